What follows belongs to an exercise in optimizing a design on an open flow for a short achievable clock period and few clock cycles; a production flow would make more cautious choices. Function was checked by simulation only, so behaviour that the tests miss may differ from the original. The runs stand in the order in which they began. Some may have run side by side, so a run need not build on the results above it, and the first need not be the original design. Some runs may be left out. An edit can pass the tests and still lose a function that they never use. Power is estimated from default activity; no workload was simulated.

### design/flow/run.sh
#!/bin/bash
# synth_recipe.tcl (not shown) runs the flow's synth.tcl, then flattens the netlist and writes it again
# the make line also repeats each setting of config.mk as NAME=value (left out here)
make -C /OpenROAD-flow-scripts/flow DESIGN_CONFIG=/design/flow/config.mk WORK_HOME=/design/flow/orfs CLKGATE_MAP_FILE= SYNTH_SCRIPT=/design/flow/synth_recipe.tcl finish
### design/flow/config.mk
export PLATFORM = sky130hd
export DESIGN_NAME = mp2
export DESIGN_NICKNAME = mp2
export VERILOG_FILES = /design/flow/design.v
export SDC_FILE = /design/flow/constraint.sdc
export NUM_CORES = 4
export LEC_CHECK = 0
export CAP_MARGIN = 20
export CORE_MARGIN = 2
export CORE_UTILIZATION = 40
export PLACE_DENSITY = 0.6
export SLEW_MARGIN = 20
### design/flow/constraint.sdc
create_clock -name core_clock -period 11.0 [get_ports {clk}]
set_input_delay 2.2000 -clock core_clock [delete_from_list [all_inputs] [get_ports {clk}]]
set_output_delay 2.2000 -clock core_clock [all_outputs]
set_load 0.01 [all_outputs]
### design/flow/design.v
package pcmux;
typedef enum bit [1:0] {
    pc_plus4  = 2'b00
    ,alu_out  = 2'b01
    ,alu_mod2 = 2'b10
} pcmux_sel_t;
endpackage
package marmux;
typedef enum bit {
    pc_out = 1'b0
    ,alu_out = 1'b1
} marmux_sel_t;
endpackage
package cmpmux;
typedef enum bit {
    rs2_out = 1'b0
    ,i_imm = 1'b1
} cmpmux_sel_t;
endpackage
package alumux;
typedef enum bit {
    rs1_out = 1'b0
    ,pc_out = 1'b1
} alumux1_sel_t;
typedef enum bit [2:0] {
    i_imm    = 3'b000
    ,u_imm   = 3'b001
    ,b_imm   = 3'b010
    ,s_imm   = 3'b011
    ,j_imm   = 3'b100
    ,rs2_out = 3'b101
} alumux2_sel_t;
endpackage
package regfilemux;
typedef enum bit [3:0] {
    alu_out   = 4'b0000
    ,br_en    = 4'b0001
    ,u_imm    = 4'b0010
    ,lw       = 4'b0011
    ,pc_plus4 = 4'b0100
    ,lb        = 4'b0101
    ,lbu       = 4'b0110   
    ,lh        = 4'b0111
    ,lhu       = 4'b1000   
} regfilemux_sel_t;
endpackage
package rv32i_types;
typedef logic [31:0] rv32i_word;
typedef logic [4:0] rv32i_reg;
typedef logic [3:0] rv32i_mem_wmask;
typedef enum bit [6:0] {
    op_lui   = 7'b0110111,  
    op_auipc = 7'b0010111,  
    op_jal   = 7'b1101111,  
    op_jalr  = 7'b1100111,  
    op_br    = 7'b1100011,  
    op_load  = 7'b0000011,  
    op_store = 7'b0100011,  
    op_imm   = 7'b0010011,  
    op_reg   = 7'b0110011,  
    op_csr   = 7'b1110011   
} rv32i_opcode;
typedef enum bit [2:0] {
    beq  = 3'b000,
    bne  = 3'b001,
    blt  = 3'b100,
    bge  = 3'b101,
    bltu = 3'b110,
    bgeu = 3'b111
} branch_funct3_t;
typedef enum bit [2:0] {
    lb  = 3'b000,
    lh  = 3'b001,
    lw  = 3'b010,
    lbu = 3'b100,
    lhu = 3'b101
} load_funct3_t;
typedef enum bit [2:0] {
    sb = 3'b000,
    sh = 3'b001,
    sw = 3'b010
} store_funct3_t;
typedef enum bit [2:0] {
    add  = 3'b000,  
    sll  = 3'b001,
    slt  = 3'b010,
    sltu = 3'b011,
    axor = 3'b100,
    sr   = 3'b101,  
    aor  = 3'b110,
    aand = 3'b111
} arith_funct3_t;
typedef enum bit [2:0] {
    alu_add = 3'b000,
    alu_sll = 3'b001,
    alu_sra = 3'b010,
    alu_sub = 3'b011,
    alu_xor = 3'b100,
    alu_srl = 3'b101,
    alu_or  = 3'b110,
    alu_and = 3'b111
} alu_ops;
endpackage : rv32i_types
module alu
(
    input rv32i_types::alu_ops aluop,
    input [31:0] a, b,
    output logic [31:0] f
);
always_comb
begin
    unique case (aluop)
        rv32i_types::alu_add:  f = a + b;
        rv32i_types::alu_sll:  f = a << b[4:0];
        rv32i_types::alu_sra:  f = $signed(a) >>> b[4:0];
        rv32i_types::alu_sub:  f = a - b;
        rv32i_types::alu_xor:  f = a ^ b;
        rv32i_types::alu_srl:  f = a >> b[4:0];
        rv32i_types::alu_or:   f = a | b;
        rv32i_types::alu_and:  f = a & b;
    endcase
end
endmodule
module cmp
(
    input rv32i_types::branch_funct3_t cmpop,  
    input [31:0] rs1_out,
    input [31:0] cmpmux_out,
    output logic br_en
);
always_comb
begin
    unique case (cmpop)
        rv32i_types::beq:  br_en = (rs1_out == cmpmux_out);  
        rv32i_types::bne:  br_en = (rs1_out != cmpmux_out);  
        rv32i_types::blt:  br_en = ($signed(rs1_out) < $signed(cmpmux_out));  
        rv32i_types::bge:  br_en = ($signed(rs1_out) >= $signed(cmpmux_out));  
        rv32i_types::bltu: br_en = (rs1_out < cmpmux_out);  
        rv32i_types::bgeu: br_en = (rs1_out >= cmpmux_out);  
    endcase
end
endmodule
module regfile
(
    input clk,
    input rst,
    input load,
    input [31:0] in,
    input [4:0] src_a, src_b, dest,
    output logic [31:0] reg_a, reg_b
);
logic [31:0] data [32];
always_ff @(posedge clk)
begin
    if (rst)
    begin
        for (int i=0; i<32; i=i+1) begin
            data[i] <= '0;
        end
    end
    else if (load && dest)
    begin
        data[dest] <= in;
    end
end
always_comb
begin
    reg_a = src_a ? data[src_a] : 0;
    reg_b = src_b ? data[src_b] : 0;
end
endmodule
module ir
(
    input clk,
    input rst,
    input load,
    input [31:0] in,
    output [2:0] funct3,
    output [6:0] funct7,
    output rv32i_types::rv32i_opcode opcode,
    output [31:0] i_imm,
    output [31:0] s_imm,
    output [31:0] b_imm,
    output [31:0] u_imm,
    output [31:0] j_imm,
    output [4:0] rs1,
    output [4:0] rs2,
    output [4:0] rd
);
logic [31:0] data;
assign funct3 = data[14:12];
assign funct7 = data[31:25];
assign opcode = rv32i_types::rv32i_opcode'(data[6:0]);
assign i_imm = {{21{data[31]}}, data[30:20]};
assign s_imm = {{21{data[31]}}, data[30:25], data[11:7]};
assign b_imm = {{20{data[31]}}, data[7], data[30:25], data[11:8], 1'b0};
assign u_imm = {data[31:12], 12'h000};
assign j_imm = {{12{data[31]}}, data[19:12], data[20], data[30:21], 1'b0};
assign rs1 = data[19:15];
assign rs2 = data[24:20];
assign rd = data[11:7];
always_ff @(posedge clk)
begin
    if (rst)
    begin
        data <= '0;
    end
    else if (load == 1)
    begin
        data <= in;
    end
    else
    begin
        data <= data;
    end
end
endmodule
module control
(
    input clk,
    input rst,
    input mem_resp,
    input rv32i_types::rv32i_opcode opcode,
    input logic [2:0] funct3,
    input logic [6:0] funct7,
    input logic br_en,
    input logic [4:0] rs1,
    input logic [4:0] rs2,
    input rv32i_types::rv32i_word mem_address,
    output pcmux::pcmux_sel_t pcmux_sel,
    output alumux::alumux1_sel_t alumux1_sel,
    output alumux::alumux2_sel_t alumux2_sel,
    output regfilemux::regfilemux_sel_t regfilemux_sel,
    output marmux::marmux_sel_t marmux_sel,
    output cmpmux::cmpmux_sel_t cmpmux_sel,
    output rv32i_types::alu_ops aluop,
    output rv32i_types::branch_funct3_t cmpop,                    
    output logic load_pc,
    output logic load_ir,
    output logic load_regfile,
    output logic load_mar,
    output logic load_mdr,
    output logic load_data_out,
    output logic mem_read,
    output logic mem_write,
    output logic [3:0] mem_byte_enable
);
logic trap;
logic [4:0] rs1_addr, rs2_addr;
logic [3:0] rmask, wmask;
rv32i_types::branch_funct3_t branch_funct3;
rv32i_types::store_funct3_t store_funct3;
rv32i_types::load_funct3_t load_funct3;
rv32i_types::arith_funct3_t arith_funct3;
assign arith_funct3 = rv32i_types::arith_funct3_t'(funct3);
assign branch_funct3 = rv32i_types::branch_funct3_t'(funct3);
assign load_funct3 = rv32i_types::load_funct3_t'(funct3);
assign store_funct3 = rv32i_types::store_funct3_t'(funct3);
assign rs1_addr = rs1;
assign rs2_addr = rs2;
always_comb
begin : trap_check
    trap = '0;
    rmask = '0;
    wmask = '0;
    case (opcode)
        rv32i_types::op_lui, rv32i_types::op_auipc, rv32i_types::op_imm, rv32i_types::op_reg, rv32i_types::op_jal, rv32i_types::op_jalr:;
        rv32i_types::op_br: begin
            case (branch_funct3)
                rv32i_types::beq, rv32i_types::bne, rv32i_types::blt, rv32i_types::bge, rv32i_types::bltu, rv32i_types::bgeu:;
                default: trap = '1;
            endcase
        end
        rv32i_types::op_load: begin
            case (load_funct3)
                rv32i_types::lw: rmask = 4'b1111;
                rv32i_types::lh, rv32i_types::lhu: rmask = 4'b0011 << mem_address[1:0];
                rv32i_types::lb, rv32i_types::lbu: rmask = 4'b0001 << mem_address[1:0];
                default: trap = '1;
            endcase
        end
        rv32i_types::op_store: begin
            case (store_funct3)
                rv32i_types::sw: wmask = 4'b1111;
                rv32i_types::sh: wmask = 4'b0011 << mem_address[1:0];
                rv32i_types::sb: wmask = 4'b0001 << mem_address[1:0];
                default: trap = '1;
            endcase
        end
        default: trap = '1;
    endcase
end
enum int unsigned {
    FETCH1,
    FETCH2,
    FETCH3,
    DECODE,
    IMM,
    LUI,
    BR,
    AUIPC,
    CALC_ADDR,
    LD1,
    LD2,
    ST1,
    ST2,
    JAL,
    JALR,
    REGREG
} state, next_states;
function void set_defaults();
    load_pc = 1'b0;
    load_ir = 1'b0;
    load_regfile = 1'b0;
    load_mar = 1'b0;
    load_mdr = 1'b0;
    load_data_out = 1'b0;
    aluop = rv32i_types::alu_add;
    cmpop = rv32i_types::beq;
    pcmux_sel = pcmux::pc_plus4;
    alumux1_sel = alumux::rs1_out;
    alumux2_sel = alumux::i_imm;
    regfilemux_sel = regfilemux::alu_out;
    marmux_sel = marmux::pc_out;
    cmpmux_sel = cmpmux::rs2_out;
    mem_read = 1'b0;
    mem_write = 1'b0;
    mem_byte_enable = 4'b0000;
endfunction
function void loadPC(pcmux::pcmux_sel_t sel);
    load_pc = 1'b1;
    pcmux_sel = sel;
endfunction
function void loadRegfile(regfilemux::regfilemux_sel_t sel);
    load_regfile = 1'b1;
    regfilemux_sel = sel;
endfunction
function void loadMAR(marmux::marmux_sel_t sel);
    load_mar = 1'b1;
    marmux_sel = sel;
endfunction
function void loadMDR();
    load_mdr = 1'b1;
endfunction
function void setALU(alumux::alumux1_sel_t sel1, alumux::alumux2_sel_t sel2, logic setop, rv32i_types::alu_ops op);
    if (setop) begin
        aluop = op;  
        alumux1_sel = sel1;
        alumux2_sel = sel2;
    end
endfunction
function automatic void setCMP(cmpmux::cmpmux_sel_t sel, logic setop, rv32i_types::branch_funct3_t op);
    if (setop) begin
        cmpmux_sel = sel;
        cmpop = op;
    end
endfunction
always_comb
begin : state_actions
    set_defaults();
    case(state)
        FETCH1 : begin
            loadMAR(marmux::pc_out);
        end
        FETCH2 : begin
            load_mdr = 1'b1;
            mem_read = 1'b1;
        end
        FETCH3  : begin
            load_ir = 1'b1;
        end
        DECODE : begin
        end
        IMM : begin
            loadPC(pcmux::pc_plus4);
            case(arith_funct3)
            rv32i_types::add : begin
                loadRegfile(regfilemux::alu_out);
                setALU(alumux::rs1_out, alumux::i_imm, 1'b1, rv32i_types::alu_ops'(funct3));
            end
            rv32i_types::slt : begin
                loadRegfile(regfilemux::br_en);
                setCMP(cmpmux::i_imm,1'b1,rv32i_types::blt);
            end
            rv32i_types::sltu : begin
                loadRegfile(regfilemux::br_en);
                setCMP(cmpmux::i_imm,1'b1,rv32i_types::bltu);
            end
            rv32i_types::axor : begin
                loadRegfile(regfilemux::alu_out);
                setALU(alumux::rs1_out, alumux::i_imm, 1'b1, rv32i_types::alu_ops'(funct3));
            end
            rv32i_types::aor : begin
                loadRegfile(regfilemux::alu_out);
                setALU(alumux::rs1_out, alumux::i_imm, 1'b1, rv32i_types::alu_ops'(funct3));
            end
            rv32i_types::aand : begin
                loadRegfile(regfilemux::alu_out);
                setALU(alumux::rs1_out, alumux::i_imm, 1'b1, rv32i_types::alu_ops'(funct3));
            end
            rv32i_types::sll : begin
                loadRegfile(regfilemux::alu_out);
                setALU(alumux::rs1_out, alumux::i_imm, 1'b1, rv32i_types::alu_ops'(funct3));
            end
            rv32i_types::sr : begin
                loadRegfile(regfilemux::alu_out);
                if(funct7[5] == 0) begin
                    setALU(alumux::rs1_out, alumux::i_imm, 1'b1, rv32i_types::alu_srl);
                end
                else begin
                    setALU(alumux::rs1_out, alumux::i_imm, 1'b1, rv32i_types::alu_sra);
                end
            end
            endcase
        end
        LUI : begin
            loadPC(pcmux::pc_plus4);
            loadRegfile(regfilemux::u_imm);
        end
        BR : begin
            setCMP(cmpmux::rs2_out, 1'b1, branch_funct3);
            case(br_en)
                1'b0 : begin
                    loadPC(pcmux::pc_plus4);
                end
                1'b1 : begin
                    setALU(alumux::pc_out, alumux::b_imm, 1'b1, rv32i_types::alu_add);
                    loadPC(pcmux::alu_out);
                end
            endcase
        end
        AUIPC : begin
            loadRegfile(regfilemux::alu_out);
            setALU(alumux::pc_out, alumux::u_imm, 1'b1, rv32i_types::alu_add);
            loadPC(pcmux::pc_plus4);
        end
        CALC_ADDR : begin
            loadMAR(marmux::alu_out);
            case(opcode)
                rv32i_types::op_load : begin
					setALU(alumux::rs1_out, alumux::i_imm, 1'b1, rv32i_types::alu_add);
                end
                rv32i_types::op_store : begin
                    setALU(alumux::rs1_out, alumux::s_imm, 1'b1, rv32i_types::alu_add);
                    load_data_out = 1'b1;
                end
            endcase
        end
        LD1 : begin
            loadMDR();
            mem_read = 1'b1;
        end
        LD2 : begin
            case(load_funct3)
                rv32i_types::lb : begin
                    loadRegfile(regfilemux::lb);
                end
                rv32i_types::lh : begin
                    loadRegfile(regfilemux::lh);
                end
                rv32i_types::lw : begin
                    loadRegfile(regfilemux::lw);
                end
                rv32i_types::lbu : begin
                    loadRegfile(regfilemux::lbu);
                end
                rv32i_types::lhu : begin
                    loadRegfile(regfilemux::lhu);
                end
            endcase  
            loadPC(pcmux::pc_plus4);
        end
        ST1 : begin
            mem_write = 1'b1;
            mem_byte_enable = wmask;
            setALU(alumux::rs1_out, alumux::s_imm, 1'b1, rv32i_types::alu_ops'(rv32i_types::alu_add));
        end
        ST2 : begin
            setALU(alumux::rs1_out, alumux::s_imm, 1'b1, rv32i_types::alu_ops'(rv32i_types::alu_add));
            loadPC(pcmux::pc_plus4);
        end
        JAL : begin
            loadRegfile(regfilemux::pc_plus4);
            setALU(alumux::pc_out, alumux::j_imm, 1'b1, rv32i_types::alu_ops'(rv32i_types::alu_add));
            loadPC(pcmux::alu_out);
        end
        JALR : begin
            loadRegfile(regfilemux::pc_plus4);
            setALU(alumux::rs1_out, alumux::i_imm, 1'b1, rv32i_types::alu_ops'(rv32i_types::alu_add));
            loadPC(pcmux::alu_mod2);
        end
        REGREG : begin
            loadPC(pcmux::pc_plus4);
            case(arith_funct3)
            rv32i_types::add : begin
                loadRegfile(regfilemux::alu_out);
                if(funct7[5] == 0) begin
                    setALU(alumux::rs1_out, alumux::rs2_out, 1'b1, rv32i_types::alu_ops'(funct3));
                end
                else begin
                    setALU(alumux::rs1_out, alumux::rs2_out, 1'b1, rv32i_types::alu_ops'(rv32i_types::alu_sub));
                end
            end
            rv32i_types::sll : begin
                loadRegfile(regfilemux::alu_out);
                setALU(alumux::rs1_out, alumux::rs2_out, 1'b1, rv32i_types::alu_ops'(funct3));
            end
            rv32i_types::slt : begin
                loadRegfile(regfilemux::br_en);
                setCMP(cmpmux::rs2_out,1'b1,rv32i_types::blt);            
            end
            rv32i_types::sltu : begin
                loadRegfile(regfilemux::br_en);
                setCMP(cmpmux::rs2_out,1'b1,rv32i_types::bltu);            
            end
            rv32i_types::axor : begin
                loadRegfile(regfilemux::alu_out);
                setALU(alumux::rs1_out, alumux::rs2_out, 1'b1, rv32i_types::alu_ops'(funct3));
            end
            rv32i_types::sr : begin
                loadRegfile(regfilemux::alu_out);
                if(funct7[5] == 0) begin
                    setALU(alumux::rs1_out, alumux::rs2_out, 1'b1, rv32i_types::alu_srl);
                end
                else begin
                    setALU(alumux::rs1_out, alumux::rs2_out, 1'b1, rv32i_types::alu_sra);
                end
            end
            rv32i_types::aor : begin
                loadRegfile(regfilemux::alu_out);
                setALU(alumux::rs1_out, alumux::rs2_out, 1'b1, rv32i_types::alu_ops'(funct3));
            end
            rv32i_types::aand : begin
                loadRegfile(regfilemux::alu_out);
                setALU(alumux::rs1_out, alumux::rs2_out, 1'b1, rv32i_types::alu_ops'(funct3));
            end
            endcase
        end
    endcase
end
always_comb
begin : next_state_logic
    next_states = FETCH1;
    unique case(state)
        FETCH1 : begin
            next_states = FETCH2;
        end
        FETCH2 : begin
            if(mem_resp == 0) begin
                next_states = FETCH2;
            end
            else begin
                next_states = FETCH3;
            end
        end
        FETCH3  : begin
            next_states = DECODE;
        end
        DECODE : begin
            case(opcode)
                rv32i_types::op_lui : begin
                    next_states = LUI;
                end
                rv32i_types::op_auipc : begin
                    next_states = AUIPC;
                end
                rv32i_types::op_jal : begin
                    next_states = JAL;
                end
                rv32i_types::op_jalr : begin
                    next_states = JALR;
                end
                rv32i_types::op_br : begin
                    next_states = BR;
                end
                rv32i_types::op_load : begin
                    next_states = CALC_ADDR;
                end
                rv32i_types::op_store : begin
                    next_states = CALC_ADDR;
                end
                rv32i_types::op_imm : begin
                    next_states = IMM;
                end
                rv32i_types::op_reg : begin
                    next_states = REGREG;
                end
                rv32i_types::op_csr : begin
                end
            endcase
        end
        IMM : begin
            next_states = FETCH1;
        end
        LUI : begin
            next_states = FETCH1;
        end
        BR : begin
            next_states = FETCH1;
        end
        AUIPC : begin
            next_states = FETCH1;
        end
        CALC_ADDR : begin
            case(opcode)
                rv32i_types::op_load : begin
                    next_states = LD1;
                end
                rv32i_types::op_store : begin
                    next_states = ST1;
                end
            endcase
        end
        LD1 : begin
            if(mem_resp == 0) begin
                next_states = LD1;
            end
            else begin
                next_states = LD2;
            end
        end
        LD2 : begin
            next_states = FETCH1;
        end
        ST1 : begin
            if(mem_resp == 0) begin
                next_states = ST1;
            end
            else begin
                next_states = ST2;
            end
        end
        ST2 : begin
            next_states = FETCH1;
        end
        JAL : begin
            next_states = FETCH1;
        end
        JALR : begin
            next_states = FETCH1;
        end
        REGREG : begin
            next_states = FETCH1;
        end
    endcase
end
always_ff @(posedge clk)
begin: next_state_assignment;
    if(rst) begin
        state <= FETCH1;
    end
    else begin
        state <= next_states;
    end
end
endmodule
module datapath
(
    input clk,                  
    input rst,
    output logic br_en,                                      
    output rv32i_types::rv32i_opcode opcode,                              
    output logic [2:0] funct3,                               
    output logic [6:0] funct7,                               
    output logic [4:0] rs2,             
    output logic [4:0] rs1,
    input pcmux::pcmux_sel_t pcmux_sel,                      
    input alumux::alumux1_sel_t alumux1_sel,                 
    input alumux::alumux2_sel_t alumux2_sel,                 
    input regfilemux::regfilemux_sel_t regfilemux_sel,       
    input marmux::marmux_sel_t marmux_sel,                   
    input cmpmux::cmpmux_sel_t cmpmux_sel,                   
    input rv32i_types::alu_ops aluop,                                     
    input rv32i_types::branch_funct3_t cmpop,                             
    input load_ir,                                           
    input load_mdr,
    input load_mar,                                          
    input load_pc,                                           
    input load_data_out,                                     
    input load_regfile,                                      
    input rv32i_types::rv32i_word mem_rdata,
    output rv32i_types::rv32i_word mem_wdata,  
    output rv32i_types::rv32i_word mem_address                           
);
rv32i_types::rv32i_word pcmux_out;
rv32i_types::rv32i_word mdrreg_out;
rv32i_types::rv32i_word alumux1_out;
rv32i_types::rv32i_word alumux2_out;
rv32i_types::rv32i_word marmux_out;
rv32i_types::rv32i_word cmpmux_out;
rv32i_types::rv32i_word i_imm;
rv32i_types::rv32i_word s_imm;
rv32i_types::rv32i_word b_imm;
rv32i_types::rv32i_word u_imm;
rv32i_types::rv32i_word j_imm;
rv32i_types::rv32i_word pc_out;
rv32i_types::rv32i_word alu_out;
rv32i_types::rv32i_word rs1_out;
rv32i_types::rv32i_word rs2_out;
rv32i_types::rv32i_word regfilemux_out;
logic [4:0] rd;
ir IR(
    .clk(clk),
    .rst(rst),
    .load(load_ir),
    .in(mdrreg_out),
    .funct3(funct3),
    .funct7(funct7),
    .opcode(opcode),
    .i_imm(i_imm),
    .s_imm(s_imm),
    .b_imm(b_imm),
    .u_imm(u_imm),
    .j_imm(j_imm),
    .rs1(rs1),
    .rs2(rs2),
    .rd(rd)
);
regfile RF(
    .clk(clk),
    .rst(rst),
    .load(load_regfile), 
    .in(regfilemux_out),
    .src_a(rs1),
    .src_b(rs2),
    .dest(rd),
    .reg_a(rs1_out),
    .reg_b(rs2_out)
);
always_ff @(posedge clk)
begin
    if(rst)
    begin
        mdrreg_out <= 32'b0;
    end
    else if(load_mdr)
    begin
        mdrreg_out <= mem_rdata;
    end
end
always_ff @(posedge clk)
begin
    if(rst)
    begin
        mem_address <= 32'b0;
    end
    else if(load_mar)
    begin
        mem_address <= marmux_out;
    end
end
always_ff @(posedge clk)
begin
    if(rst)
    begin
        pc_out <= 32'h40000000;
    end
    else if(load_pc)
    begin
        pc_out <= pcmux_out;
    end
end
rv32i_types::rv32i_word mem_temp;
always_ff @(posedge clk)
begin
    if(rst)
    begin
        mem_temp <= 32'b0;
    end
    else if(load_data_out)
    begin
        mem_temp <= rs2_out;
    end
end
assign mem_wdata = mem_temp << (8*mem_address[1:0]);
alu ALU(
    .aluop(aluop),
    .a(alumux1_out), 
    .b(alumux2_out),
    .f(alu_out)
);
cmp CMP(
    .cmpop(cmpop),
    .rs1_out(rs1_out),
    .cmpmux_out(cmpmux_out),
    .br_en(br_en)
);
always_comb begin : MUXES
    unique case (marmux_sel)
        marmux::pc_out : marmux_out = pc_out;
        marmux::alu_out : marmux_out = alu_out;
    endcase
    unique case (pcmux_sel)
        pcmux::pc_plus4: pcmux_out = pc_out + 4;
        pcmux::alu_out: pcmux_out  = alu_out;
        pcmux::alu_mod2: pcmux_out = {alu_out[31:1], 1'b0};
    endcase
    unique case (alumux1_sel)
        alumux::rs1_out : alumux1_out = rs1_out;
        alumux::pc_out : alumux1_out = pc_out;
    endcase
    unique case (cmpmux_sel)
        cmpmux::rs2_out : cmpmux_out = rs2_out;
        cmpmux::i_imm : cmpmux_out = i_imm;
    endcase
    unique case (alumux2_sel)
        alumux::i_imm : alumux2_out = i_imm;
        alumux::u_imm : alumux2_out = u_imm;
        alumux::b_imm : alumux2_out = b_imm;
        alumux::s_imm : alumux2_out = s_imm;
        alumux::j_imm : alumux2_out = j_imm;
        alumux::rs2_out : alumux2_out = rs2_out;
    endcase    
    unique case (regfilemux_sel)
        regfilemux::alu_out : regfilemux_out = alu_out;
        regfilemux::br_en : regfilemux_out = {31'b0, br_en};
        regfilemux::u_imm : regfilemux_out = u_imm;
        regfilemux::lw : regfilemux_out = mdrreg_out;
        regfilemux::pc_plus4 : regfilemux_out = pc_out + 4;
        regfilemux::lb : begin
            case(mem_address[1:0])
                2'b00: begin
                    regfilemux_out = {{24{mdrreg_out[7]}}, mdrreg_out[7:0]};
                end
                2'b01: begin
                    regfilemux_out = {{24{mdrreg_out[15]}}, mdrreg_out[15:8]};
                end
                2'b10: begin
                    regfilemux_out = {{24{mdrreg_out[23]}}, mdrreg_out[23:16]};
                end
                2'b11: begin
                    regfilemux_out = {{24{mdrreg_out[31]}}, mdrreg_out[31:24]};
                end
            endcase
        end
        regfilemux::lbu : begin
            case(mem_address[1:0])
                2'b00: begin
                    regfilemux_out = {24'b0, mdrreg_out[7:0]};
                end
                2'b01: begin
                    regfilemux_out = {24'b0, mdrreg_out[15:8]};
                end
                2'b10: begin
                    regfilemux_out = {24'b0, mdrreg_out[23:16]};
                end
                2'b11: begin
                    regfilemux_out = {24'b0, mdrreg_out[31:24]};
                end
            endcase
        end
        regfilemux::lh : begin
            case(mem_address[1:0])
                2'b10: begin
                    regfilemux_out = {{16{mdrreg_out[31]}}, mdrreg_out[31:16]};
                end
                default: begin
                    regfilemux_out = {{16{mdrreg_out[15]}}, mdrreg_out[15:0]};
                end
            endcase
        end
        regfilemux::lhu : begin
            case(mem_address[1:0])
                2'b10: begin
                    regfilemux_out = {16'b0, mdrreg_out[31:16]};
                end
                default: begin
                    regfilemux_out = {16'b0, mdrreg_out[15:0]};
                end
            endcase
        end
    endcase
end
endmodule
module mp2
(
    input clk,
    input rst,
    input mem_resp,
    input rv32i_types::rv32i_word mem_rdata,
    output logic mem_read,
    output logic mem_write,
    output logic [3:0] mem_byte_enable,
    output rv32i_types::rv32i_word mem_address,
    output rv32i_types::rv32i_word mem_wdata
);
logic load_pc;
logic load_regfile;
logic load_mdr;
logic load_mar;
pcmux::pcmux_sel_t pcmux_sel;
alumux::alumux1_sel_t alumux1_sel;
alumux::alumux2_sel_t alumux2_sel;
regfilemux::regfilemux_sel_t regfilemux_sel;
marmux::marmux_sel_t marmux_sel;
cmpmux::cmpmux_sel_t cmpmux_sel;
logic br_en;
rv32i_types::rv32i_opcode opcode;
logic [2:0] funct3;
logic [6:0] funct7;
logic [4:0] rs2;
logic [4:0] rs1;
rv32i_types::alu_ops aluop;
rv32i_types::branch_funct3_t cmpop;
logic load_ir;
logic load_data_out;
control control( 
    .clk(clk), 
    .rst(rst), 
    .mem_resp(mem_resp), 
    .opcode(opcode),  
    .funct3(funct3),  
    .funct7(funct7),  
    .br_en(br_en),  
    .rs1(rs1),  
    .rs2(rs2),  
    .mem_address(mem_address),
    .pcmux_sel(pcmux_sel), 
    .alumux1_sel(alumux1_sel),
    .alumux2_sel(alumux2_sel),
    .regfilemux_sel(regfilemux_sel),
    .marmux_sel(marmux_sel),
    .cmpmux_sel(cmpmux_sel),
    .aluop(aluop),  
    .cmpop(cmpop),   
    .load_pc(load_pc),
    .load_ir(load_ir),  
    .load_regfile(load_regfile),
    .load_mar(load_mar),
    .load_mdr(load_mdr),
    .load_data_out(load_data_out),  
    .mem_read(mem_read),  
    .mem_write(mem_write),
    .mem_byte_enable(mem_byte_enable)
);
datapath datapath(
    .clk(clk),
    .rst(rst),
    .br_en(br_en),  
    .opcode(opcode),  
    .funct3(funct3),  
    .funct7(funct7),  
    .rs2(rs2),  
    .rs1(rs1),  
    .pcmux_sel(pcmux_sel),
    .alumux1_sel(alumux1_sel),
    .alumux2_sel(alumux2_sel),
    .regfilemux_sel(regfilemux_sel),
    .marmux_sel(marmux_sel),
    .cmpmux_sel(cmpmux_sel),
    .aluop(aluop),  
    .cmpop(cmpop),  
    .load_ir(load_ir),  
    .load_mdr(load_mdr),
    .load_mar(load_mar),
    .load_pc(load_pc),
    .load_data_out(load_data_out),  
    .load_regfile(load_regfile),
    .mem_rdata(mem_rdata),
    .mem_wdata(mem_wdata),
    .mem_address(mem_address)
);
endmodule
==> results of run 1 <==
## path summary, 6_finish.rpt
kind                              endpoint  slack, ps  cells after the start
setup / recovery  datapath.RF.data[31][29]        310                     36
setup reg to reg  datapath.RF.data[31][29]        310                     36
hold reg to reg   datapath.mem_address[26]        450                      2
hold / removal    datapath.mem_address[26]        450                      2
## cell type report
| class | instances | area (sq um) |
|---|---|---|
| Fill cell | 16700 | 99300 |
| Multi-Input combinational cell | 4525 | 37200 |
| Sequential cell | 1198 | 34300 |
| Timing Repair Buffer | 513 | 4800 |
| Clock buffer | 169 | 3560 |
| Tap cell | 2464 | 3080 |
| Clock inverter | 74 | 781 |
| Inverter | 111 | 419 |
| Antenna cell | 8 | 20.0 |
## layer usage
layer  GRT usage  vias to the layer above  wire (um)
met2       0.545                     4969     151000
li1            -                    24700          -
met1       0.452                    31100     120000
met4       0.257                        6      30800
met5           0                        -         40
met3      0.0993                     1250      44100
## critical path, delay by kind of cell, from the launching register on
kind | cells | cell delay [ps]
muxes | 3 | 1570
and+or+nand+nor | 7 | 1700
buffers and inverters | 7 | 1750
AOI/OAI and AO/OA | 16 | 3780
DFF | 1 | 520
adders and majority gates | 2 | 530
xor gates and xnor gates | 1 | 410
## Yosys cell counts (27+ instances only)
library cell	instances	area [sq um]
mux4_2	625	14100
mux2_2	42	473
a21o_1	34	255
nor3_1	259	1300
a21oi_1	385	1930
a221o_1	28	280
a221oi_1	63	552
dfxtp_1	174	3480
nand2_1	486	1820
a211oi_1	57	428
xnor2_1	64	561
and2_1	28	175
buf_4	32	240
nor2_2	31	194
nand3_1	88	440
buf_2	159	796
o211ai_1	34	255
o21a_1	28	210
buf_1	46	173
a22o_1	51	447
buf_6	27	304
ha_1	132	1650
a31oi_1	52	325
o21ai_0	164	821
o22ai_1	31	194
nor2_1	1141	4280
a22oi_1	64	480
clkbuf_1	388	1460
edfxtp_1	1024	30700
mux2i_1	133	1330
inv_1	104	390
## per-stage QoR
step	power, W	setup slack [ps]	area [sq um]	instances	util
4_1_cts	0.0120	235	83900	9036	0.457
5_1_grt	0.0123	45.3	84100	9055	0.458
3_5_place_dp	0.00755	331	79500	8793	0.434
6_report	0.0121	309	84100	9062	0.459
2_1_floorplan	0.00646	558	74200	6486	-
3_3_place_gp	0.00754	336	79500	8792	0.433
## state kept, by name, indices dropped and copies added (netlist names), named ones only
signal / count
datapath.pc_out: 32
datapath.RF.data: 1024
datapath.mdrreg_out: 32
datapath.mem_temp: 32
control.state: 4
datapath.mem_address: 32
datapath.IR.data: 32
## power breakdown
group	switching, W	leakage (nW)	internal, W
Clock	0.00202	2.10	0.00248
Sequential	0.0000930	12.0	0.00507
Combinational	0.00172	14.6	0.000692
## repair_timing
action | 4_1_cts | 5_1_grt
buffers inserted | 0 | 14
hold buffers | 0 | 0
setup endpoints to repair | 0 | 215
gates resized for setup | 0 | 10
## cells by family (layout without fill, tap and decap cells)
logic type,Yosys count,in the layout,share of synthesized area
fa+ha+maj,133,133,0.0226
compound gates,1238,1238,0.115
flops,1198,1198,0.462
buf+inv,763,867,0.0457
mux,802,802,0.215
other cells,1,40,0.0000506
xor+xnor,89,89,0.0105
simple gates,2231,2231,0.130
==> results_dict.tcl, run 1 <==
set metrics [dict create \
    ios 105 \
    initial_core_util 0.404 \
    slew_violations 0 \
    core.rowCount 157 \
    ys_seq_elements 1198 \
    p_leak_nw 28.7 \
    place_hpwl_mm 232 \
    die_h_um 434 \
    cp_slowest_cell "mux4_2" \
    cp.required_ps 11510 \
    finalCritPeriodShare 0.972 \
    dieArea_sq_um 189000 \
    gp_congestion 1.05 \
    drtIter0Drc 9770 \
    arrival_ps 11200 \
    cp_common_cell "buf_4" \
    crit_fanout 33 \
    setup.worst_path.class "reg2reg" \
    grt_antenna_before_repair 13 \
    finalSetupViolations 0 \
    worst_pin_slew_ps 1340 \
    maxCapViolations 0 \
    root_buffer "clkbuf_16" \
    syn_area_per_cell_sq_um 11.5 \
    cts_sinks 1198 \
    drive_above_1_share 0.228 \
    netlist_instances 6455 \
    layout_commonest_cell "nor2_1" \
    clk_pin_slew_ps 60 \
    cts_made_buffers 135 \
    ys_seq_area_frac 0.462 \
    via_count 62100 \
    layout_common_cells "nor2_1, edfxtp_1, mux4_2, nand2_1, a21oi_1" \
    final.setup.tns_ps 0 \
    core_area_sq_um 183000 \
    async_flop_share 0 \
    synth_edf_count 1024 \
    yosys_warnings 6 \
    ys.flop_type "edfxtp_1" \
    fin_crit_ps 10690 \
    end_kind "flop" \
    route.detailed.drc 0 \
    nNetsFinal 6652 \
    finalHoldViolations 0 \
    relSlewSlack 0.104 \
    fin_hold_ws_ps 450 \
    outcome "no timing/DRC/antenna violations" \
    syn-cell-area_sq_um 74100 \
    startpoint_type "flop" \
    clk_latency_ps 830 \
    grt_pass1_vias 59100 \
    vdd_drop_max_mv 0.130 \
    via_per_inst 6.85 \
    grt_max_degree 88 \
    synth_cell_types 106 \
    track_usage 0.362 \
    hold_class "reg2reg" \
    crit_path_max_incr_delay_ps 590 \
    fin_skew_ps 65.8 \
    drtAntennaViolNets 0 \
    power_density_nw_per_um2 143 \
    hp-start "datapath.mem_address[26]" \
    cts_buffer_depth 3 \
    grt_pass1_wl_mm 474 \
    post_drt_wl_per_cell_um 38.1 \
    htree_levels 4 \
    area.growth.synth_to_final_pct 13.6 \
    fmaxAchievable_mhz 93.5 \
    wl_mm 345 \
    rsz0062_at_grt "false" \
    numPortBuffers 104 \
    die_w_um 434 \
    cts_tree "yes" \
    first_pass_iters 7 \
    globalRouteOverflowTotal 0 \
]
Testbench counts, summed over its fixed seeds: cycles 62,908.
==> inputs of run 2 (changes only) <==
==> design/flow/design.v (replaced) <==
package pcmux;
typedef enum bit [1:0] {
    pc_plus4  = 2'b00
    ,alu_out  = 2'b01
    ,alu_mod2 = 2'b10
} pcmux_sel_t;
endpackage
package marmux;
typedef enum bit {
    pc_out = 1'b0
    ,alu_out = 1'b1
} marmux_sel_t;
endpackage
package cmpmux;
typedef enum bit {
    rs2_out = 1'b0
    ,i_imm = 1'b1
} cmpmux_sel_t;
endpackage
package alumux;
typedef enum bit {
    rs1_out = 1'b0
    ,pc_out = 1'b1
} alumux1_sel_t;
typedef enum bit [2:0] {
    i_imm    = 3'b000
    ,u_imm   = 3'b001
    ,b_imm   = 3'b010
    ,s_imm   = 3'b011
    ,j_imm   = 3'b100
    ,rs2_out = 3'b101
} alumux2_sel_t;
endpackage
package regfilemux;
typedef enum bit [3:0] {
    alu_out   = 4'b0000
    ,br_en    = 4'b0001
    ,u_imm    = 4'b0010
    ,lw       = 4'b0011
    ,pc_plus4 = 4'b0100
    ,lb        = 4'b0101
    ,lbu       = 4'b0110   
    ,lh        = 4'b0111
    ,lhu       = 4'b1000   
} regfilemux_sel_t;
endpackage
package rv32i_types;
typedef logic [31:0] rv32i_word;
typedef logic [4:0] rv32i_reg;
typedef logic [3:0] rv32i_mem_wmask;
typedef enum bit [6:0] {
    op_lui   = 7'b0110111,  
    op_auipc = 7'b0010111,  
    op_jal   = 7'b1101111,  
    op_jalr  = 7'b1100111,  
    op_br    = 7'b1100011,  
    op_load  = 7'b0000011,  
    op_store = 7'b0100011,  
    op_imm   = 7'b0010011,  
    op_reg   = 7'b0110011,  
    op_csr   = 7'b1110011   
} rv32i_opcode;
typedef enum bit [2:0] {
    beq  = 3'b000,
    bne  = 3'b001,
    blt  = 3'b100,
    bge  = 3'b101,
    bltu = 3'b110,
    bgeu = 3'b111
} branch_funct3_t;
typedef enum bit [2:0] {
    lb  = 3'b000,
    lh  = 3'b001,
    lw  = 3'b010,
    lbu = 3'b100,
    lhu = 3'b101
} load_funct3_t;
typedef enum bit [2:0] {
    sb = 3'b000,
    sh = 3'b001,
    sw = 3'b010
} store_funct3_t;
typedef enum bit [2:0] {
    add  = 3'b000,  
    sll  = 3'b001,
    slt  = 3'b010,
    sltu = 3'b011,
    axor = 3'b100,
    sr   = 3'b101,  
    aor  = 3'b110,
    aand = 3'b111
} arith_funct3_t;
typedef enum bit [2:0] {
    alu_add = 3'b000,
    alu_sll = 3'b001,
    alu_sra = 3'b010,
    alu_sub = 3'b011,
    alu_xor = 3'b100,
    alu_srl = 3'b101,
    alu_or  = 3'b110,
    alu_and = 3'b111
} alu_ops;
endpackage : rv32i_types
module mp2
(
    input clk,
    input rst,
    input mem_resp,
    input logic [31:0] mem_rdata,
    output logic mem_read,
    output logic mem_write,
    output logic [3:0] mem_byte_enable,
    output logic [31:0] mem_address,
    output logic [31:0] mem_wdata
);
localparam int IW = 6;                  
localparam int NL = 1 << IW;
localparam int TW = 30 - IW;            
localparam int DW = 5;                  
localparam int DN = 1 << DW;
localparam int DT = 30 - DW;
localparam int PD = 48;                 
localparam logic [2:0] S_W = 3'd0;      
localparam logic [2:0] S_X = 3'd1;      
localparam logic [2:0] S_M = 3'd2;      
localparam logic [2:0] S_D = 3'd3;      
localparam logic [2:0] S_J = 3'd4;      
localparam logic [2:0] S_S = 3'd5;      
logic [2:0]  state;
logic [31:0] pc;         
logic [31:0] la;         
logic [31:0] la4;        
logic        hl;         
logic [31:0] nw;         
logic [31:0] bt;         
logic [31:0] bt4;        
logic        dmh;        
logic [31:0] pf;         
logic        pf_ok;      
logic        pf_new;     
logic        pk;         
logic [31:0] ir;
logic [31:0] opa, opb;
logic [31:0] opbi;       
logic        a_sub;      
logic        a_sra;      
logic [7:0]  a_sel;      
logic [2:0]  w_sel;      
logic [31:0] rf [1:31];
logic [2:0]  ld_f3;
logic [4:0]  ld_rd;
logic [1:0]  ld_off;
logic [31:0] da;         
logic [31:0] sa;         
logic [3:0]  sbe;        
logic [31:0] swd;        
wire busy        = mem_read | mem_write;
wire free_next   = ~busy | mem_resp;
wire fetch_resp  = mem_resp & ~pk;
wire data_resp   = mem_resp & pk;
wire inflight_la = busy & ~pk & (mem_address[31:2] == la[31:2]);
logic [31:0]   cd [NL];
logic [TW-1:0] ct [NL];
logic [NL-1:0] cv;
wire [IW-1:0] fa_idx = mem_address[IW+1:2];
always_ff @(posedge clk) begin
    if (rst)
        cv <= '0;
    else if (fetch_resp)
        cv[fa_idx] <= 1'b1;
end
always_ff @(posedge clk) begin
    if (fetch_resp) begin
        cd[fa_idx] <= mem_rdata;
        ct[fa_idx] <= mem_address[31:IW+2];
    end
end
wire [IW-1:0] la4_i   = la4[IW+1:2];
wire          la4_f   = fetch_resp && fa_idx == la4_i;
wire          la4_hit = la4_f ? mem_address[31:IW+2] == la4[31:IW+2]
                            : cv[la4_i] && ct[la4_i] == la4[31:IW+2];
wire [31:0]   la4_w   = la4_f ? mem_rdata : cd[la4_i];
wire [IW-1:0] bt_i   = bt[IW+1:2];
wire          bt_f   = fetch_resp && fa_idx == bt_i;
wire          bt_hit = bt_f ? mem_address[31:IW+2] == bt[31:IW+2]
                            : cv[bt_i] && ct[bt_i] == bt[31:IW+2];
wire [31:0]   bt_w   = bt_f ? mem_rdata : cd[bt_i];
wire          la_f   = fetch_resp && fa_idx == la[IW+1:2];
logic [31:0]   dd [DN];
logic [DT-1:0] dt [DN];
logic [DN-1:0] dv;
wire [DW-1:0] dm_idx = mem_address[DW+1:2];
wire [DW-1:0] da_idx = da[DW+1:2];
wire [31:0]   ddat   = dd[da_idx];
wire          dhit   = dv[da_idx] && (dt[da_idx] == da[31:DW+2]) && ~mem_write;
always_ff @(posedge clk)
    dmh <= dv[dm_idx] && (dt[dm_idx] == mem_address[31:DW+2]);
always_ff @(posedge clk) begin
    if (rst)
        dv <= '0;
    else if (data_resp && mem_read)
        dv[dm_idx] <= 1'b1;
end
always_ff @(posedge clk) begin
    if (data_resp && mem_read) begin
        dd[dm_idx] <= mem_rdata;
        dt[dm_idx] <= mem_address[31:DW+2];
    end else if (data_resp && mem_write && dmh) begin
        for (int i = 0; i < 4; i++)
            if (mem_byte_enable[i]) dd[dm_idx][8*i +: 8] <= mem_wdata[8*i +: 8];
    end
end
wire [6:0] opc = ir[6:0];
wire [2:0] f3  = ir[14:12];
wire [4:0] rd  = ir[11:7];
wire op_lui   = (opc == 7'b0110111);
wire op_auipc = (opc == 7'b0010111);
wire op_jal   = (opc == 7'b1101111);
wire op_jalr  = (opc == 7'b1100111);
wire op_br    = (opc == 7'b1100011);
wire op_load  = (opc == 7'b0000011);
wire op_store = (opc == 7'b0100011);
wire op_imm   = (opc == 7'b0010011);
wire op_reg   = (opc == 7'b0110011);
wire [31:0] i_imm = {{21{ir[31]}}, ir[30:20]};
wire [31:0] s_imm = {{21{ir[31]}}, ir[30:25], ir[11:7]};
wire [31:0] u_imm = {ir[31:12], 12'h000};
wire [31:0] agen  = opa + (op_store ? s_imm : i_imm);
wire [31:0] jr    = {agen[31:1], 1'b0};
wire [31:0] jr4s  = opa + (i_imm + 32'd4);
wire [31:0] jr4   = {jr4s[31:1], 1'b0};
wire [31:0] alu_b = opbi;
wire [31:0] alu_sum = opa + (a_sub ? ~alu_b : alu_b) + {31'b0, a_sub};
wire [31:0] alu_r = ({32{a_sel[0]}} & alu_sum)
                  | ({32{a_sel[1]}} & (opa << alu_b[4:0]))
                  | ({32{a_sel[2]}} & {31'b0, $signed(opa) < $signed(alu_b)})
                  | ({32{a_sel[3]}} & {31'b0, opa < alu_b})
                  | ({32{a_sel[4]}} & (opa ^ alu_b))
                  | ({32{a_sel[5]}} & (a_sra ? 32'($signed(opa) >>> alu_b[4:0]) : opa >> alu_b[4:0]))
                  | ({32{a_sel[6]}} & (opa | alu_b))
                  | ({32{a_sel[7]}} & (opa & alu_b))
                  | ({32{w_sel[0]}} & u_imm)
                  | ({32{w_sel[1]}} & (pc + u_imm))
                  | ({32{w_sel[2]}} & la);
logic taken;
always_comb begin
    unique case (f3)
        3'b000:  taken = (opa == opb);
        3'b001:  taken = (opa != opb);
        3'b100:  taken = ($signed(opa) < $signed(opb));
        3'b101:  taken = ($signed(opa) >= $signed(opb));
        3'b110:  taken = (opa < opb);
        3'b111:  taken = (opa >= opb);
        default: taken = 1'b0;
    endcase
end
logic [31:0] ld_data;
always_comb begin
    logic [31:0] w;
    logic [7:0]  b;
    logic [15:0] h;
    w = (state == S_D) ? ddat : mem_rdata;
    b = w[8*ld_off +: 8];
    h = ld_off[1] ? w[31:16] : w[15:0];
    unique case (ld_f3)
        3'b000:  ld_data = {{24{b[7]}}, b};
        3'b001:  ld_data = {{16{h[15]}}, h};
        3'b100:  ld_data = {24'b0, b};
        3'b101:  ld_data = {16'b0, h};
        default: ld_data = w;
    endcase
end
logic        rf_we;
logic [4:0]  rf_wa;
logic [31:0] rf_wd;
always_comb begin
    rf_we = 1'b0;
    rf_wa = rd;
    rf_wd = alu_r;
    if (state == S_M || state == S_D) begin
        rf_we = (state == S_D) ? 1'b1 : data_resp & mem_read;
        rf_wa = ld_rd;
        rf_wd = ld_data;
    end else if (state == S_X) begin
        rf_we = op_reg | op_imm | op_lui | op_auipc | op_jal | op_jalr;
    end
end
always_ff @(posedge clk) begin
    if (rf_we && rf_wa != 5'd0) rf[rf_wa] <= rf_wd;
end
wire x_redir = op_br & taken;
wire x_seq   = ~op_load & ~op_jal & ~op_jalr & ~x_redir & (~op_store | free_next);
wire wants_la = (state == S_W) | (state == S_X & x_seq) | (state == S_M & data_resp)
              | (state == S_D & dhit) | (state == S_S & free_next);
wire take_c   = wants_la & hl;
wire take_p   = wants_la & ~hl & inflight_la & mem_resp;
wire consume  = take_c | take_p;
wire demand   = wants_la & ~hl & ~inflight_la;
wire st_go_x  = (state == S_X) & op_store & free_next;
wire st_go_s  = (state == S_S) & free_next;
wire st_go    = st_go_x | st_go_s;
wire ld_go    = (state == S_D) & ~dhit & free_next;
wire data_go  = st_go | ld_go;
wire        rd_jal = fetch_resp & (mem_rdata[6:0] == 7'b1101111);
wire [11:0] rd_jlo = mem_address[11:0] + {mem_rdata[20], mem_rdata[30:21], 1'b0};
wire [11:0] rd_jlo4 = mem_address[11:0] + {mem_rdata[20], mem_rdata[30:21], 1'b0} + 12'd4;
wire        pf_go  = free_next & ~data_go & ~demand & ~rd_jal & ~pf_new & pf_ok;
wire [29:0] pf_dist = pf[31:2] - la[31:2];
wire        pf_win  = pf_dist < 30'(PD);
logic [31:0] rfv [32];
always_comb begin
    rfv[0] = 32'h0;
    for (int i = 1; i < 32; i++) rfv[i] = rf[i];
end
wire [31:0] w_in  = hl ? nw : mem_rdata;
wire [4:0] rs1 = w_in[19:15];
wire [4:0] rs2 = w_in[24:20];
wire wr_any = rf_we && rf_wa != 5'd0;
wire [31:0] rd_a = (wr_any && rf_wa == rs1) ? rf_wd : rfv[rs1];
wire [31:0] rd_b = (wr_any && rf_wa == rs2) ? rf_wd : rfv[rs2];
wire [12:0] w_bimm = {w_in[31], w_in[7], w_in[30:25], w_in[11:8], 1'b0};
wire [13:0] bt_lo  = {1'b0, la[12:0]}  + {1'b0, w_bimm};
wire [13:0] bt4_lo = {1'b0, la4[12:0]} + {1'b0, w_bimm};
wire [18:0] la_hi  = la[31:13];
wire [18:0] la4_hi = la4[31:13];
wire [18:0] bt_hi  = (w_in[31] == bt_lo[13])  ? la_hi  : w_in[31] ? la_hi - 19'd1  : la_hi + 19'd1;
wire [18:0] bt4_hi = (w_in[31] == bt4_lo[13]) ? la4_hi : w_in[31] ? la4_hi - 19'd1 : la4_hi + 19'd1;
wire [31:0] j_imm = {{12{ir[31]}}, ir[19:12], ir[20], ir[30:21], 1'b0};
wire [31:0] jt    = pc + j_imm;
wire [31:0] jt4   = la + j_imm;
always_ff @(posedge clk) begin
    ir  <= w_in;
    opa <= rd_a;
    opb <= rd_b;
    opbi  <= w_in[5] ? rd_b : {{21{w_in[31]}}, w_in[30:20]};
    a_sub <= w_in[5] & w_in[30];
    a_sra <= w_in[30];
    a_sel <= (w_in[4] & ~w_in[6] & ~w_in[2]) ? 8'b1 << w_in[14:12] : 8'b0;
    w_sel <= {w_in[6] & w_in[2], ~w_in[6] & w_in[4] & w_in[2] & ~w_in[5], ~w_in[6] & w_in[4] & w_in[2] & w_in[5]};
    bt4 <= {bt4_hi, bt4_lo[12:0]};
    if (state == S_X && op_jalr)
        bt <= jr;            
    else if (state == S_X && op_jal)
        bt <= jt;
    else
        bt <= {bt_hi, bt_lo[12:0]};
end
always_ff @(posedge clk) begin
    if (rst) begin
        state <= S_W;
        pc    <= 32'h40000000;
        la    <= 32'h40000000;
        la4   <= 32'h40000004;
        hl    <= 1'b0;
    end else begin
        if (consume) begin
            state <= S_X;
            pc    <= la;
            la    <= la4;
            la4   <= la4 + 32'd4;
            hl    <= la4_hit;
            nw    <= la4_w;
        end else begin
            if (la_f) begin
                hl <= inflight_la;
                nw <= mem_rdata;
            end
            unique case (state)
                S_W: ;
                S_X: begin
                    if (op_load) begin
                        state <= S_D;
                    end else if (op_store) begin
                        state <= free_next ? S_W : S_S;
                    end else if (op_jalr) begin
                        state <= S_J;
                        la    <= jr;
                        la4   <= jr4;
                    end else if (op_jal) begin
                        state <= S_J;
                        la    <= jt;
                        la4   <= jt4;
                    end else begin
                        state <= S_W;
                        if (x_redir) begin
                            la  <= bt;
                            la4 <= bt4;
                            hl  <= bt_hit;
                            nw  <= bt_w;
                        end
                    end
                end
                S_M: if (data_resp) state <= S_W;
                S_D: if (dhit) state <= S_W; else if (free_next) state <= S_M;
                S_S: if (free_next) state <= S_W;
                S_J: begin
                    state <= S_W;
                    hl    <= bt_hit;
                    nw    <= bt_w;
                end
                default: state <= S_W;
            endcase
        end
    end
end
always_ff @(posedge clk) begin
    if (rst) begin
        mem_read    <= 1'b1;
        mem_write   <= 1'b0;
        mem_address <= 32'h40000000;
        pk          <= 1'b0;
        pf          <= 32'h40000004;
        pf_new      <= 1'b1;
    end else begin
        pf_new <= 1'b0;
        if (mem_resp) begin
            mem_read  <= 1'b0;
            mem_write <= 1'b0;
        end
        if (data_go) begin
            mem_read    <= ld_go;
            mem_write   <= st_go;
            mem_address <= ld_go ? da : st_go_s ? sa : agen;
            pk          <= 1'b1;
        end else if (free_next && demand) begin
            mem_read    <= 1'b1;
            mem_address <= la;
            pk          <= 1'b0;
            pf          <= la4;
            pf_new      <= 1'b1;
        end else if (rd_jal) begin
            mem_read    <= 1'b1;
            mem_address <= {mem_address[31:12], rd_jlo};
            pk          <= 1'b0;
            pf          <= {mem_address[31:12], rd_jlo4};
            pf_new      <= 1'b1;
        end else if (pf_go) begin
            mem_read    <= 1'b1;
            mem_address <= pf;
            pk          <= 1'b0;
            pf          <= pf + 32'd4;
            pf_new      <= 1'b1;
        end
    end
end
always_ff @(posedge clk) begin
    pf_ok <= pf_win;
end
logic [3:0]  x_be;
logic [31:0] x_wd;
always_comb begin
    unique case (f3[1:0])
        2'b00:   x_be = 4'b0001 << agen[1:0];
        2'b01:   x_be = agen[1] ? 4'b1100 : 4'b0011;
        default: x_be = 4'b1111;
    endcase
    unique case (f3[1:0])
        2'b00:   x_wd = {4{opb[7:0]}};
        2'b01:   x_wd = {2{opb[15:0]}};
        default: x_wd = opb;
    endcase
end
always_ff @(posedge clk) begin
    if (state == S_X) begin
        ld_f3  <= f3;
        ld_rd  <= rd;
        ld_off <= agen[1:0];
        da     <= agen;
        sa     <= agen;
        sbe    <= x_be;
        swd    <= x_wd;
    end
    if (rst)
        mem_byte_enable <= 4'b0000;
    else if (st_go)
        mem_byte_enable <= st_go_s ? sbe : x_be;
    if (st_go)
        mem_wdata <= st_go_s ? swd : x_wd;
end
endmodule
==> design/flow/flow/run.sh (new file) <==
#!/bin/bash
# The standard layout (standard.sh: the standard synthesis and ORFS steps,
# with the design's SDC unchanged), except that timing repair aims for
# SETUP_SLACK_MARGIN ns of setup slack, more than config.mk may ask for.
# make's output goes to flow.log; each ORFS step logs under orfs/logs/.
set -euo pipefail
bash standard.sh SETUP_SLACK_MARGIN=7 finish > flow.log 2>&1
==> design/flow/standard.sh (new file) <==
#!/bin/bash
# synth_recipe.tcl (not shown) runs the flow's synth.tcl, then flattens the netlist and writes it again
# the make line also repeats each setting of config.mk as NAME=value (left out here)
make -C /OpenROAD-flow-scripts/flow DESIGN_CONFIG=/design/flow/config.mk WORK_HOME=/design/flow/orfs CLKGATE_MAP_FILE= SYNTH_SCRIPT=/design/flow/synth_recipe.tcl "${@:-finish}"
==> design/flow/config.mk (replaced) <==
export PLATFORM = sky130hd
export DESIGN_NAME = mp2
export DESIGN_NICKNAME = mp2
export VERILOG_FILES = /design/flow/design.v
export SDC_FILE = /design/flow/constraint.sdc
export NUM_CORES = 4
export LEC_CHECK = 0
export ABC_CLOCK_PERIOD_IN_PS = 3000
export CAP_MARGIN = 20
export CELL_PAD_IN_SITES_DETAIL_PLACEMENT = 1
export CELL_PAD_IN_SITES_GLOBAL_PLACEMENT = 2
export CORE_MARGIN = 2
export CORE_UTILIZATION = 30
export PLACE_DENSITY = 0.45
export SLEW_MARGIN = 20
export TNS_END_PERCENT = 10
removed: design/flow/run.sh
==> run 2 against run 1 <==
Effect of this change: critical path depth fell by 17; clock skew is 43 ps higher; setup slack better by 5900 ps; wire length rose to 5.0 times the previous value; sequential power rose to 6.2 times the previous value; global-route usage fell by 6.4 points; cell area grew to 4.8 times the previous value; critical path type unchanged.
==> results_dict.tcl, run 2 <==
set metrics [dict create \
    route.detailed.drc 0 \
    fmaxAchievable_mhz 209 \
    top_register "cd" \
    cts_made_buffers 841 \
    cts_buffer_depth 5 \
    crit_fanout 28 \
    die_w_mm 1.06 \
    place_hpwl_mm 1030 \
    largest_reg_flops 2048 \
    outcome "no timing/DRC/antenna violations" \
    drtIter0Drc 27400 \
    cts_sinks 7030 \
    synth_area_leader_cell "edfxtp_1" \
    ios 105 \
    setup.worst_path.class "reg2reg" \
    rsz0062_at_grt "true" \
    core.rowCount 386 \
    grt_pass1_vias 222000 \
    maxCapViolations 0 \
    ys.flop_type "edfxtp_1" \
    final_area_sq_um 407000 \
    yosys_warnings 2 \
    vdd_drop_max_mv 0.164 \
    core_area_sq_um 1110000 \
    numPortBuffers 104 \
    finalSetupViolations 0 \
    layout_commonest_cell "edfxtp_1" \
    clk_pin_slew_ps 70 \
    yosysMostFrequentCell "edfxtp_1" \
    startpoint_type "flop" \
    syn-cell-area_sq_um 333000 \
    power_density_nw_per_um2 250 \
    htree_levels 6 \
    ys_seq_area_frac 0.620 \
    initial_core_util 0.301 \
    root_buffer "clkbuf_16" \
    synth_commonest_cells "edfxtp_1, mux4_2, clkbuf_1" \
    power_w 0.102 \
    wl_mm 1720 \
    end_kind "flop" \
    netlist_instances 19300 \
    hold_class "reg2reg" \
    p_leak_nw 132 \
    grt_pass1_wl_mm 2240 \
    grt_antenna_before_repair 149 \
    ys_seq_elements 7030 \
    clk_latency_ps 1230 \
    worst_pin_slew_ps 1300 \
    first_pass_iters 8 \
    via_count 219000 \
    gp_congestion 0.862 \
    syn_area_per_cell_sq_um 17.2 \
    via_per_inst 6.04 \
    cp.required_ps 12120 \
    finalCritPeriodShare 0.434 \
    reg_top3 "cd (2048), ct (1536), dd (1024)" \
    cts_tree "yes" \
    synth_top_area_frac 0.591 \
    finalHoldViolations 0 \
    async_flop_share 0 \
    fin_crit_ps 4770 \
    final.setup.tns_ps 0 \
    dieArea_sq_um 1120000 \
    dpl_cell_area_sq_um 358000 \
    drive_above_1_share 0.351 \
    area.growth.synth_to_final_pct 22.5 \
    nNetsFinal 21200 \
    synth_cell_types 103 \
    grt_max_degree 103 \
    ctsHoldBuffers 0 \
    relSlewSlack 0.135 \
    arrival_ps 5890 \
    slew_violations 0 \
    drtAntennaViolNets 0 \
    hp-start "pc[16]" \
    synth_top_cells_by_area "edfxtp_1, mux4_2, dfxtp_1" \
    die_h_mm 1.06 \
    post_drt_wl_per_cell_um 47.6 \
    globalRouteOverflowTotal 0 \
    layout_common_cells "edfxtp_1, mux4_2, buf_4, clkbuf_16, nand2_1" \
    fin_skew_ps 109 \
    synth_edf_count 6540 \
    track_usage 0.298 \
]
[run 2: cell count changes after synthesis, moves of 328 or more]
| cell | previous run | this run |
|---|---|---|
| a22oi_1 | 64 | 533 |
| clkbuf_1 | 388 | 938 |
| edfxtp_1 | 1024 | 6540 |
| mux4_2 | 625 | 3053 |
| nand2_1 | 486 | 829 |
| o21ai_0 | 164 | 492 |
[run 2: final timing paths]
path,depth (start not counted),endpoint,slack [ps]
worst max-delay path,19,la4[16],6230
worst min-delay path,2,pc[16],460
worst min register to register,2,pc[16],460
worst max register to register,19,la4[16],6230
[run 2: power by group]
part | switching (W) | internal, W
Sequential | 0.00126 | 0.0309
Combinational | 0.0241 | 0.0167
Clock | 0.0122 | 0.0165
Total | 0.0375 | 0.0641
[run 2: cell families (layout without fill, tap and decap cells)]
family	Yosys count	in the layout	synth area share
AO/OA/AOI/OAI	3290	3294	0.0697
buffers and inverters	1741	3866	0.0210
XOR/XNOR	484	484	0.0127
other	0	27	0
flip-flops	7030	7030	0.620
AND/OR/NAND/NOR	2817	2825	0.0387
adder cells (fa/ha/maj)	406	406	0.0155
multiplexers	3526	3529	0.222
[run 2: area by class of cell]
class                   instances  area, sq um
repair inverters               15          113
multi-input cells           10500       128000
diodes                         27         67.6
flip-flops and latches       7030       206000
repair buffers               1953        25600
clock buffers                1041        22300
inverters                     346         1520
fillers                    109000       698000
clock inverters               511         5360
well taps                   14700        18400
[run 2: worst max-delay path, cell delays in order, from the launching register on]
cell and delay, ps:
dfxtp_4 390, buf_4 160, buf_16 160, nor2_4 170
buf_8 300, a22oi_1 180, and3_1 200, a311o_2 450
xnor2_1 180, nand4_1 180, or3_4 440, or3_4 490
clkinv_8 90, o21ai_4 110, buf_12 180, buf_16 150
buf_4 130, buf_6 120, or4_4 410, o311ai_2 70
[run 2: routing by layer]
layer	track usage	part of all wire	wire length, um
met1	0.413	0.43	735000
met2	0.486	0.47	811000
met3	0.0458	0.063	109000
met4	0.0905	0.039	67200
met5	0	0.00013	230
[run 2: through the flow]
step | hold WS [ps] | worst slack (ps) | std cells | utilization
floorplan | 364 | 6070 | 19300 | -
global placement | 447 | 3110 | 33700 | 0.323
detailed placement | 456 | 3560 | 33700 | 0.324
CTS | 465 | 6210 | 36000 | 0.364
global route | 481 | 6120 | 36200 | 0.369
finish | 465 | 6230 | 36200 | 0.369
[run 2: repair_timing]
action | CTS | global route
setup endpoints to repair | 7766 | 4908
cloned | 156 | 57
resized for setup | 1561 | 610
pin swaps | 361 | 208
buffers inserted | 571 | 158
Testbench counts for the RTL of run 2, summed over its fixed seeds: cycles 16,013.
==> inputs of run 3 (changes only) <==
--- a/design/flow/design.v
+++ b/design/flow/design.v
@@ -134,7 +134,10 @@
 logic [31:0] nw;         
 logic [31:0] bt;         
 logic [31:0] bt4;        
-logic        dmh;        
+logic [31:0] ddat;       
+logic [DT-1:0] dtag;     
+logic        dval;       
+logic        dbad;       
 logic [31:0] pf;         
 logic        pf_ok;      
 logic        pf_new;     
@@ -190,24 +193,22 @@
 logic [DT-1:0] dt [DN];
 logic [DN-1:0] dv;
 wire [DW-1:0] dm_idx = mem_address[DW+1:2];
-wire [DW-1:0] da_idx = da[DW+1:2];
-wire [31:0]   ddat   = dd[da_idx];
-wire          dhit   = dv[da_idx] && (dt[da_idx] == da[31:DW+2]) && ~mem_write;
+wire          dhit   = dval && (dtag == da[31:DW+2]) && ~mem_write && ~dbad;
 always_ff @(posedge clk)
-    dmh <= dv[dm_idx] && (dt[dm_idx] == mem_address[31:DW+2]);
+    if (state == S_X)
+        dbad <= data_resp & mem_write;
+    else if (data_resp & mem_write)
+        dbad <= 1'b1;
 always_ff @(posedge clk) begin
     if (rst)
         dv <= '0;
-    else if (data_resp && mem_read)
-        dv[dm_idx] <= 1'b1;
+    else if (data_resp)
+        dv[dm_idx] <= mem_read | (mem_byte_enable == 4'b1111);
 end
 always_ff @(posedge clk) begin
-    if (data_resp && mem_read) begin
-        dd[dm_idx] <= mem_rdata;
+    if (data_resp) begin
+        dd[dm_idx] <= mem_read ? mem_rdata : mem_wdata;
         dt[dm_idx] <= mem_address[31:DW+2];
-    end else if (data_resp && mem_write && dmh) begin
-        for (int i = 0; i < 4; i++)
-            if (mem_byte_enable[i]) dd[dm_idx][8*i +: 8] <= mem_wdata[8*i +: 8];
     end
 end
 wire [6:0] opc = ir[6:0];
@@ -225,10 +226,15 @@
 wire [31:0] i_imm = {{21{ir[31]}}, ir[30:20]};
 wire [31:0] s_imm = {{21{ir[31]}}, ir[30:25], ir[11:7]};
 wire [31:0] u_imm = {ir[31:12], 12'h000};
+wire [DW+1:0] x_lo = opa[DW+1:0] + i_imm[DW+1:0];
+always_ff @(posedge clk)
+    if (state == S_X) begin
+        ddat <= dd[x_lo[DW+1:2]];
+        dtag <= dt[x_lo[DW+1:2]];
+        dval <= dv[x_lo[DW+1:2]];
+    end
 wire [31:0] agen  = opa + (op_store ? s_imm : i_imm);
 wire [31:0] jr    = {agen[31:1], 1'b0};
-wire [31:0] jr4s  = opa + (i_imm + 32'd4);
-wire [31:0] jr4   = {jr4s[31:1], 1'b0};
 wire [31:0] alu_b = opbi;
 wire [31:0] alu_sum = opa + (a_sub ? ~alu_b : alu_b) + {31'b0, a_sub};
 wire [31:0] alu_r = ({32{a_sel[0]}} & alu_sum)
@@ -327,7 +333,6 @@
 wire [18:0] bt4_hi = (w_in[31] == bt4_lo[13]) ? la4_hi : w_in[31] ? la4_hi - 19'd1 : la4_hi + 19'd1;
 wire [31:0] j_imm = {{12{ir[31]}}, ir[19:12], ir[20], ir[30:21], 1'b0};
 wire [31:0] jt    = pc + j_imm;
-wire [31:0] jt4   = la + j_imm;
 always_ff @(posedge clk) begin
     ir  <= w_in;
     opa <= rd_a;
@@ -372,14 +377,8 @@
                         state <= S_D;
                     end else if (op_store) begin
                         state <= free_next ? S_W : S_S;
-                    end else if (op_jalr) begin
-                        state <= S_J;
-                        la    <= jr;
-                        la4   <= jr4;
-                    end else if (op_jal) begin
-                        state <= S_J;
-                        la    <= jt;
-                        la4   <= jt4;
+                    end else if (op_jalr | op_jal) begin
+                        state <= S_J;      
                     end else begin
                         state <= S_W;
                         if (x_redir) begin
@@ -395,6 +394,8 @@
                 S_S: if (free_next) state <= S_W;
                 S_J: begin
                     state <= S_W;
+                    la    <= bt;
+                    la4   <= bt + 32'd4;
                     hl    <= bt_hit;
                     nw    <= bt_w;
                 end
==> design/flow/flow/run.sh (replaced) <==
#!/bin/bash
# The standard layout (standard.sh: the standard synthesis and ORFS steps,
# with the design's SDC unchanged), with two settings changed: timing repair
# aims for SETUP_SLACK_MARGIN ns of setup slack, more than config.mk may ask
# for, and the port buffers are buf_4 cells (which the resizer may size)
# rather than the delay cell buffer_ports picks by default.
# make's output goes to flow.log; each ORFS step logs under orfs/logs/.
set -euo pipefail
bash standard.sh SETUP_SLACK_MARGIN=7 "BUFFER_PORTS_ARGS=-buffer_cell sky130_fd_sc_hd__buf_4" finish > flow.log 2>&1
==> run 3 against run 2 <==
Effect of this change: clock skew shrank 5.3 ps; still clean on timing, DRC and antenna; cell area shrank 3.3%; setup slack gained 120 ps; total power grew 18%; worst hold slack lost 56 ps; first-iteration DRC count grew 16%; highest routed layer unchanged; clock power shrank 5%; critical endpoint is now mem_wdata[22].
==> results_dict.tcl, run 3 <==
set metrics [dict create \
    worst_pin_slew_ps 1270 \
    core_area_sq_um 1080000 \
    layout_common_cells "edfxtp_1, mux4_2, buf_4, clkbuf_16, nand2_1" \
    first_pass_iters 9 \
    synth_cell_types 94 \
    hold_path_depth 0 \
    reg2reg_to "mem_address[24]" \
    slew_violations 0 \
    arrival_ps 2450 \
    crit_fanout 2 \
    power_density_nw_per_um2 305 \
    whs_endpoint "bt4[0]" \
    top_register "cd" \
    place_hpwl_mm 1020 \
    layout_commonest_cell "edfxtp_1" \
    ctsHoldBuffers 0 \
    ios 105 \
    rsz0062_at_grt "true" \
    synth_area_leader_cell "edfxtp_1" \
    path_cells "buf_4" \
    hold_class "reg2reg" \
    route.detailed.drc 0 \
    outcome "no timing/DRC/antenna violations" \
    gp_congestion 0.866 \
    area.growth.synth_to_final_pct 21.5 \
    yosys_warnings 2 \
    cts_sinks 7078 \
    fin_skew_ps 104 \
    cts_buffer_depth 5 \
    cts_tree "yes" \
    startpoint_type "flop" \
    die_h_mm 1.04 \
    dieArea_sq_um 1090000 \
    maxCapViolations 0 \
    grt_pass1_wl_mm 2260 \
    reg2reg_depth 21 \
    vdd_drop_max_mv 0.305 \
    synth_commonest_cells "edfxtp_1, mux4_2, nor2_1" \
    drive_above_1_share 0.340 \
    crit_path_max_incr_delay_ps 1040 \
    ys_seq_elements 7078 \
    fin_hold_ws_ps 409 \
    clk_pin_slew_ps 60 \
    finalHoldViolations 0 \
    setup_slack_ps 6350 \
    cp.depth 1 \
    die_w_mm 1.04 \
    post_drt_wl_per_cell_um 50.1 \
    cts_made_buffers 835 \
    htree_levels 6 \
    end_kind "output pin" \
    core.rowCount 381 \
    drtIter0Drc 31900 \
    grt_antenna_before_repair 202 \
    netlist_instances 18400 \
    synth_top_area_frac 0.611 \
    ys_seq_area_frac 0.641 \
    wl_mm 1750 \
    setup.worst_path.class "reg2out" \
    fmaxAchievable_mhz 215 \
    synth_top_cells_by_area "edfxtp_1, mux4_2, dfxtp_1" \
    cp_slowest_cell "edfxtp_1" \
    place_ws_ps 3900 \
    cp.required_ps 8800 \
    yosysMostFrequentCell "edfxtp_1" \
    p_leak_nw 128 \
    finalSetupViolations 0 \
    hp-start "la4[0]" \
    reg_top3 "cd (2048), ct (1536), dd (1024)" \
    fin_crit_ps 4650 \
    initial_core_util 0.301 \
    startpoint "mem_wdata[22]" \
    grt_max_degree 119 \
    via_count 215000 \
    synth_edf_count 6599 \
    root_buffer "clkbuf_16" \
    relSlewSlack 0.151 \
    regToRegSetupSlack_ps 6470 \
    finalCoreUtilization 0.366 \
    via_per_inst 6.15 \
    track_usage 0.314 \
    ys.flop_type "edfxtp_1" \
    finalCritPeriodShare 0.423 \
    drtAntennaViolNets 0 \
    timing.rr.start "ir[3]" \
    path_delay_family "flip-flops" \
    async_flop_share 0 \
    numPortBuffers 104 \
    clk_latency_ps 1210 \
    final.setup.tns_ps 0 \
    syn-cell-area_sq_um 324000 \
    grt_pass1_vias 214000 \
    nNetsFinal 20200 \
    largest_reg_flops 2048 \
    globalRouteOverflowTotal 0 \
    syn_area_per_cell_sq_um 17.6 \
    critPathBufInv 1 \
]
==> run 3: logic make-up after synthesis <==
group                    after synthesis  synth area share
AND/OR/NAND/NOR                     2592            0.0369
AO/OA/AOI/OAI                       3072            0.0676
flip-flops                          7078             0.641
XOR/XNOR                             439            0.0119
buffers and inverters               1572            0.0206
adder cells (fa/ha/maj)              348            0.0136
multiplexers                        3290             0.209
==> run 3: worst max path at each step <==
stage	endpoint	slack [ps]
floorplan	bt4[31]	5510
global placement	opbi[23]	3660
detailed placement	opbi[27]	3900
CTS	ct[53][21]	6270
global route	mem_address[28]	6370
finish	mem_wdata[22]	6350
==> run 3: area by class of cell <==
cell class	instances	area [sq um]
multi-input combinational	9749	116000
timing repair buffer	1888	24400
tap	14400	18000
inverter	288	1220
fill	105000	683000
clock buffer	1082	22300
clock inverter	439	3710
sequential	7078	208000
timing repair inverter	3	22.5
antenna	59	148
==> run 3: where the power goes <==
part           internal [W]  switching, W  leakage, nW  total (W)
sequential           0.0321       0.00159         65.0     0.0337
clock                0.0153        0.0120         12.7     0.0273
combinational        0.0240        0.0349         50.8     0.0589
total                0.0714        0.0486          128      0.120
==> run 3: worst reg2reg max path, delay by kind of cell, from the launching register on <==
family,cells,cell delay [ps]
AO/OA/AOI/OAI,6,1280
buffers and inverters,4,580
XOR/XNOR,1,210
AND/OR/NAND/NOR,6,990
adder cells (fa/ha/maj),2,400
flip-flops,1,390
multiplexers,2,510
==> run 3: repair_timing <==
action	CTS	global route
pin swaps	321	28
endpoints found under the setup margin	5830	5116
setup buffers	645	52
gates resized for setup	1817	86
gates cloned	164	0
==> run 3: metal layers <==
layer | GRT usage | share of wire | up-vias
met2 | 0.492 | 0.45 | 10900
met3 | 0.0493 | 0.072 | 2542
met1 | 0.446 | 0.43 | 121000
li1 | - | - | 80600
met5 | 0 | 0.00019 | -
met4 | 0.103 | 0.041 | 47
==> run 3: stage by stage <==
| stage | total power, W | area [sq um] | instances |
|---|---|---|---|
| after floorplan | 0.0614 | 325000 | 18400 |
| after global placement | 0.0834 | 347000 | 32500 |
| after detailed placement | 0.0833 | 348000 | 32500 |
| after CTS | 0.120 | 393000 | 34800 |
| after global routing | 0.123 | 394000 | 34900 |
| final | 0.120 | 394000 | 34900 |
Testbench counts for the RTL of run 3, summed over its fixed seeds: cycles 16,076.
==> inputs of run 4 (changes only) <==
==> design/flow/flow/run.sh (replaced) <==
#!/bin/bash
# The standard layout (standard.sh: the standard synthesis and ORFS steps,
# with the design's SDC unchanged), except that timing repair aims for
# SETUP_SLACK_MARGIN ns of setup slack, more than config.mk may ask for.
# make's output goes to flow.log; each ORFS step logs under orfs/logs/.
set -euo pipefail
bash standard.sh SETUP_SLACK_MARGIN=7 finish > flow.log 2>&1
==> run 4 against run 3 <==
Effect of this change: sequential power about the same; non-clock buffer count grew 218; combinational power grew 2%; largest cell class unchanged.
==> results_dict.tcl, run 4 <==
set metrics [dict create \
    outcome "no timing/DRC/antenna violations" \
    yosysMostFrequentCell "edfxtp_1" \
    syn_area_per_cell_sq_um 17.6 \
    finalHoldViolations 0 \
    synth_edf_count 6599 \
    yosys_warnings 2 \
    globalRouteOverflowTotal 0 \
    power_w 0.122 \
    grt_max_degree 98 \
    setup_slack_ps 6560 \
    p_sw_w 0.0492 \
    ys_seq_elements 7078 \
    async_flop_share 0 \
    clk_latency_ps 1240 \
    wl_mm 1750 \
    dpl_cell_area_sq_um 348000 \
    place_hpwl_mm 1030 \
    numPortBuffers 104 \
    slew_violations 0 \
    fin_hold_ws_ps 439 \
    final.setup.tns_ps 0 \
    startpoint_type "flop" \
    dr_wl_met2_mm 782 \
    nNetsFinal 20500 \
    finalSetupViolations 0 \
    htree_levels 6 \
    relSlewSlack 0.167 \
    core.rowCount 381 \
    layout_commonest_cell "edfxtp_1" \
    core_area_sq_um 1080000 \
    synth_cell_types 94 \
    cp.required_ps 12080 \
    initial_core_util 0.301 \
    route.detailed.drc 0 \
    cts_buffer_depth 5 \
    layout_common_cells "edfxtp_1, mux4_2, buf_4, clkbuf_16, nand2_1" \
    grt_antenna_before_repair 204 \
    p_leak_nw 131 \
    area.growth.synth_to_final_pct 22.9 \
    seq_power_share 0.275 \
    fin_skew_ps 145 \
    fin_crit_ps 4440 \
    drtAntennaViolNets 0 \
    track_usage 0.311 \
    cp_slowest_cell "dfxtp_2" \
    syn-cell-area_sq_um 324000 \
    finalCritPeriodShare 0.404 \
    cts_made_buffers 843 \
    pwr-share-clk 0.231 \
    internal_power_w 0.0723 \
    highest_layer "met5" \
    combPwrFrac 0.494 \
    dr_wl_met3_mm 134 \
    end_kind "flop" \
    first_pass_iters 8 \
    via_per_inst 6.16 \
    largest_reg_flops 2048 \
    setup.worst_path.class "reg2reg" \
    synth_commonest_cells "edfxtp_1, mux4_2, nor2_1" \
    ys_seq_area_frac 0.641 \
    post_drt_wl_per_cell_um 49.8 \
    power_density_nw_per_um2 305 \
    worst_pin_slew_ps 1250 \
    drtIter0Drc 32200 \
    crit_fanout 5 \
    clk_pin_slew_ps 60 \
    root_buffer "clkbuf_16" \
    die_w_mm 1.04 \
    synth_area_leader_cell "edfxtp_1" \
    drive_above_1_share 0.353 \
    top_register "cd" \
    fmaxAchievable_mhz 225 \
    grt_pass1_wl_mm 2250 \
    synth_top_area_frac 0.611 \
    vdd_drop_max_mv 0.427 \
    cp_common_cell "buf_4" \
    maxCapViolations 0 \
    die_h_mm 1.04 \
    gp_congestion 0.853 \
    reg_top3 "cd (2048), ct (1536), dd (1024)" \
    ys.flop_type "edfxtp_1" \
    grt_pass1_vias 214000 \
    p_sw_frac 0.405 \
    rsz0062_at_grt "true" \
    cts_sinks 7078 \
    final_area_sq_um 398000 \
    ios 105 \
    netlist_instances 18400 \
    crit_path_max_incr_delay_ps 460 \
    cts_tree "yes" \
    via_count 217000 \
    fill_cells 105000 \
    dieArea_sq_um 1090000 \
    place_ws_ps 3440 \
    met1_length_mm 764 \
    synth_top_cells_by_area "edfxtp_1, mux4_2, dfxtp_1" \
    hold_class "reg2reg" \
    arrival_ps 5530 \
    path_cells "nand3b_1, nor4_4, buf_4, nand2_8, mux2_4, ha_4, inv_2, fa_2, nor2b_4, o31ai_4, a211oi_4, buf_12, nor4b_4, o31ai_2, buf_4, a31oi_4, buf_6, o21bai_4, xor2_4, mux2i_4, nand2_1, a32o_1" \
]
## run 4: metal layers
metal  vias up  global-route usage
li1      81100                   -
met1    122000               0.449
met2     11200               0.481
met3      2597              0.0516
met4        52              0.0999
met5         -                   0
## run 4: power by group through the flow
| stage | combinational [W] | clock [W] | sequential (W) |
|---|---|---|---|
| 5_1_grt | 0.0617 | 0.0294 | 0.0334 |
| 6_report | 0.0601 | 0.0280 | 0.0334 |
| 2_1_floorplan | 0.0281 | 0 | 0.0334 |
| 3_5_place_dp | 0.0490 | 0 | 0.0345 |
| 3_3_place_gp | 0.0492 | 0 | 0.0345 |
| 4_1_cts | 0.0579 | 0.0285 | 0.0335 |
## run 4: logic make-up after synthesis
logic type / count (synthesis) / synth area share
adders and majority gates: 348 / 0.0136
DFF: 7078 / 0.641
AOI/OAI and AO/OA: 3072 / 0.0676
muxes: 3290 / 0.209
buffers and inverters: 1572 / 0.0206
xor gates and xnor gates: 439 / 0.0119
and+or+nand+nor: 2592 / 0.0369
## run 4: path summary, 6_finish.rpt
kind | startpoint | to | slack, ps | cells after the start
min reg2reg | bt4[1] | la4[1] | 440 | 2
max | ir[1] | mem_address[24] | 6560 | 22
min | bt4[1] | la4[1] | 440 | 2
max reg2reg | ir[1] | mem_address[24] | 6560 | 22
## run 4: area by class of cell
type,instances,area (sq um),share of cell area
Antenna cell,69,173,0.000433
Clock buffer,1044,22200,0.0556
Clock inverter,497,4620,0.0116
Inverter,288,1250,0.00313
Multi-Input combinational cell,9750,117000,0.293
Sequential cell,7078,208000,0.522
Tap cell,14400,18000,0.0451
Timing Repair Buffer,2106,27300,0.0685
Timing Repair inverter,5,40.0,0.000100
## run 4: critical path: cells and delay by family (launching register included)
kind	cells	cell delay, ps
AOI/OAI and AO/OA	6	1080
xor gates and xnor gates	1	190
adders and majority gates	2	390
buffers and inverters	5	720
DFF	1	460
muxes	2	550
and+or+nand+nor	6	910
## run 4: through the flow
step           utilization  instances
6_report             0.370      35200
5_1_grt              0.370      35100
4_1_cts              0.365      34900
3_5_place_dp         0.323      32500
3_3_place_gp         0.323      32500
2_1_floorplan            -      18400
## run 4: repair_timing
item | CTS | global route
setup endpoints to repair | 7832 | 3149
setup buffers | 639 | 223
hold buffers | 0 | 0
resized for setup | 1713 | 772
gates cloned | 161 | 31
pin swaps | 272 | 229
==> inputs of run 5 (changes only) <==
--- a/design/flow/design.v
+++ b/design/flow/design.v
@@ -203,11 +203,11 @@
     if (rst)
         dv <= '0;
     else if (data_resp)
-        dv[dm_idx] <= mem_read | (mem_byte_enable == 4'b1111);
+        dv[dm_idx] <= mem_read;
 end
 always_ff @(posedge clk) begin
-    if (data_resp) begin
-        dd[dm_idx] <= mem_read ? mem_rdata : mem_wdata;
+    if (data_resp && mem_read) begin
+        dd[dm_idx] <= mem_rdata;
         dt[dm_idx] <= mem_address[31:DW+2];
     end
 end
==> design/flow/flow/run.sh (replaced) <==
#!/bin/bash
# The standard layout (standard.sh: the standard synthesis and ORFS steps,
# with the design's SDC unchanged), with two settings changed: timing repair
# aims for SETUP_SLACK_MARGIN ns of setup slack, more than config.mk may ask
# for, and the port buffers are buf_4 cells (which the resizer may size)
# rather than the delay cell buffer_ports picks by default.
# make's output goes to flow.log; each ORFS step logs under orfs/logs/.
set -euo pipefail
bash standard.sh SETUP_SLACK_MARGIN=7 "BUFFER_PORTS_ARGS=-buffer_cell sky130_fd_sc_hd__buf_4" finish > flow.log 2>&1
==> run 5 against run 4 <==
Effect of this change: still clean; count of clock-buffer cells in the layout increased by 12; fmax down 6.9%; non-clock buffer count is 173 lower; sequential share of layout area grew 0.35 points; sequential power about the same; worst hold slack worse by 23 ps; critical endpoint is now bt4[20].
==> results_dict.tcl, run 5 <==
set metrics [dict create \
    outcome "no timing/DRC/antenna violations" \
    largest_reg_flops 2048 \
    fin_crit_ps 4770 \
    end_kind "flop" \
    reg2reg_depth 6 \
    ys_seq_elements 7078 \
    post_drt_wl_per_cell_um 48.3 \
    ys_seq_area_frac 0.642 \
    synth_adder_area_share 0.0137 \
    top_register "cd" \
    via_per_inst 6.08 \
    htree_levels 6 \
    hold_path_depth 0 \
    async_flop_share 0 \
    finalSetupViolations 0 \
    cts_tree "yes" \
    die_w_mm 1.04 \
    fin_skew_ps 147 \
    startpoint_type "input port" \
    layout_commonest_cell "edfxtp_1" \
    track_usage 0.301 \
    maxCapViolations 0 \
    vdd_drop_max_mv 0.193 \
    area.growth.synth_to_final_pct 22.4 \
    combPwrFrac 0.452 \
    reg2reg_to "cd[22][30]" \
    grt_max_degree 98 \
    rsz0062_at_grt "true" \
    first_pass_iters 9 \
    core_area_sq_um 1080000 \
    reg_top3 "cd (2048), ct (1536), dd (1024)" \
    fmaxAchievable_mhz 210 \
    ctsHoldBuffers 0 \
    seq_power_share 0.299 \
    p_sw_w 0.0436 \
    startpoint "mem_rdata[8]" \
    hold_class "reg2reg" \
    finalCritPeriodShare 0.434 \
    setup.worst_path.class "in2reg" \
    power_density_nw_per_um2 283 \
    root_buffer "clkbuf_16" \
    place_hpwl_mm 970 \
    synth_edf_count 6599 \
    globalRouteOverflowTotal 0 \
    internal_power_w 0.0683 \
    cts_made_buffers 846 \
    cts_sinks 7078 \
    pwr-share-clk 0.249 \
    synthSimpleGateAreaFrac 0.0370 \
    grt_pass1_vias 213000 \
    timing.rr.start "mem_address[6]" \
    layout_common_cells "edfxtp_1, mux4_2, buf_4, clkbuf_16, nand2_1" \
    route.detailed.drc 0 \
    ys.flop_type "edfxtp_1" \
    drtAntennaViolNets 0 \
    drtIter0Drc 29400 \
    synth_top_family_by_area "multiplexers" \
    arrival_ps 5840 \
    yosys_warnings 2 \
    crit_fanout 4 \
    synth_cell_types 96 \
    setup_slack_ps 6230 \
    synth_area_leader_cell "edfxtp_1" \
    endpoint "bt4[20]" \
    wl_mm 1690 \
    p_leak_nw 129 \
    synth-xor-area-share 0.0117 \
    die_h_mm 1.04 \
    yosysMostFrequentCell "edfxtp_1" \
    clk_latency_ps 1220 \
    synth_top_area_frac 0.613 \
    relSlewSlack 0.145 \
    drive_above_1_share 0.348 \
    clk_pin_slew_ps 60 \
    gp_congestion 0.841 \
    ios 105 \
    synth_compound_area_frac 0.0652 \
    final.setup.tns_ps 0 \
    synth_commonest_cells "edfxtp_1, mux4_2, clkbuf_1" \
    synth_top_cells_by_area "edfxtp_1, mux4_2, dfxtp_1" \
    initial_core_util 0.301 \
    netlist_instances 18400 \
    place_ws_ps 3470 \
    cp.required_ps 12070 \
    p_sw_frac 0.389 \
    dieArea_sq_um 1090000 \
    grt_pass1_wl_mm 2190 \
    syn-cell-area_sq_um 323000 \
    regToRegSetupSlack_ps 6310 \
    synthMuxAreaShare 0.210 \
    grt_antenna_before_repair 177 \
    core.rowCount 381 \
    nNetsFinal 20200 \
    via_count 212000 \
    slew_violations 0 \
    cts_buffer_depth 5 \
    syn_area_per_cell_sq_um 17.6 \
    worst_pin_slew_ps 1270 \
    numPortBuffers 104 \
    finalHoldViolations 0 \
]
## run 5: changes by cell type after synthesis, moves of 50 or more
cell      delta
a211oi_1    +63
a21oi_1     +68
a22oi_1     -75
buf_2       -50
clkbuf_1    +78
nand2_1     +87
## run 5: stage by stage
step / util / std cells / instance area (sq um) / hold WS, ps / total power (W)
6_report: 0.368 / 35000 / 396000 / 416 / 0.112
5_1_grt: 0.368 / 34900 / 396000 / 426 / 0.115
4_1_cts: 0.365 / 34700 / 392000 / 412 / 0.111
3_5_place_dp: 0.323 / 32500 / 348000 / 403 / 0.0756
3_3_place_gp: 0.323 / 32500 / 348000 / 394 / 0.0757
2_1_floorplan: - / 18400 / 324000 / 364 / 0.0570
## run 5: worst min-delay path by stage
stage,start,endpoint
after detailed placement,la4[0],bt4[0]
final,la4[0],bt4[0]
after global placement,la4[0],bt4[0]
after CTS,la4[0],bt4[0]
after global routing,la4[0],bt4[0]
after floorplan,la4[0],bt4[0]
## run 5: critical path, stage by stage
cell	delay, ps
buf_16	110
clkinvlp_4	170
o21ai_4	340
buf_6	190
buf_6	110
ha_4	160
inv_2	40
fa_2	350
nor2b_2	130
o21ai_2	80
a21boi_2	180
o21ai_2	90
a21boi_2	170
o21ai_1	90
nand2b_1	110
nand4_1	200
a41oi_4	350
xnor2_4	180
buf_6	140
buf_12	110
mux2_4	290
## run 5: area by class of cell
type / count / area, sq um
diodes: 37 / 92.6
inverters: 293 / 1200
repair buffers: 1933 / 25500
clock inverters: 483 / 4370
multi-input cells: 9702 / 116000
clock buffers: 1056 / 22300
fillers: 105000 / 680000
repair inverters: 6 / 42.5
well taps: 14400 / 18000
flip-flops and latches: 7078 / 208000
## run 5: per-layer routing
layer | GRT usage | wire length, um
met1 | 0.430 | 735000
met2 | 0.470 | 765000
met4 | 0.0916 | 62600
met5 | 0 | 148
met3 | 0.0521 | 127000
## run 5: power by group through the flow
stage                     combinational [W]  clock [W]  sequential [W]
after global placement               0.0415          0          0.0342
after floorplan                      0.0236          0          0.0334
final                                0.0506     0.0279          0.0334
after global routing                 0.0522     0.0293          0.0334
after detailed placement             0.0414          0          0.0342
after CTS                            0.0488     0.0284          0.0334
## run 5: cell families (layout without fill, tap and decap cells)
group,after synthesis,count (layout)
simple gates,2628,2629
flops,7078,7078
fa+ha+maj,348,348
mux,3306,3306
other cells,0,37
buf+inv,1583,3771
compound gates,2981,2986
xor+xnor,433,433
## run 5: what timing repair did
item / CTS / global route
setup endpoints to repair: 4584 / 3267
gates cloned: 154 / 35
buffers inserted: 561 / 130
resized for setup: 1748 / 350
endpoints found under the hold margin: 0 / 0
pin swaps: 366 / 120
Testbench counts for the RTL of run 5, summed over its fixed seeds: cycles 16,077.
==> inputs of run 6 (changes only) <==
==> design/flow/flow/run.sh (replaced) <==
#!/bin/bash
# The standard layout (standard.sh: the standard synthesis and ORFS steps,
# with the design's SDC unchanged), except that timing repair aims for
# SETUP_SLACK_MARGIN ns of setup slack, more than config.mk may ask for.
# make's output goes to flow.log; each ORFS step logs under orfs/logs/.
set -euo pipefail
bash standard.sh SETUP_SLACK_MARGIN=7 finish > flow.log 2>&1
==> run 6 against run 5 <==
Effect of this change: wire length down 0.32%; count of clock-buffer cells in the layout up 25; die area unchanged; sequential power about the same; sequential cell count unchanged; global-route usage about the same.
==> results_dict.tcl, run 6 <==
set metrics [dict create \
    outcome "no timing/DRC/antenna violations" \
    ys_seq_elements 7078 \
    dp_cells 32500 \
    setup.worst_path.class "reg2reg" \
    reg2reg_depth 14 \
    route.detailed.drc 0 \
    via_count 212000 \
    place_ws_ps 3400 \
    drtIter0Drc 28400 \
    hold_class "reg2reg" \
    die_h_mm 1.04 \
    track_usage 0.301 \
    synth_top_area_frac 0.613 \
    reg_top3 "cd (2048), ct (1536), dd (1024)" \
    power_density_nw_per_um2 284 \
    finalCoreUtilization 0.369 \
    nNetsFinal 20300 \
    internal_power_w 0.0686 \
    yosysMostFrequentCell "edfxtp_1" \
    dieArea_sq_um 1090000 \
    synth_commonest_cells "edfxtp_1, mux4_2, clkbuf_1" \
    cts_buffer_depth 5 \
    place_hpwl_mm 974 \
    arrival_ps 5730 \
    globalRouteOverflowTotal 0 \
    die_w_mm 1.04 \
    synth_area_leader_cell "edfxtp_1" \
    layout_common_cells "edfxtp_1, mux4_2, buf_4, clkbuf_16, nand2_1" \
    fin_skew_ps 94.7 \
    grt_pass1_wl_mm 2190 \
    slew_violations 0 \
    crit_fanout 46 \
    end_kind "flop" \
    fin_cells 35100 \
    fmaxAchievable_mhz 214 \
    worst_pin_slew_ps 1340 \
    numPortBuffers 104 \
    clk_pin_slew_ps 70 \
    core_area_sq_um 1080000 \
    fin_hold_ws_ps 375 \
    synth_top_cells_by_area "edfxtp_1, mux4_2, dfxtp_1" \
    drive_above_1_share 0.349 \
    gp_congestion 0.838 \
    finalSetupViolations 0 \
    async_flop_share 0 \
    finalCritPeriodShare 0.425 \
    maxCapViolations 0 \
    top_register "cd" \
    layout_commonest_cell "edfxtp_1" \
    combPwrFrac 0.457 \
    cts_made_buffers 845 \
    syn_area_per_cell_sq_um 17.6 \
    first_pass_iters 10 \
    ys_seq_area_frac 0.642 \
    startpoint_type "flop" \
    area.growth.synth_to_final_pct 22.6 \
    relSlewSlack 0.105 \
    ys.flop_type "edfxtp_1" \
    setup_slack_ps 6330 \
    fin_crit_ps 4670 \
    root_buffer "clkbuf_16" \
    vdd_drop_max_mv 0.235 \
    regArea_sq_um 208000 \
    multi_input_area_sq_um 116000 \
    cts_tree "yes" \
    p_leak_nw 129 \
    post_drt_wl_per_cell_um 48.0 \
    wl_mm 1680 \
    ios 105 \
    htree_levels 6 \
    netlist_instances 18400 \
    final.setup.tns_ps 0 \
    via_per_inst 6.04 \
    syn-cell-area_sq_um 323000 \
    fill_cells 105000 \
    pwr-share-clk 0.247 \
    clk_latency_ps 1220 \
    cts_sinks 7078 \
    largest_reg_flops 2048 \
    synth_edf_count 6599 \
    yosys_warnings 2 \
    rsz0062_at_grt "true" \
    initial_core_util 0.301 \
    synth_cell_types 96 \
    hold_path_depth 0 \
    grt_antenna_before_repair 158 \
    core.rowCount 381 \
    grt_max_degree 157 \
    cp.required_ps 12060 \
    seq_power_share 0.296 \
    p_sw_w 0.0438 \
    grt_pass1_vias 212000 \
    finalHoldViolations 0 \
    p_sw_frac 0.390 \
    drtAntennaViolNets 0 \
]
[run 6: cell counts after synthesis]
Identical to the previous run, type by type.
[run 6: logic make-up (layout without fill, tap and decap cells)]
kind of cell	Yosys count	in the layout	share of synthesized area
AOI/OAI and AO/OA	2981	2984	0.0652
other	0	90	0
buffers and inverters	1583	3835	0.0198
and+or+nand+nor	2628	2630	0.0370
adders and majority gates	348	348	0.0137
xor gates and xnor gates	433	433	0.0117
DFF	7078	7078	0.642
muxes	3306	3306	0.210
[run 6: worst max-delay path, cell delays in order (launching register included)]
cell and delay (ps):
dfxtp_4 350, buf_12 210, buf_16 200, buf_12 170
buf_16 350, mux4_2 290, nand2_1 50, a32oi_1 750
a21oi_1 270, a221oi_1 310, nand4_1 160, nor4_2 360
nand4_1 410, o211a_1 370, a211oi_2 140
[run 6: stage by stage]
| step | power [W] | area, sq um |
|---|---|---|
| 2_1_floorplan | 0.0570 | 324000 |
| 3_3_place_gp | 0.0759 | 348000 |
| 3_5_place_dp | 0.0758 | 348000 |
| 4_1_cts | 0.112 | 393000 |
| 5_1_grt | 0.116 | 396000 |
| 6_report | 0.112 | 396000 |
[run 6: metal layers]
metal	track usage	wire length, um
met3	0.0539	123000
met1	0.426	731000
met5	0	167
met2	0.476	772000
met4	0.0878	58800
[run 6: path summary, 6_finish.rpt]
check	from	to	slack (ps)
setup reg to reg	bt[3]	hl	6330
hold reg to reg	la4[0]	bt4[0]	370
hold / removal	la4[0]	bt4[0]	370
setup / recovery	bt[3]	hl	6330
[run 6: cell type report]
class / instances / share of cell area
clock inverters: 474 / 0.0103
well taps: 14400 / 0.0453
inverters: 293 / 0.00309
diodes: 90 / 0.000568
repair inverters: 8 / 0.000145
repair buffers: 1979 / 0.0659
multi-input cells: 9701 / 0.293
clock buffers: 1081 / 0.0570
flip-flops and latches: 7078 / 0.525
[run 6: timing repair]
| item | CTS | global route |
|---|---|---|
| pin swaps | 324 | 189 |
| endpoints found under the hold margin | 0 | 0 |
| resized for setup | 1802 | 516 |
| setup endpoints to repair | 6778 | 2845 |
| setup buffers | 572 | 147 |
| hold buffers | 0 | 0 |
| cloned | 172 | 23 |
[run 6: power by group through the flow]
stage | Sequential (W) | Combinational [W] | Clock (W)
4_1_cts | 0.0333 | 0.0500 | 0.0284
5_1_grt | 0.0333 | 0.0530 | 0.0293
3_3_place_gp | 0.0341 | 0.0418 | 0
6_report | 0.0333 | 0.0514 | 0.0278
3_5_place_dp | 0.0341 | 0.0417 | 0
2_1_floorplan | 0.0334 | 0.0236 | 0

-- what the ideal ports hide --
How much do the figures lean on ideal ports? The routed layouts below were timed once more, with nothing changed but the port constraints. Step 1 assumes that a clkbuf_16 drives the clock port and a buf_2 every other input. Step 2 also shifts input and output timing later by t, the mid clock arrival at the registers, as if the neighbouring blocks saw the same clock. Slacks: ideal / step 1 / step 2; pairs: ideal / step 1.
run | shift t [ns] | setup WS [ns] | pins driven straight from the clock port
run 1 | 0.884 | 0.309 / 0.309 / 0.309 | 1
run 2 | 1.344 | 6.226 / 6.085 / 4.925 | 1
run 3 | 1.315 | 6.349 / 6.194 / 5.221 | 1
run 4 | 1.335 | 6.556 / 6.433 / 5.231 | 1
run 5 | 1.309 | 6.229 / 6.176 / 4.867 | 1
run 6 | 1.318 | 6.330 / 6.330 / 5.108 | 1
After both steps setup and hold are still met in every run listed. For run 5, which loses most, drivers alone change the setup slack by -0.053 ns; drivers and shift together by -1.362 ns.
